What follows belongs to an exercise in optimizing a design on an open flow for small area; a production flow would make more cautious choices.
The RTL was checked by simulation tests, not by an equivalence proof against the original design.
Order is by start time. A run may have started before the one above it ended, and the first run may already hold edits.
Some runs may be left out. An edit can pass the tests and still lose a function that they never use.
No driver is modelled on the clock port, so clock power and skew are understated where the tree is cut down; a real chip needs a root buffer or a tree.
Power is estimated from default activity; no workload was simulated.

[run.sh]
#!/bin/bash
# synth_recipe.tcl (not shown) runs the flow's synth.tcl, then flattens the netlist and writes it again
# the make line also repeats each setting of config.mk as NAME=value (left out here)
make -C /OpenROAD-flow-scripts/flow DESIGN_CONFIG=/design/flow/config.mk WORK_HOME=/design/flow/orfs CLKGATE_MAP_FILE= SYNTH_SCRIPT=/design/flow/synth_recipe.tcl finish
[config.mk]
export PLATFORM = sky130hd
export DESIGN_NAME = lcd_top
export DESIGN_NICKNAME = lcd_top
export VERILOG_FILES = /design/flow/design.v
export SDC_FILE = /design/flow/constraint.sdc
export NUM_CORES = 4
export LEC_CHECK = 0
export CAP_MARGIN = 20
export CORE_MARGIN = 2
export CORE_UTILIZATION = 40
export SLEW_MARGIN = 20
[constraint.sdc]
create_clock -name core_clock -period 10.0 [get_ports {clk}]
set_input_delay 2.0000 -clock core_clock [delete_from_list [all_inputs] [get_ports {clk}]]
set_output_delay 2.0000 -clock core_clock [all_outputs]
set_load 0.01 [all_outputs]
[design.v]
`timescale 1ns / 1ps
module lcd_init (
    input clk,
    input nrst,
    input sw0,
    input btn0,
    input btn1,
    input btn2,
    input btn3,
    output reg [3:0] data,
    output reg rs,
    output wire rw,
    output reg en
);
    localparam 
        FS_8bit1            = 5'd0,
        FS_8bit2            = 5'd1,
        FS_8bit3            = 5'd2,
        FS_4bit             = 5'd3,
        FS_NF               = 5'd4,
        DISPLAY_OFF         = 5'd5,
        CLEAR_DISPLAY       = 5'd6,
        ENTRY_MODE          = 5'd7,
        DISPLAY_ON          = 5'd8,
        FN_DELAY            = 5'd9,
        FIRST_NAME          = 5'd10,
        NEXT_LINE_DELAY     = 5'd11,
        NEXT_LINE           = 5'd12,
        LN_DELAY            = 5'd13,
        LAST_NAME           = 5'd14,
        CLEAR_NAME_DELAY    = 5'd15,
        CLEAR_NAME          = 5'd16,  
        ENABLE              = 5'd17,
        DONE                = 5'd18,
        TYPE_MODE           = 5'd19,
        BROWSE              = 5'd20;
    reg [5:0]   state;
    reg [5:0]   next_state;
    reg [31:0]  delay_counter;
    reg         flag;
    reg         next_flag;
    reg [31:0]  first_row;
    reg [39:0]  second_row;
    reg [2:0]   char_index;
    reg [6:0]   curr_addr;
    reg         btn0_pressed;
    reg         btn2_pressed;
    reg         btn3_pressed;
    reg         pressed;
    parameter S2    =   1994000;
    parameter M30   =     30000;
    parameter M6    =      6000;
    parameter M1    =      1000;
    parameter U400  =       400;
    assign rw = 1'b0;
    task handle_state;
        input [3:0] upper;
        input [3:0] lower;
        input [5:0] next;
        begin
            if (delay_counter == U400) begin
                data <= (flag) ? upper : lower;
                next_state <= (flag) ? state : next;
                state <= ENABLE;
                next_flag <= ~flag;
                flag <= 1;
                delay_counter <= 0;
            end else begin
                delay_counter <= delay_counter + 1;
            end
        end
    endtask
    always @(posedge clk or negedge nrst) begin
        if (!nrst) begin
            first_row  = {8'b01001101, 8'b01000001, 8'b01010010, 8'b01001011};
            second_row = {8'b01000011, 8'b01000001, 8'b01000111, 8'b01000001, 8'b01010011};
            state           <= FS_8bit1;
            next_state      <= FS_8bit2;
            delay_counter   <= 0;
            data            <= 4'b0000;
            rs              <= 0;
            en              <= 0;
            flag            <= 1;
            next_flag       <= 1;
            char_index      <= 0;
            curr_addr       <= 7'h0;
            btn0_pressed    <= 0;
            btn2_pressed    <= 0;
            btn3_pressed    <= 0;
            pressed         <= 0;
        end else begin
            case (state)
                ENABLE: begin
                    if (flag) begin  
                        if (delay_counter == U400) begin
                            en <= 1'b1;
                            delay_counter <= 0;
                            flag <= 0;  
                        end else begin
                            delay_counter <= delay_counter + 1;
                        end
                    end else begin  
                        if (delay_counter == M1) begin
                            en <= 1'b0;
                            state <= next_state;
                            delay_counter <= 0;
                            flag <= next_flag;  
                        end else begin
                            delay_counter <= delay_counter + 1;
                        end
                    end
                end
                FS_8bit1, FS_8bit2, FS_8bit3, FS_4bit: begin
                    if (delay_counter == (state == FS_8bit1 ? M30 : (state == FS_8bit2 ? M6 : U400))) begin
                        data <= (state == FS_4bit) ? 4'b0010 : 4'b0011;  
                        next_state <= state + 1;
                        state <= ENABLE;
                        flag <= 1;
                        next_flag <= 1;
                        delay_counter <= 0;
                    end else begin
                        delay_counter <= delay_counter + 1;
                    end
                end
                FS_NF: handle_state(4'b0010, 4'b1000, DISPLAY_OFF);
                DISPLAY_OFF: handle_state(4'b0000, 4'b1000, CLEAR_DISPLAY);
                CLEAR_DISPLAY: handle_state(4'b0000, 4'b0001, ENTRY_MODE);
                ENTRY_MODE: handle_state(4'b0000, 4'b0110, DISPLAY_ON);
                DISPLAY_ON: handle_state(4'b0000, 4'b1111, FN_DELAY);
                FN_DELAY, LN_DELAY: begin  
                    if (delay_counter == U400) begin
                        rs <= 1'b1;
                        state <= (state == FN_DELAY) ? FIRST_NAME : LAST_NAME;
                        next_state <= (state == FN_DELAY) ? FIRST_NAME : LAST_NAME;
                        flag <= 1;
                        delay_counter <= 0;
                    end else begin
                        delay_counter <= delay_counter + 1;
                    end
                end
                FIRST_NAME: begin
                    if (delay_counter == U400) begin
                        if (flag == 1) begin             
                            case (char_index)
                                0: data <= first_row[31:28];  
                                1: data <= first_row[23:20];  
                                2: data <= first_row[15:12];  
                                3: data <= first_row[7:4];    
                            endcase
                            flag <= 1;
                            next_flag <= 0; 
                        end else begin
                            case (char_index)
                                0: data <= first_row[27:24];  
                                1: data <= first_row[19:16];  
                                2: data <= first_row[11:8];   
                                3: data <= first_row[3:0];    
                            endcase
                            flag <= 1;
                            next_flag <= 1;
                            char_index <= char_index + 1; 
                        end
                        state <= ENABLE;
                        delay_counter <= 0;
                        if (char_index == 4 && flag == 1) begin
                            char_index <= 0;
                            state <= NEXT_LINE_DELAY;
                        end
                    end else begin
                        delay_counter <= delay_counter + 1;
                    end
                end
                NEXT_LINE_DELAY: begin
                    if (delay_counter == U400) begin
                        rs <= 1'b0;
                        state <= NEXT_LINE;
                        flag <= 1;
                        delay_counter <= 0;
                    end else begin
                        delay_counter <= delay_counter + 1;
                    end
                end
                NEXT_LINE: handle_state(4'b1100, 4'b0000, LN_DELAY);
                LAST_NAME: begin
                    if (delay_counter == U400) begin
                        if (flag == 1) begin             
                            case (char_index)
                                0: data <= second_row[39:36];  
                                1: data <= second_row[31:28];  
                                2: data <= second_row[23:20];  
                                3: data <= second_row[15:12];  
                                4: data <= second_row[7:4];    
                            endcase
                            flag <= 1;
                            next_flag <= 0; 
                        end else begin
                            case (char_index)
                                0: data <= second_row[35:32];  
                                1: data <= second_row[27:24];  
                                2: data <= second_row[19:16];  
                                3: data <= second_row[11:8];   
                                4: data <= second_row[3:0];    
                            endcase
                            flag <= 1;
                            next_flag <= 1;
                            char_index <= char_index + 1; 
                        end
                        state <= ENABLE;
                        delay_counter <= 0;
                        if (char_index == 5 && flag == 1) begin
                            char_index <= 0;
                            state <= CLEAR_NAME_DELAY;
                        end
                    end else begin
                        delay_counter <= delay_counter + 1;
                    end
                end
                CLEAR_NAME_DELAY: begin
                    if (delay_counter == S2) begin
                        rs <= 1'b0;
                        state <= CLEAR_NAME;
                        flag <= 1;
                        delay_counter <= 0;
                    end else begin
                        delay_counter <= delay_counter + 1;
                    end
                end
                CLEAR_NAME: handle_state(4'b0000, 4'b0001, DONE);
                DONE: begin
                    if (delay_counter == U400) begin
                        data <= 4'b0000;
                        state <= ENABLE;
                        next_state <= TYPE_MODE;
                        next_flag <= 1;
                        flag <= 1;
                        delay_counter <= 0;
                    end else begin
                        delay_counter <= delay_counter + 1;
                    end
                end
                TYPE_MODE: begin
                    if (sw0) begin  
                        if (btn0) begin
                            btn0_pressed <= 1;
                        end else if (btn2) begin
                            btn2_pressed <= 1;
                        end else if (btn3) begin
                            btn3_pressed <= 1;
                        end
                        if (!btn2 && btn2_pressed) begin  
                            if (curr_addr == 7'h27) begin
                                curr_addr <= 7'h40;
                            end else if (curr_addr == 7'h67) begin
                                curr_addr <= 7'h0;
                            end else begin
                                curr_addr <= curr_addr + 7'h1;
                            end 
                            state <= BROWSE;
                            flag <= 1;
                            next_flag <= 1;
                            delay_counter <= 0;
                            btn2_pressed <= 0;
                            rs <= 0;
                        end else if (!btn3 && btn3_pressed) begin  
                            if (curr_addr == 7'h0) begin
                                curr_addr <= 7'h67;
                            end else if (curr_addr == 7'h40) begin
                                curr_addr <= 7'h27;
                            end else begin
                                curr_addr = curr_addr - 7'h1;
                            end 
                            state <= BROWSE;
                            flag <= 1;
                            next_flag <= 1;
                            delay_counter <= 0;
                            btn3_pressed <= 0;
                            rs <= 0;
                        end else if (!btn0 && btn0_pressed) begin
                            if (curr_addr < 7'h28) begin
                                curr_addr <= curr_addr + 7'h40;
                            end else begin
                                curr_addr <= curr_addr - 7'h40;
                            end
                            state <= BROWSE;
                            flag <= 1;
                            next_flag <= 1;
                            delay_counter <= 0;
                            btn0_pressed <= 0;
                            rs <= 0;
                        end
                    end
                end
                BROWSE: handle_state(curr_addr[3:0], {1'b1, curr_addr[6:4]}, TYPE_MODE);
            endcase
        end
    end
endmodule
`timescale 1ns / 1ps
module lcd_top(
    input clk,
    input nrst,
    input sw0,
    input btn0,
    input btn1,
    input btn2,
    input btn3,
    output [3:0] data,   
    output rs,
    output rw,
    output en   
);
    wire [3:0] data_internal;
    wire rs_internal;
    wire rw_internal;
    wire en_internal;
    lcd_init init (
        .clk(clk),
        .nrst(nrst),
        .sw0(sw0),
        .btn0(btn0),
        .btn1(btn1),
        .btn2(btn2),
        .btn3(btn3),
        .data(data_internal),   
        .rs(rs_internal),      
        .rw(rw_internal),      
        .en(en_internal)       
    );
    assign data = data_internal;
    assign rs   = rs_internal;
    assign rw   = rw_internal;
    assign en   = en_internal;
endmodule
==> results of run 1 <==
[path summary, 6_finish.rpt]
| kind | from | end |
|---|---|---|
| max | btn2 | init.delay_counter[4] |
| min | init.btn0_pressed | init.btn0_pressed |
| max reg2reg | init.state[0] | init.delay_counter[9] |
| min reg2reg | init.btn0_pressed | init.btn0_pressed |
| max in group asynchronous | nrst | init.delay_counter[24] |
| min in group asynchronous | nrst | init.state[1] |
[synth_stat cells (4+ instances only)]
| cell | instances |
|---|---|
| sky130_fd_sc_hd__a211oi_1 | 8 |
| sky130_fd_sc_hd__dfrtp_1 | 62 |
| sky130_fd_sc_hd__nand3b_1 | 4 |
| sky130_fd_sc_hd__and3_1 | 15 |
| sky130_fd_sc_hd__a31oi_1 | 8 |
| sky130_fd_sc_hd__clkbuf_1 | 20 |
| sky130_fd_sc_hd__nand2b_1 | 6 |
| sky130_fd_sc_hd__nor3_1 | 29 |
| sky130_fd_sc_hd__o31ai_1 | 17 |
| sky130_fd_sc_hd__and4_1 | 4 |
| sky130_fd_sc_hd__xnor2_1 | 19 |
| sky130_fd_sc_hd__o22ai_1 | 4 |
| sky130_fd_sc_hd__inv_1 | 29 |
| sky130_fd_sc_hd__o21ai_0 | 32 |
| sky130_fd_sc_hd__nand3_1 | 32 |
| sky130_fd_sc_hd__nor4_1 | 9 |
| sky130_fd_sc_hd__o211ai_1 | 5 |
| sky130_fd_sc_hd__buf_2 | 11 |
| sky130_fd_sc_hd__a2111oi_0 | 5 |
| sky130_fd_sc_hd__nor2b_1 | 4 |
| sky130_fd_sc_hd__a2111oi_2 | 5 |
| sky130_fd_sc_hd__nand2_1 | 52 |
| sky130_fd_sc_hd__and3b_1 | 5 |
| sky130_fd_sc_hd__or4_1 | 12 |
| sky130_fd_sc_hd__nand4_1 | 14 |
| sky130_fd_sc_hd__buf_6 | 4 |
| sky130_fd_sc_hd__ha_1 | 14 |
| sky130_fd_sc_hd__nor2_1 | 43 |
| sky130_fd_sc_hd__mux2i_1 | 6 |
| sky130_fd_sc_hd__and2_1 | 5 |
| sky130_fd_sc_hd__mux2_2 | 12 |
| sky130_fd_sc_hd__a21oi_1 | 41 |
[logic make-up (layout without fill, tap and decap cells)]
logic type / after synthesis / in the layout / synth area share [%]
compound gates: 167 / 167 / 22.8
xor+xnor: 21 / 21 / 3.53
fa+ha+maj: 14 / 14 / 3.37
buf+inv: 69 / 63 / 6.03
flops: 65 / 65 / 31.3
mux: 20 / 20 / 4.33
other cells: 1 / 1 / 0.0721
simple gates: 261 / 261 / 28.5
[area by class of cell]
class,instances,area share [%]
Clock buffer,11,4.46
Tap cell,172,3.80
Inverter,29,1.92
Clock inverter,5,0.530
Sequential cell,65,28.8
Multi-Input combinational cell,484,57.7
Timing Repair Buffer,18,2.78
[per-stage QoR]
stage / hold WS, ns / setup slack, ns / cells / instance area, um2 / util, %
after floorplan: 0.449 / 6.35 / 618 / 5200 / -
after global placement: 0.472 / 5.01 / 768 / 5380 / 42.5
after detailed placement: 0.474 / 4.96 / 768 / 5380 / 42.5
after CTS: 0.489 / 5.30 / 784 / 5670 / 44.7
after global routing: 0.525 / 5.08 / 784 / 5670 / 44.7
final: 0.486 / 5.36 / 784 / 5670 / 44.7
[layer usage]
| metal | routed length, um | vias up | global-route usage, % | part of all wire [%] |
|---|---|---|---|---|
| li1 | - | 2294 | - | - |
| met1 | 6500 | 2346 | 28.6 | 47 |
| met2 | 6410 | 163 | 32.3 | 46 |
| met3 | 822 | 22 | 5.67 | 5.9 |
| met4 | 247 | 0 | 7.45 | 1.8 |
| met5 | 0 | - | 0 | 0 |
[sequential cells by signal, indices dropped and copies added (netlist names)]
signal,cells
init.next_state,6
init.flag,1
init.next_flag,1
init.rs,1
init.btn3_pressed,1
init.btn2_pressed,1
init.curr_addr,7
init.char_index,3
init.en,1
init.btn0_pressed,1
init.state,6
init.delay_counter,32
init.data,4
[worst max-delay path, cell delays in order]
cell and delay, ns:
sky130_fd_sc_hd__clkdlybuf4s50_1 0.53, sky130_fd_sc_hd__nor2b_1 0.13, sky130_fd_sc_hd__a211o_1 0.33, sky130_fd_sc_hd__a21oi_2 0.14, sky130_fd_sc_hd__buf_4 0.31, sky130_fd_sc_hd__a21o_1 0.79
sky130_fd_sc_hd__nor2_1 0.37, sky130_fd_sc_hd__a211oi_1 0.27
==> load_flow_metrics.sql, run 1 <==
INSERT INTO impl_metrics (metric_group, metric, value, unit) VALUES
('status', 'outcome', 'no timing/DRC/antenna violations', ''),
('route', 'detailedRoute.firstIterationViolations', '469', ''),
('floorplan', 'core', '12700', 'um2'),
('place', 'port-buffer-count', '11', ''),
('clock_tree', 'clock_sinks', '65', ''),
('timing', 'clock.fmax', '215', 'MHz'),
('timing', 'skew', '0.00537', 'ns'),
('timing', 'slew_violations', '0', ''),
('timing', 'post-route-period-util', '46.4', '%'),
('grt', 'maximum_number_of_pins_on_one_net_before_global_route_repair', '49', ''),
('floorplan', 'die_h', '118', 'um'),
('timing', 'grt_setup_unrepaired', 'no', ''),
('route', 'detail_route.drc_violations', '0', ''),
('floorplan', 'core.rowCount', '41', ''),
('logic_synthesis', 'netlist.top_cell.by_area', 'sky130_fd_sc_hd__dfrtp_1', ''),
('route', 'drt-vias-per-instance', '6.15', ''),
('logic_synthesis', 'avgSynthCellArea', '8.42', 'um2'),
('logic_synthesis', 'synth-edff-count', '0', ''),
('clock_tree', 'clk_latency', '0.35', 'ns'),
('min_path', 'worst_hold_path_type', 'reg2reg', ''),
('clock_tree', 'cts-htree-levels', '3', ''),
('clock_tree', 'cts_hold_buf', '0', ''),
('min_path', 'worstHoldPathCells', '2', ''),
('grt', 'grt_usage', '21.1', '%'),
('timing', 'finalHoldViolCount', '0', ''),
('critical_path', 'cp-end-kind', 'flip-flop', ''),
('timing', 'min_period', '4.64', 'ns'),
('timing', 'timing_worst_slew_pin_value', '0.999', 'ns'),
('logic_synthesis', 'synth-main-ff-cell', 'sky130_fd_sc_hd__dfrtp_1', ''),
('clock_tree', 'cts_tree', 'yes', ''),
('logic_synthesis', 'netlist_instances', '618', ''),
('route', 'finalWirelength', '14000', 'um'),
('floorplan', 'chipWidth', '118', 'um'),
('place', 'dp_hpwl', '9650', 'um'),
('logic_synthesis', 'top_cells_by_area_in_the_synthesized_netlist', 'sky130_fd_sc_hd__dfrtp_1 (30%), sky130_fd_sc_hd__a21oi_1 (3.9%), sky130_fd_sc_hd__nand2_1 (3.8%), sky130_fd_sc_hd__ha_1 (3.4%), sky130_fd_sc_hd__xnor2_1 (3.2%)', ''),
('clock_tree', 'tritoncts.num_buffers', '9', ''),
('logic_synthesis', 'yosys_warnings', '1', ''),
('logic_synthesis', 'netlist_area', '5200', 'um2'),
('logic_synthesis', 'asyncSetResetFlopFracSynth', '100', '%'),
('critical_path', 'worst_setup_sp_type', 'input pin', ''),
('grt', 'wire_length_of_the_first_global_routing_pass', '23800', 'um'),
('logic_synthesis', 'seq_cells_post_synth', '65', ''),
('critical_path', 'critical_path.max_fanout', '35', ''),
('route', 'ant_nets', '0', ''),
('critical_path', 'count_of_cells_along_the_worst_register_to_register_path', '10', ''),
('critical_path', 'worstSetupPathType', 'in2reg', ''),
('route', 'routed-via-count', '4825', ''),
('place', 'gpl.final_weighted_congestion', '0.894', ''),
('final_layout', 'sequential_cell_area', '1630', 'um2'),
('final_layout', 'drive_gt1_share', '11.4', '%'),
('final_layout', 'fillers', '1303', ''),
('timing', 'count_of_endpoints_failing_setup_in_the_final_report', '0', ''),
('floorplan', 'effective_utilization_at_floorplan', '41.1', '%'),
('clock_tree', 'clockRootBuffer', 'sky130_fd_sc_hd__clkbuf_16', ''),
('final_layout', 'multiInputGateArea', '3270', 'um2'),
('clock_tree', 'post_cts.resized_instances', '0', ''),
('floorplan', 'design.portCount', '14', ''),
('timing', 'fin_setup_tns', '0', 'ns'),
('grt', 'grt_antenna_before_repair', '0', ''),
('route', 'drt-pass1-iter-count', '5', ''),
('clock_tree', 'longest_clk_path_bufs', '2', ''),
('clock_tree', 'cts.repair_timing.setup_buffer_count', '0', ''),
('floorplan', 'floorplan.die_area', '13900', 'um2'),
('critical_path', 'worst_ep_required_time', '10.25', 'ns'),
('final_layout', 'number_of_antenna_cells_inserted', '0', ''),
('run', 'timing.max_cap.violations', '0', ''),
('logic_synthesis', 'ys_seq_area_share', '31.3', '%'),
('critical_path', 'crit_path_dat', '4.89', 'ns'),
('logic_synthesis', 'synth_largest_type_area_fraction', '29.8', '%'),
('final_layout', 'layout.cells.most_common_list', 'sky130_fd_sc_hd__dfrtp_1 (62), sky130_fd_sc_hd__nand2_1 (52), sky130_fd_sc_hd__nor2_1 (43)', ''),
('final_layout', 'num-nets-final', '628', ''),
('grt', 'global_route.overflow_total', '0', ''),
('logic_synthesis', 'syn-num-nets', '639', ''),
('logic_synthesis', 'synth_cell_type_count', '81', ''),
('final_layout', 'mostFrequentLayoutCell', 'sky130_fd_sc_hd__dfrtp_1', ''),
('timing', 'max-slew-margin-rel', '33.4', '%'),
('critical_path', 'r2r_slack', '5.92', 'ns'),
('clock_tree', 'path_clk_slew', '0.06', 'ns'),
('grt', 'grt_pass1_vias', '4623', ''),
('route', 'wl_per_cell', '17.8', 'um'),
('final_layout', 'area_growth_syn_to_layout', '8.90', '%');
Power of run 1 is not shown: the default activity estimate is doubtful for this run.
==> run 2: changes to the inputs <==
==> design.v (replaced) <==
`timescale 1ns / 1ps
module lcd_init (
    input clk,
    input nrst,
    input sw0,
    input btn0,
    input btn1,
    input btn2,
    input btn3,
    output reg [3:0] data,
    output reg rs,
    output wire rw,
    output wire en
);
    localparam W = 21;
    localparam [W-1:0] M_L = 21'h1404d, V_L = 21'h8;
    localparam [W-1:0] M_H = 21'h200bb, V_H = 21'ha8;
    localparam [W-1:0] M_P0 = 21'h12ed8e, V_P0 = 21'h2a90a;
    localparam [W-1:0] M_P1 = 21'h20d7f, V_P1 = 21'h2;
    localparam [W-1:0] M_XNL = 21'h12469, V_XNL = 21'h10420;
    localparam [W-1:0] M_XS2 = 21'h1fffff, V_XS2 = 21'h13ec51;
    localparam [1:0] PH_X = 2'd0, PH_L = 2'd1, PH_H = 2'd2, PH_P = 2'd3;
    localparam [5:0] K_DONE = 6'd37,
                     K_BR1  = 6'd38,    
                     K_BR2  = 6'd39,    
                     K_PR0  = 6'd40,    
                     K_PL0  = 6'd41,
                     K_PT0  = 6'd42,
                     K_PR1  = 6'd44,    
                     K_PL1  = 6'd45,
                     K_PT1  = 6'd46;
    reg [5:0]   k;
    reg [1:0]   ph;
    reg [W-1:0] cnt;
    reg [6:0]   addr;
    reg         b0p, b2p, b3p;
    assign rw = 1'b0;
    assign en = (ph == PH_H);
    function hit(input [W-1:0] m, input [W-1:0] v);
        hit = ((cnt & m) == v);
    endfunction
    wire idle = (ph == PH_X) && (k == K_DONE || k == K_BR2);
    wire mv_r = !btn2 && b2p;
    wire mv_l = !btn3 && b3p;
    wire mv_t = !btn0 && b0p;
    wire mv   = sw0 && (mv_r || mv_l || mv_t);
    reg adv;
    always @* begin
        case (ph)
            PH_L: adv = hit(M_L, V_L);
            PH_H: adv = hit(M_H, V_H);
            PH_P: adv = (k == 6'd0) ? hit(M_P0, V_P0) : (k == 6'd1) ? hit(M_P1, V_P1) : hit(M_L, V_L);
            default: case (k)
                6'd0:          adv = 1'b1;
                6'd22:         adv = hit(M_XNL, V_XNL);
                6'd34:         adv = hit(M_XS2, V_XS2);
                K_DONE, K_BR2: adv = mv;
                default:       adv = hit(M_L, V_L);
            endcase
        endcase
    end
    wire has_x = (k == 6'd14) || (k == 6'd22) || (k == 6'd24) || (k == 6'd34) ||
                 (k == K_DONE) || (k == K_BR2);
    wire [5:0] col = {addr[5:0]};
    wire       col_last = (addr[5:0] == 6'd39);
    wire       col_first = (addr[5:0] == 6'd0);
    always @(posedge clk or negedge nrst) begin
        if (!nrst) begin
            k   <= 6'd0;
            ph  <= PH_X;
            addr <= 7'd0;
            b0p <= 1'b0;
            b2p <= 1'b0;
            b3p <= 1'b0;
        end else begin
            if (idle && sw0) begin
                if (btn0)      b0p <= 1'b1;
                else if (btn2) b2p <= 1'b1;
                else if (btn3) b3p <= 1'b1;
                if (mv_r)      b2p <= 1'b0;
                else if (mv_l) b3p <= 1'b0;
                else if (mv_t) b0p <= 1'b0;
            end
            if (adv) begin
                case (ph)
                    PH_L: ph <= PH_H;
                    PH_H: ph <= has_x ? PH_X : PH_P;
                    PH_X: begin
                        ph <= PH_P;
                        if (idle)
                            k <= {3'b101, k == K_BR2, mv_r ? 2'd0 : mv_l ? 2'd1 : 2'd2};
                    end
                    default: begin
                        ph <= PH_L;
                        if (k[5:3] == 3'b101) begin
                            k <= K_BR1;
                            case (k[1:0])
                                2'd0: addr <= col_last ? {~addr[6], 6'd0} : addr + 7'd1;
                                2'd1: addr <= col_first ? {~addr[6], 6'd39} : addr - 7'd1;
                                default: addr <= {~addr[6], addr[5:0]};
                            endcase
                        end else begin
                            k <= k + 6'd1;
                        end
                    end
                endcase
            end
        end
    end
    always @(posedge clk) begin
        if (adv || idle) cnt <= {W{1'b0}};
        else             cnt <= {cnt[W-2:0], ~(cnt[20] ^ cnt[18])};
    end
    always @* begin
        if (k >= 6'd15 && k <= 6'd22)      rs = !(k == 6'd22 && ph == PH_P);
        else if (k >= 6'd25 && k <= 6'd34) rs = !(k == 6'd34 && ph == PH_P);
        else                               rs = (k == 6'd14 || k == 6'd24) && ph == PH_P;
    end
    always @* begin
        case (k)
            6'd1, 6'd2, 6'd3:  data = 4'h3;
            6'd4, 6'd5:        data = 4'h2;
            6'd6, 6'd8:        data = 4'h8;
            6'd12:             data = 4'h6;
            6'd10, 6'd36:      data = 4'h1;
            6'd14:             data = 4'hF;
            6'd15, 6'd17, 6'd21, 6'd25, 6'd27, 6'd29, 6'd31: data = 4'h4;
            6'd16:             data = 4'hD;
            6'd18, 6'd28, 6'd32: data = 4'h1;
            6'd19, 6'd33:      data = 4'h5;
            6'd20:             data = 4'h2;
            6'd22:             data = 4'hB;
            6'd23:             data = 4'hC;
            6'd26, 6'd34:      data = 4'h3;
            6'd30:             data = 4'h7;
            K_BR1:             data = addr[3:0];
            K_BR2, K_PR1, K_PL1, K_PT1: data = {1'b1, addr[6:4]};
            default:           data = 4'h0;
        endcase
    end
endmodule
`timescale 1ns / 1ps
module lcd_top(
    input clk,
    input nrst,
    input sw0,
    input btn0,
    input btn1,
    input btn2,
    input btn3,
    output [3:0] data,   
    output rs,
    output rw,
    output en   
);
    wire [3:0] data_internal;
    wire rs_internal;
    wire rw_internal;
    wire en_internal;
    lcd_init init (
        .clk(clk),
        .nrst(nrst),
        .sw0(sw0),
        .btn0(btn0),
        .btn1(btn1),
        .btn2(btn2),
        .btn3(btn3),
        .data(data_internal),   
        .rs(rs_internal),      
        .rw(rw_internal),      
        .en(en_internal)       
    );
    assign data = data_internal;
    assign rs   = rs_internal;
    assign rw   = rw_internal;
    assign en   = en_internal;
endmodule
==> run 2 against run 1 <==
  * Still clean
  * Flip-flop and latch count decreased by 26
  * Register-to-register slack improved by 0.05 ns
  * Clock skew increased by 0.0044 ns
  * Via count decreased by 50%
  * Utilization increased by 0.24 points
  * Worst hold slack got worse by 0.035 ns
  * Count of clock-buffer cells in the layout decreased by 4
  * Critical endpoint is now data[0]
==> load_flow_metrics.sql, run 2 <==
INSERT INTO impl_metrics (metric_group, metric, value, unit) VALUES
('logic_synthesis', 'ys_seq_area_share', '32.8', '%'),
('grt', 'wire_length_of_the_first_global_routing_pass', '11100', 'um'),
('min_path', 'hold_path_startpoint', 'init.cnt[9]', ''),
('timing', 'fin_setup_tns', '0', 'ns'),
('place', 'gpl.final_weighted_congestion', '0.863', ''),
('final_layout', 'largest_register_ff_count', '21', ''),
('final_layout', 'largest_registers', 'init.cnt: 21 flops, init.addr: 7 flops, init.k: 6 flops', ''),
('min_path', 'worst_hold_path_type', 'reg2reg', ''),
('critical_path', 'worst_setup_sp_type', 'flip-flop', ''),
('logic_synthesis', 'netlist_area', '2660', 'um2'),
('status', 'outcome', 'no timing/DRC/antenna violations', ''),
('route', 'finalWirelength', '6450', 'um'),
('place', 'placed_cells', '395', ''),
('logic_synthesis', 'yosys.cell_count.top_type', 'sky130_fd_sc_hd__nand2_1', ''),
('timing', 'skew', '0.00976', 'ns'),
('timing', 'post-route-period-util', '51.2', '%'),
('timing', 'max-slew-margin-rel', '29.8', '%'),
('route', 'drt-vias-per-instance', '5.94', ''),
('critical_path', 'worstReg2RegEnd', 'init.cnt[17]', ''),
('place', 'dp_hpwl', '4520', 'um'),
('route', 'detailedRoute.firstIterationViolations', '130', ''),
('logic_synthesis', 'yosys_warnings', '1', ''),
('logic_synthesis', 'netlist.top_cell.by_area', 'sky130_fd_sc_hd__dfrtp_1', ''),
('final_layout', 'stdcell_count', '403', ''),
('logic_synthesis', 'synth-edff-count', '0', ''),
('route', 'wl_per_cell', '16.0', 'um'),
('route', 'drt-pass1-iter-count', '5', ''),
('critical_path', 'worst_setup_path_startpoint', 'init.k[3]', ''),
('route', 'dr_wl_met3', '290', 'um'),
('logic_synthesis', 'netlist_instances', '329', ''),
('clock_tree', 'path_clk_slew', '0.08', 'ns'),
('floorplan', 'core.rowCount', '29', ''),
('logic_synthesis', 'top_cells_by_area_in_the_synthesized_netlist', 'sky130_fd_sc_hd__dfrtp_1 (17%), sky130_fd_sc_hd__dfxtp_1 (16%), sky130_fd_sc_hd__ha_1 (5.7%), sky130_fd_sc_hd__and2_1 (5.2%), sky130_fd_sc_hd__o21ai_0 (4.7%)', ''),
('grt', 'grt_pass1_vias', '2253', ''),
('clock_tree', 'longest_clk_path_bufs', '2', ''),
('clock_tree', 'clock_sinks', '39', ''),
('logic_synthesis', 'avgSynthCellArea', '8.07', 'um2'),
('floorplan', 'die_h', '85.5', 'um'),
('clock_tree', 'cts.repair_timing.setup_buffer_count', '0', ''),
('min_path', 'holdPathEnd', 'init.cnt[10]', ''),
('critical_path', 'cp-end-kind', 'output port', ''),
('min_path', 'worstHoldPathCells', '1', ''),
('timing', 'postLayoutSetupSlackWorst', '4.88', 'ns'),
('timing', 'slew_violations', '0', ''),
('final_layout', 'fillers', '641', ''),
('grt', 'grt_usage', '18.9', '%'),
('timing', 'grt_setup_unrepaired', 'no', ''),
('final_layout', 'drive_gt1_share', '5.52', '%'),
('grt', 'maximum_number_of_pins_on_one_net_before_global_route_repair', '29', ''),
('clock_tree', 'tritoncts.num_buffers', '5', ''),
('critical_path', 'count_of_cells_along_the_worst_register_to_register_path', '7', ''),
('final_layout', 'num-nets-final', '344', ''),
('grt', 'grt_antenna_before_repair', '0', ''),
('route', 'maxUsedRoutingLayer', 'met4', ''),
('critical_path', 'worstSetupPathType', 'reg2out', ''),
('run', 'timing.max_cap.violations', '0', ''),
('logic_synthesis', 'asyncSetResetFlopFracSynth', '46.2', '%'),
('route', 'ant_nets', '0', ''),
('logic_synthesis', 'syn-num-nets', '348', ''),
('final_layout', 'layout.cells.most_common_list', 'sky130_fd_sc_hd__nand2_1 (30), sky130_fd_sc_hd__o21ai_0 (25), sky130_fd_sc_hd__nor2_1 (22), sky130_fd_sc_hd__and2_1 (22), sky130_fd_sc_hd__dfxtp_1 (21)', ''),
('timing', 'timing_worst_slew_pin_value', '1.05', 'ns'),
('clock_tree', 'clk_latency', '0.29', 'ns'),
('floorplan', 'floorplan.die_area', '7310', 'um2'),
('floorplan', 'chipWidth', '85.5', 'um'),
('route', 'wl_met2', '2980', 'um'),
('logic_synthesis', 'commonest_cells_in_the_netlist', 'sky130_fd_sc_hd__nand2_1 (30), sky130_fd_sc_hd__o21ai_0 (25), sky130_fd_sc_hd__and2_1 (22), sky130_fd_sc_hd__nor2_1 (22), sky130_fd_sc_hd__dfxtp_1 (21)', ''),
('grt', 'global_route.overflow_total', '0', ''),
('timing', 'clock.fmax', '195', 'MHz'),
('final_layout', 'area_growth_syn_to_layout', '8.15', '%'),
('route', 'wirelength_met1', '3080', 'um'),
('clock_tree', 'cts-htree-levels', '2', ''),
('floorplan', 'effective_utilization_at_floorplan', '41.6', '%'),
('logic_synthesis', 'synth-main-ff-cell', 'sky130_fd_sc_hd__dfxtp_1', ''),
('final_layout', 'mostFrequentLayoutCell', 'sky130_fd_sc_hd__nand2_1', ''),
('logic_synthesis', 'synth_cell_type_count', '71', ''),
('route', 'routed-via-count', '2393', ''),
('timing', 'min_period', '5.12', 'ns'),
('clock_tree', 'cts_hold_buf', '0', ''),
('critical_path', 'r2r_slack', '5.97', 'ns'),
('clock_tree', 'clockRootBuffer', 'sky130_fd_sc_hd__clkbuf_8', ''),
('final_layout', 'largest_register', 'init.cnt', ''),
('clock_tree', 'cts_tree', 'yes', ''),
('route', 'detail_route.drc_violations', '0', ''),
('final_layout', 'number_of_antenna_cells_inserted', '0', ''),
('place', 'pre_cts_worst_setup_slack', '5.10', 'ns'),
('logic_synthesis', 'seq_cells_post_synth', '39', ''),
('timing', 'count_of_endpoints_failing_setup_in_the_final_report', '0', ''),
('critical_path', 'crit_path_dat', '3.12', 'ns'),
('critical_path', 'r2r_path_start', 'init.k[3]', ''),
('floorplan', 'core', '6390', 'um2'),
('critical_path', 'critical_path.max_fanout', '21', ''),
('clock_tree', 'post_cts.resized_instances', '0', ''),
('critical_path', 'worst_ep_required_time', '8.00', 'ns'),
('timing', 'finalHoldViolCount', '0', ''),
('floorplan', 'design.portCount', '14', ''),
('logic_synthesis', 'synth_largest_type_area_fraction', '17.0', '%'),
('place', 'port-buffer-count', '11', '');
==> run 2: cell types whose count changed in the layout (fill, tap and decap cells not counted), moves of 12 or more <==
cell / delta
sky130_fd_sc_hd__inv_1: -14
sky130_fd_sc_hd__dfrtp_1: -44
sky130_fd_sc_hd__o31ai_1: -12
sky130_fd_sc_hd__and2_1: +17
sky130_fd_sc_hd__nand2_1: -22
sky130_fd_sc_hd__nor3_1: -19
sky130_fd_sc_hd__nand3_1: -23
sky130_fd_sc_hd__a21oi_1: -22
sky130_fd_sc_hd__xnor2_1: -17
sky130_fd_sc_hd__nor2_1: -21
sky130_fd_sc_hd__and3_1: -14
sky130_fd_sc_hd__dfxtp_1: +21
==> run 2: worst max path at each step <==
stage / endpoint / slack (ns)
floorplan: data[2] / 6.31
global placement: init.cnt[3] / 5.03
detailed placement: init.cnt[17] / 5.10
CTS: data[0] / 4.95
global route: data[2] / 4.74
finish: data[0] / 4.88
==> run 2: logic make-up after synthesis <==
logic type	count (synthesis)	synth area share, %
muxes	7	2.97
buffers and inverters	38	6.13
xor gates and xnor gates	3	0.990
DFF	39	32.8
and+or+nand+nor	132	26.9
other	1	0.141
adders and majority gates	12	5.65
AOI/OAI and AO/OA	97	24.4
==> run 2: area by class of cell <==
| cell class | instances | area [um2] | share of cell area (%) |
|---|---|---|---|
| clock inverter | 1 | 5.00 | 0.174 |
| sequential | 39 | 871 | 30.3 |
| timing repair buffer | 11 | 110 | 3.83 |
| multi-input combinational | 252 | 1620 | 56.5 |
| tap | 77 | 96.3 | 3.36 |
| inverter | 16 | 60.1 | 2.09 |
| clock buffer | 7 | 108 | 3.75 |
==> run 2: metrics by stage <==
step	utilization [%]	area [um2]	hold WS, ns
floorplan	-	2660	0.421
global placement	43.2	2760	0.434
detailed placement	43.2	2760	0.439
CTS	45.0	2870	0.455
global route	45.0	2870	0.486
finish	45.0	2870	0.451
==> run 2: worst max-delay path, cell delays in order, from the launching register on <==
cell	delay, ns
sky130_fd_sc_hd__dfrtp_1	0.64
sky130_fd_sc_hd__or2_2	0.42
sky130_fd_sc_hd__nor4_1	0.74
sky130_fd_sc_hd__a211oi_1	0.11
sky130_fd_sc_hd__o21ai_0	0.20
sky130_fd_sc_hd__nor3_1	0.12
sky130_fd_sc_hd__nand2_1	0.07
sky130_fd_sc_hd__clkdlybuf4s50_1	0.53
==> run 2: per-layer routing <==
| layer | track usage, % | vias to the layer above |
|---|---|---|
| met5 | 0 | - |
| met4 | 6.35 | 0 |
| met3 | 2.82 | 9 |
| met2 | 29.6 | 61 |
| met1 | 26.6 | 1129 |
| li1 | - | 1194 |
Power of run 2 is not shown: the default activity estimate is doubtful for this run.
==> run 3: changes to the inputs <==
==> design.v (replaced) <==
`timescale 1ns / 1ps
module lcd_init (
    input clk,
    input nrst,
    input sw0,
    input btn0,
    input btn1,
    input btn2,
    input btn3,
    output reg [3:0] data,
    output reg rs,
    output wire rw,
    output wire en
);
    localparam [9:0]  M_U4  = 10'h38f, V_U4  = 10'h089;
    localparam [9:0]  M_M1  = 10'h3ff, V_M1  = 10'h247;
    localparam [9:0]  M_NL  = 10'h3dd, V_NL  = 10'h044;
    localparam [20:0] M_M6  = 21'h0043ff, V_M6  = 21'h0043cd;
    localparam [20:0] M_M30 = 21'h0307f7, V_M30 = 21'h010336;
    localparam [20:0] M_S2  = 21'h1ffffd, V_S2  = 21'h1dac59;
    localparam [5:0] K_START = 6'd11;
    localparam [1:0] PH_X = 2'd0, PH_L = 2'd1, PH_H = 2'd2, PH_P = 2'd3;
    reg [5:0]  k;
    reg [1:0]  ph;
    reg [9:0]  lo;
    reg [10:0] hi;
    assign rw = 1'b0;
    assign en = (ph == PH_H);
    wire tm   = k[5] & k[4];
    wire pend = tm & k[2];
    wire idle = tm & (ph == PH_X);
    wire [6:0] addr = hi[6:0];
    wire b0p = hi[7];
    wire b2p = hi[8];
    wire b3p = hi[9];
    wire mv_r = !btn2 && b2p;
    wire mv_l = !btn3 && b3p;
    wire mv_t = !btn0 && b0p;
    wire mv   = sw0 && (mv_r || mv_l || mv_t);
    wire hit_u4  = ((lo & M_U4) == V_U4);
    wire hit_m1  = ((lo & M_M1) == V_M1);
    wire hit_nl  = ((lo & M_NL) == V_NL);
    wire hit_m6  = (({hi, lo} & M_M6) == V_M6);
    wire hit_m30 = (({hi, lo} & M_M30) == V_M30);
    wire hit_s2  = (({hi, lo} & M_S2) == V_S2);
    reg adv;
    always @* begin
        case (ph)
            PH_L: adv = hit_u4;
            PH_H: adv = hit_m1;
            PH_P: adv = (k == 6'd11) ? hit_m30 : (k == 6'd12) ? hit_m6 : hit_u4;
            default: begin
                if (tm)                adv = mv;
                else if (k == 6'd11) adv = 1'b1;
                else if (k == 6'd33) adv = hit_nl;
                else if (k == 6'd45) adv = hit_s2;
                else                   adv = hit_u4;
            end
        endcase
    end
    wire has_x = (tm & ~k[2] & ~k[0]) | (k == 6'd25) | (k == 6'd33) | (k == 6'd35) | (k == 6'd45);
    wire [5:0] kinc;
    assign kinc[0] = ~k[0];
    assign kinc[1] = k[1] ^ k[0];
    assign kinc[2] = k[2] ^ (k[1] & k[0]);
    assign kinc[3] = k[3] ^ (k[2] & k[1] & k[0]);
    assign kinc[4] = k[4] ^ (k[3] & k[2] & k[1] & k[0]);
    assign kinc[5] = k[5] ^ (k[4] & k[3] & k[2] & k[1] & k[0]);
    always @(posedge clk or negedge nrst) begin
        if (!nrst) begin
            k  <= 6'd11;
            ph <= PH_X;
            rs <= 1'b0;
        end else if (adv) begin
            case (ph)
                PH_L: ph <= PH_H;
                PH_H: ph <= has_x ? PH_X : PH_P;
                PH_X: begin
                    ph <= PH_P;
                    if (tm)
                        k <= {2'b11, k[3], 1'b1, mv_r ? 2'd0 : mv_l ? 2'd1 : 2'd2};
                    else if (k != K_START)
                        rs <= ~rs;
                end
                default: begin
                    ph <= PH_L;
                    if (pend)
                        k <= 6'b111001;
                    else if (tm)
                        k <= 6'b111000;
                    else
                        k <= kinc;
                end
            endcase
        end
    end
    wire clr = adv | idle | hit_m1;
    always @(posedge clk) begin
        lo[0] <= ~(clr | (lo[9] ^ ~lo[6]));
        lo[9:1] <= ~(lo[8:0] | {9{clr}});
    end
    wire dec = k[0];
    wire tog = k[1];
    wire [5:0] col = addr[5:0];
    wire [5:0] y = col ^ {6{dec}};
    wire [5:0] t;
    assign t[0] = 1'b1;
    assign t[1] = y[0];
    assign t[2] = y[0] & y[1];
    assign t[3] = y[0] & y[1] & y[2];
    assign t[4] = y[0] & y[1] & y[2] & y[3];
    assign t[5] = y[0] & y[1] & y[2] & y[3] & y[4];
    wire wrap = dec ? (t[5] & y[5]) : (col == 6'd39);
    wire [5:0] col_n = tog ? col : wrap ? (dec ? 6'd39 : 6'd0) : (col ^ t);
    wire line_n = addr[6] ^ (tog | wrap);
    always @(posedge clk) begin
        if (tm) begin
            if (idle && sw0) begin
                if (btn0)      hi[7] <= 1'b1;
                else if (btn2) hi[8] <= 1'b1;
                else if (btn3) hi[9] <= 1'b1;
                if (mv_r)      hi[8] <= 1'b0;
                else if (mv_l) hi[9] <= 1'b0;
                else if (mv_t) hi[7] <= 1'b0;
            end
            if (adv && ph == PH_P && pend)
                hi[6:0] <= {line_n, col_n};
        end else if (adv) begin
            hi <= 11'd0;
        end else if (hit_m1) begin
            hi <= {hi[9:0], ~(hi[10] ^ hi[8])};
        end
    end
    always @* begin
        if (tm)
            data = ~k[3] ? 4'h0 : (k[2:0] == 3'b001) ? addr[3:0] : {1'b1, addr[6:4]};
        else
            case (k)
                6'd21, 6'd29, 6'd39, 6'd43, 6'd47: data = 4'h1;
                6'd15, 6'd16, 6'd31: data = 4'h2;
                6'd12, 6'd13, 6'd14, 6'd37, 6'd45: data = 4'h3;
                6'd26, 6'd28, 6'd32, 6'd36, 6'd38, 6'd40, 6'd42: data = 4'h4;
                6'd30, 6'd44: data = 4'h5;
                6'd23: data = 4'h6;
                6'd41: data = 4'h7;
                6'd17, 6'd19: data = 4'h8;
                6'd33: data = 4'hB;
                6'd34: data = 4'hC;
                6'd27: data = 4'hD;
                6'd25: data = 4'hF;
                default: data = 4'h0;
            endcase
    end
endmodule
`timescale 1ns / 1ps
module lcd_top(
    input clk,
    input nrst,
    input sw0,
    input btn0,
    input btn1,
    input btn2,
    input btn3,
    output [3:0] data,   
    output rs,
    output rw,
    output en   
);
    wire [3:0] data_internal;
    wire rs_internal;
    wire rw_internal;
    wire en_internal;
    lcd_init init (
        .clk(clk),
        .nrst(nrst),
        .sw0(sw0),
        .btn0(btn0),
        .btn1(btn1),
        .btn2(btn2),
        .btn3(btn3),
        .data(data_internal),   
        .rs(rs_internal),      
        .rw(rw_internal),      
        .en(en_internal)       
    );
    assign data = data_internal;
    assign rs   = rs_internal;
    assign rw   = rw_internal;
    assign en   = en_internal;
endmodule
==> run 3 against run 2 <==
  * Area after synthesis down 11%
  * Utilization up 0.91 points
  * Synthesized cell count down 15%
  * Setup slack better by 0.27 ns
==> load_flow_metrics.sql, run 3 <==
INSERT INTO impl_metrics (metric_group, metric, value, unit) VALUES
('status', 'outcome', 'no timing/DRC/antenna violations', ''),
('critical_path', 'worst_setup_sp_type', 'flip-flop', ''),
('critical_path', 'cp-end-kind', 'output port', ''),
('floorplan', 'design.portCount', '14', ''),
('critical_path', 'critical_path.slowest_cell', 'sky130_fd_sc_hd__dfrtp_1', ''),
('logic_synthesis', 'synth_largest_type_area_fraction', '14.0', '%'),
('final_layout', 'drive_gt1_share', '10.7', '%'),
('logic_synthesis', 'asyncSetResetFlopFracSynth', '30.0', '%'),
('clock_tree', 'cts.repair_timing.setup_buffer_count', '0', ''),
('final_layout', 'mostFrequentLayoutCell', 'sky130_fd_sc_hd__nor2_1', ''),
('grt', 'grt_antenna_before_repair', '0', ''),
('critical_path', 'critPathTopFamily', 'buffers and inverters', ''),
('critical_path', 'critPathBufInv', '2', ''),
('logic_synthesis', 'commonest_cells_in_the_netlist', 'sky130_fd_sc_hd__nor2_1 (32), sky130_fd_sc_hd__nand2_1 (24), sky130_fd_sc_hd__o21ai_0 (20)', ''),
('timing', 'skew', '0.00672', 'ns'),
('route', 'detail_route.drc_violations', '0', ''),
('place', 'dp_hpwl', '4240', 'um'),
('grt', 'global_route.overflow_total', '0', ''),
('logic_synthesis', 'netlist.top_cell.by_area', 'sky130_fd_sc_hd__edfxtp_1', ''),
('critical_path', 'cp_cell_sequence', 'clkinv_1 -> nand2_1 -> nor2_1 -> a21oi_1 -> o32ai_1 -> a221o_1 -> clkdlybuf4s50_1', ''),
('timing', 'worst_hold_slack', '0.465', 'ns'),
('clock_tree', 'post_cts.resized_instances', '0', ''),
('final_layout', 'stdcell_count', '353', ''),
('logic_synthesis', 'ys_seq_area_share', '32.1', '%'),
('clock_tree', 'tritoncts.num_buffers', '5', ''),
('floorplan', 'core.rowCount', '27', ''),
('clock_tree', 'clock_sinks', '30', ''),
('route', 'drt-vias-per-instance', '6.01', ''),
('timing', 'slew_violations', '0', ''),
('logic_synthesis', 'top_cells_by_area_in_the_synthesized_netlist', 'sky130_fd_sc_hd__edfxtp_1 (14%), sky130_fd_sc_hd__dfxtp_1 (8.5%), sky130_fd_sc_hd__dfrtp_1 (6.4%), sky130_fd_sc_hd__ha_1 (6.4%), sky130_fd_sc_hd__nor2_1 (5.1%)', ''),
('floorplan', 'core', '5610', 'um2'),
('timing', 'timing_worst_slew_pin_value', '0.928', 'ns'),
('critical_path', 'crit_path_dat', '2.85', 'ns'),
('clock_tree', 'longest_clk_path_bufs', '2', ''),
('floorplan', 'floorplan.die_area', '6540', 'um2'),
('logic_synthesis', 'syn-num-nets', '300', ''),
('timing', 'clock.fmax', '206', 'MHz'),
('place', 'gpl.final_weighted_congestion', '0.796', ''),
('floorplan', 'chipWidth', '80.9', 'um'),
('route', 'ant_nets', '0', ''),
('critical_path', 'crit_path_max_incr_delay', '0.75', 'ns'),
('timing', 'fin_setup_tns', '0', 'ns'),
('timing', 'finalHoldViolCount', '0', ''),
('grt', 'wire_length_of_the_first_global_routing_pass', '9910', 'um'),
('final_layout', 'number_of_antenna_cells_inserted', '0', ''),
('clock_tree', 'clk_latency', '0.28', 'ns'),
('clock_tree', 'cts_hold_buf', '0', ''),
('final_layout', 'area_growth_syn_to_layout', '8.84', '%'),
('logic_synthesis', 'synth-main-ff-cell', 'sky130_fd_sc_hd__edfxtp_1', ''),
('final_layout', 'fillers', '572', ''),
('floorplan', 'die_h', '80.9', 'um'),
('final_layout', 'num-nets-final', '299', ''),
('final_layout', 'largest_registers', 'init.hi: 11 flops, init.lo: 10 flops, init.k: 6 flops', ''),
('critical_path', 'worstSetupPathType', 'reg2out', ''),
('timing', 'post-route-period-util', '48.5', '%'),
('critical_path', 'worst_ep_required_time', '8.00', 'ns'),
('logic_synthesis', 'yosys_warnings', '1', ''),
('route', 'routed-via-count', '2120', ''),
('timing', 'min_period', '4.85', 'ns'),
('clock_tree', 'cts_tree', 'yes', ''),
('route', 'detailedRoute.firstIterationViolations', '178', ''),
('route', 'drt-pass1-iter-count', '4', ''),
('logic_synthesis', 'yosys.cell_count.top_type', 'sky130_fd_sc_hd__nor2_1', ''),
('floorplan', 'effective_utilization_at_floorplan', '42.1', '%'),
('run', 'timing.max_cap.violations', '0', ''),
('timing', 'count_of_endpoints_failing_setup_in_the_final_report', '0', ''),
('final_layout', 'largest_register_ff_count', '11', ''),
('timing', 'max-slew-margin-rel', '38.0', '%'),
('final_layout', 'largest_register', 'init.hi', ''),
('logic_synthesis', 'synth-edff-count', '11', ''),
('grt', 'grt_usage', '19.6', '%'),
('logic_synthesis', 'netlist_area', '2360', 'um2'),
('route', 'finalWirelength', '5870', 'um'),
('clock_tree', 'path_clk_slew', '0.07', 'ns'),
('grt', 'grt_pass1_vias', '1888', ''),
('logic_synthesis', 'avgSynthCellArea', '8.41', 'um2'),
('final_layout', 'layout.cells.most_common_list', 'sky130_fd_sc_hd__nor2_1 (32), sky130_fd_sc_hd__nand2_1 (24), sky130_fd_sc_hd__o21ai_0 (20)', ''),
('critical_path', 'count_of_cells_along_the_worst_register_to_register_path', '9', ''),
('clock_tree', 'cts-htree-levels', '2', ''),
('logic_synthesis', 'seq_cells_post_synth', '30', ''),
('critical_path', 'crit_cells', '7', ''),
('logic_synthesis', 'synth_cell_type_count', '68', ''),
('timing', 'grt_setup_unrepaired', 'no', ''),
('critical_path', 'critical_path.max_fanout', '22', ''),
('route', 'wl_per_cell', '16.6', 'um'),
('place', 'placed_cells', '345', ''),
('logic_synthesis', 'netlist_instances', '281', ''),
('min_path', 'worstHoldPathCells', '1', ''),
('clock_tree', 'clockRootBuffer', 'sky130_fd_sc_hd__clkbuf_8', ''),
('min_path', 'worst_hold_path_type', 'reg2reg', ''),
('grt', 'maximum_number_of_pins_on_one_net_before_global_route_repair', '27', ''),
('place', 'port-buffer-count', '11', '');
-- run 3: layout make-up --
cell class / count / area [um2] / area share [%]
Clock buffer: 6 / 82.6 / 3.21
Clock inverter: 2 / 11.3 / 0.438
Inverter: 16 / 60.1 / 2.33
Multi-Input combinational cell: 216 / 1460 / 56.7
Sequential cell: 30 / 759 / 29.5
Tap cell: 72 / 90.1 / 3.50
Timing Repair Buffer: 11 / 110 / 4.28
-- run 3: metrics by stage --
step / worst slack (ns) / area [um2] / util, %
after floorplan: 6.15 / 2360 / -
after global placement: 5.44 / 2480 / 44.2
after detailed placement: 5.45 / 2480 / 44.2
after CTS: 5.14 / 2570 / 45.9
after global routing: 4.91 / 2570 / 45.9
final: 5.15 / 2570 / 45.9
-- run 3: logic make-up (layout without fill, tap and decap cells) --
| family | count (synthesis) | after routing | share of synthesized area, % |
|---|---|---|---|
| adder cells (fa/ha/maj) | 12 | 12 | 6.35 |
| other | 1 | 1 | 0.159 |
| XOR/XNOR | 7 | 7 | 2.59 |
| AO/OA/AOI/OAI | 79 | 79 | 24.6 |
| buffers and inverters | 35 | 35 | 6.14 |
| AND/OR/NAND/NOR | 112 | 112 | 25.8 |
| flip-flops | 30 | 30 | 32.1 |
| multiplexers | 5 | 5 | 2.22 |
-- run 3: layer usage --
layer / part of all wire, % / GRT usage, % / vias to the layer above
li1: - / - / 1040
met1: 49 / 28.0 / 996
met2: 45 / 29.6 / 80
met3: 4.9 / 3.89 / 4
met4: 0.87 / 6.78 / 0
met5: 0 / 0 / -
-- run 3: final timing paths --
| kind | from | slack [ns] | to |
|---|---|---|---|
| worst max-delay path | init.k[2] | 5.15 | data[0] |
| worst min-delay path | init.lo[5] | 0.46 | init.lo[6] |
| worst max register to register | init.k[0] | 6.83 | init.hi[2] |
| worst min register to register | init.lo[5] | 0.46 | init.lo[6] |
| max in group asynchronous | nrst | 7.68 | init.k[1] |
| min in group asynchronous | nrst | 2.00 | init.ph[0] |
-- run 3: worst register-to-register path: stages (launching register included) --
cell and delay [ns]:
sky130_fd_sc_hd__dfstp_2 0.76, sky130_fd_sc_hd__inv_1 0.27, sky130_fd_sc_hd__ha_1 0.34, sky130_fd_sc_hd__nand3_1 0.12
sky130_fd_sc_hd__nor4_1 0.07, sky130_fd_sc_hd__o2111a_2 0.26, sky130_fd_sc_hd__o31ai_4 0.31, sky130_fd_sc_hd__and2_4 0.37
sky130_fd_sc_hd__o21ai_0 0.15, sky130_fd_sc_hd__and2_1 0.26
Power of run 3 is not shown: the default activity estimate is doubtful for this run.
==> run 4: changes to the inputs <==
==> flow/run.sh (new file) <==
#!/bin/bash
# The standard layout (standard.sh), with one change: Yosys's ABC
# mapping step uses an area-oriented script (flow/area.abc) instead of ORFS's
# speed script. Everything else, registers included, is the standard
# synthesis and flow.
set -euo pipefail
W=$PWD
{
  cat <<'TCL'
proc abc {args} {
  set i [lsearch -exact $args -script]
  if {$i >= 0} { lset args [expr {$i + 1}] $::env(AREA_ABC_SCRIPT) }
  yosys abc {*}$args
}
TCL
  cat "$W/synth_recipe.tcl"
} > "$W/area_synth.tcl"
sed -E "s#SYNTH_SCRIPT=[^ ]*synth_recipe\.tcl'?#SYNTH_SCRIPT=$W/area_synth.tcl#" "$W/standard.sh" > "$W/area_standard.sh"
grep -q "SYNTH_SCRIPT=$W/area_synth.tcl" "$W/area_standard.sh"
export AREA_ABC_SCRIPT="$W/flow/area.abc"
bash "$W/area_standard.sh" finish > "$W/flow.log" 2>&1
==> flow/area.abc (new file) <==
strash
balance -l; resub -K 6 -l; rewrite -l; resub -K 6 -N 2 -l; refactor -l; resub -K 8 -l; balance -l; resub -K 8 -N 2 -l; rewrite -l; resub -K 10 -l; rewrite -z -l; resub -K 10 -N 2 -l; balance -l; resub -K 12 -l; refactor -z -l; resub -K 12 -N 2 -l; rewrite -z -l; balance -l
dch -f
amap -m
topo
==> standard.sh (new file) <==
#!/bin/bash
# synth_recipe.tcl (not shown) runs the flow's synth.tcl, then flattens the netlist and writes it again
# the make line also repeats each setting of config.mk as NAME=value (left out here)
make -C /OpenROAD-flow-scripts/flow DESIGN_CONFIG=/design/flow/config.mk WORK_HOME=/design/flow/orfs CLKGATE_MAP_FILE= SYNTH_SCRIPT=/design/flow/synth_recipe.tcl "${@:-finish}"
removed: run.sh
==> run 4 against run 3 <==
  * Maximum frequency is 6.0% lower
  * Area after synthesis is 13% lower
  * Flip-flop and latch count stayed put
  * Cell count stayed put
  * First-iteration DRC count is 12% lower
  * Via count is 6.0% lower
  * Utilization is 0.81 points higher
  * Non-clock buffer count is 2 higher
  * Setup slack worse by 0.31 ns
  * Synthesized cell count is 6.4% lower
  * Routed wire length is 10% lower
  * Register-to-register slack worse by 1.1 ns
  * Critical path type unchanged
==> load_flow_metrics.sql, run 4 <==
INSERT INTO impl_metrics (metric_group, metric, value, unit) VALUES
('status', 'outcome', 'no timing/DRC/antenna violations', ''),
('critical_path', 'cp-end-kind', 'output port', ''),
('timing', 'post-route-period-util', '51.6', '%'),
('critical_path', 'worst_ep_required_time', '8.00', 'ns'),
('route', 'routed-via-count', '1993', ''),
('timing', 'max-slew-margin-rel', '53.3', '%'),
('critical_path', 'count_of_cells_along_the_worst_register_to_register_path', '15', ''),
('critical_path', 'critical_path.slowest_cell', 'sky130_fd_sc_hd__clkdlybuf4s50_1', ''),
('floorplan', 'effective_utilization_at_floorplan', '40.8', '%'),
('floorplan', 'die_h', '75.5', 'um'),
('power', 'clock_power_share', '42.5', '%'),
('timing', 'min_period', '5.16', 'ns'),
('critical_path', 'worst_setup_path_startpoint', 'init.k[4]', ''),
('logic_synthesis', 'netlist_area', '2050', 'um2'),
('place', 'placed_cells', '344', ''),
('critical_path', 'critPathTopFamily', 'buffers and inverters', ''),
('place', 'dp_hpwl', '3980', 'um'),
('floorplan', 'core', '5010', 'um2'),
('logic_synthesis', 'netlist.top_cell.by_area', 'sky130_fd_sc_hd__edfxtp_1', ''),
('logic_synthesis', 'yosys_warnings', '1', ''),
('critical_path', 'worst_setup_sp_type', 'flip-flop', ''),
('logic_synthesis', 'synth_cell_type_count', '41', ''),
('critical_path', 'crit_path_max_incr_delay', '0.56', 'ns'),
('min_path', 'worstHoldPathCells', '1', ''),
('critical_path', 'critical_path.max_fanout', '15', ''),
('critical_path', 'worstReg2RegEnd', 'init.hi[3]', ''),
('grt', 'global_route.overflow_total', '0', ''),
('clock_tree', 'cts_hold_buf', '0', ''),
('critical_path', 'r2r_slack', '5.77', 'ns'),
('final_layout', 'largest_register', 'init.hi', ''),
('logic_synthesis', 'synth_largest_type_area_fraction', '16.1', '%'),
('route', 'drt-vias-per-instance', '5.65', ''),
('power', 'max-vdd-ir-drop', '70.2', 'uV'),
('power', 'combinationalPowerShare', '3.7', '%'),
('power', 'cell_internal_pwr', '0.000187', 'W'),
('clock_tree', 'cts-htree-levels', '2', ''),
('critical_path', 'cp_cell_sequence', 'clkinv_1 -> nor2_1 -> buf_4 -> clkinv_1 -> nor2_1 -> o21ai_0 -> a21oi_1 -> nor2_1 -> o21ai_0 -> clkdlybuf4s50_1', ''),
('logic_synthesis', 'syn-num-nets', '282', ''),
('power', 'power.density_cell_area', '101', 'nW/um2'),
('final_layout', 'largest_register_ff_count', '11', ''),
('critical_path', 'critical_path.most_common_cell', 'sky130_fd_sc_hd__nor2_1', ''),
('power', 'p_sw_share', '20.9', '%'),
('timing', 'fin_setup_tns', '0', 'ns'),
('floorplan', 'chipWidth', '75.5', 'um'),
('timing', 'worst_hold_slack', '0.448', 'ns'),
('timing', 'count_of_endpoints_failing_setup_in_the_final_report', '0', ''),
('grt', 'grt_antenna_before_repair', '0', ''),
('final_layout', 'stdcell_count', '353', ''),
('run', 'timing.max_cap.violations', '0', ''),
('final_layout', 'largest_registers', 'init.hi: 11 flops, init.lo: 10 flops, init.k: 6 flops', ''),
('floorplan', 'floorplan.die_area', '5700', 'um2'),
('timing', 'slew_violations', '0', ''),
('place', 'gpl.final_weighted_congestion', '0.871', ''),
('clock_tree', 'cts_tree', 'yes', ''),
('floorplan', 'design.portCount', '14', ''),
('clock_tree', 'post_cts.resized_instances', '0', ''),
('route', 'ant_nets', '0', ''),
('power', 'power_leakage', '0.828', 'nW'),
('final_layout', 'number_of_antenna_cells_inserted', '0', ''),
('clock_tree', 'clock_sinks', '30', ''),
('logic_synthesis', 'seq_cells_post_synth', '30', ''),
('clock_tree', 'longest_clk_path_bufs', '2', ''),
('logic_synthesis', 'netlist_instances', '263', ''),
('final_layout', 'mostFrequentLayoutCell', 'sky130_fd_sc_hd__nor2_1', ''),
('logic_synthesis', 'ys_seq_area_share', '37.1', '%'),
('critical_path', 'critPathBufInv', '4', ''),
('grt', 'wire_length_of_the_first_global_routing_pass', '8670', 'um'),
('route', 'wl_per_cell', '15.0', 'um'),
('clock_tree', 'clk_latency', '0.29', 'ns'),
('timing', 'skew', '0.0116', 'ns'),
('min_path', 'worst_hold_path_type', 'reg2reg', ''),
('place', 'port-buffer-count', '11', ''),
('critical_path', 'worstSetupPathType', 'reg2out', ''),
('logic_synthesis', 'yosys.cell_count.top_type', 'sky130_fd_sc_hd__nor2_1', ''),
('logic_synthesis', 'asyncSetResetFlopFracSynth', '30.0', '%'),
('timing', 'finalHoldViolCount', '0', ''),
('timing', 'grt_setup_unrepaired', 'no', ''),
('power', 'p_total', '0.000236', 'W'),
('logic_synthesis', 'top_cells_by_area_in_the_synthesized_netlist', 'sky130_fd_sc_hd__edfxtp_1 (16%), sky130_fd_sc_hd__dfxtp_1 (9.8%), sky130_fd_sc_hd__nor2_1 (8.3%), sky130_fd_sc_hd__clkinv_1 (7.9%), sky130_fd_sc_hd__dfrtp_1 (7.3%)', ''),
('logic_synthesis', 'commonest_cells_in_the_netlist', 'sky130_fd_sc_hd__nor2_1 (45), sky130_fd_sc_hd__clkinv_1 (43), sky130_fd_sc_hd__nand2_1 (20)', ''),
('logic_synthesis', 'synth-edff-count', '11', ''),
('route', 'detail_route.drc_violations', '0', ''),
('power', 'sequentialPowerShare', '53.8', '%'),
('route', 'finalWirelength', '5280', 'um'),
('final_layout', 'area_growth_syn_to_layout', '14.3', '%'),
('grt', 'grt_usage', '20.4', '%'),
('floorplan', 'core.rowCount', '26', ''),
('power', 'power_switching', '0.0000493', 'W'),
('final_layout', 'drive_gt1_share', '3.89', '%'),
('final_layout', 'num-nets-final', '301', ''),
('logic_synthesis', 'synth-main-ff-cell', 'sky130_fd_sc_hd__edfxtp_1', ''),
('clock_tree', 'path_clk_slew', '0.06', 'ns'),
('timing', 'timing_worst_slew_pin_value', '0.694', 'ns'),
('clock_tree', 'clockRootBuffer', 'sky130_fd_sc_hd__clkbuf_8', ''),
('min_path', 'hold_path_startpoint', 'init.lo[8]', ''),
('timing', 'clock.fmax', '194', 'MHz'),
('critical_path', 'crit_path_dat', '3.16', 'ns'),
('clock_tree', 'tritoncts.num_buffers', '5', ''),
('grt', 'maximum_number_of_pins_on_one_net_before_global_route_repair', '16', ''),
('min_path', 'holdPathEnd', 'init.lo[9]', ''),
('route', 'drt-pass1-iter-count', '4', ''),
('clock_tree', 'cts.repair_timing.setup_buffer_count', '0', ''),
('critical_path', 'r2r_path_start', 'init.k[0]', ''),
('logic_synthesis', 'avgSynthCellArea', '7.78', 'um2'),
('grt', 'grt_pass1_vias', '1818', ''),
('route', 'detailedRoute.firstIterationViolations', '156', ''),
('final_layout', 'layout.cells.most_common_list', 'sky130_fd_sc_hd__nor2_1 (45), sky130_fd_sc_hd__clkinv_1 (43), sky130_fd_sc_hd__nand2_1 (20)', ''),
('final_layout', 'utilization', '46.7', '%');
run 4: cell types whose count changed in the layout (fill, tap and decap cells not counted), sizes merged, moves of 6 or more:
cell and delta:
clkinv +40, o22ai +13, nor2 +13, inv -15, nand3 -10, xnor2 -6
run 4: area by class of cell:
| cell class | instances | area [um2] |
|---|---|---|
| clock buffer | 8 | 90.1 |
| fill | 517 | 2670 |
| inverter | 43 | 161 |
| multi-input combinational | 189 | 1120 |
| sequential | 30 | 759 |
| tap | 70 | 87.6 |
| timing repair buffer | 13 | 123 |
run 4: metrics by stage:
stage               cell area (um2)  setup WS (ns)
finish                         2340           4.84
global route                   2340           4.62
CTS                            2330           4.91
detailed placement             2240           4.99
global placement               2240           5.05
floorplan                      2050           5.84
run 4: worst register-to-register path, stage by stage (launching register included):
cell and delay, ns:
sky130_fd_sc_hd__dfstp_2 0.69, sky130_fd_sc_hd__ha_1 0.27, sky130_fd_sc_hd__clkinv_1 0.10, sky130_fd_sc_hd__nor2_1 0.21, sky130_fd_sc_hd__nand3_1 0.13, sky130_fd_sc_hd__or4_1 0.42
sky130_fd_sc_hd__nor4_1 0.16, sky130_fd_sc_hd__o21ai_0 0.12, sky130_fd_sc_hd__nand3b_1 0.09, sky130_fd_sc_hd__nand2_1 0.05, sky130_fd_sc_hd__a31oi_1 0.43, sky130_fd_sc_hd__clkinv_1 0.36
sky130_fd_sc_hd__nor2_1 0.23, sky130_fd_sc_hd__clkinv_1 0.12, sky130_fd_sc_hd__o22ai_1 0.19, sky130_fd_sc_hd__o21a_1 0.35
run 4: power groups by stage:
| stage | Sequential, W | Combinational (W) | Clock, W |
|---|---|---|---|
| after floorplan | 0.000129 | 0.00000422 | 0 |
| after global placement | 0.000130 | 0.00000857 | 0 |
| after detailed placement | 0.000130 | 0.00000863 | 0 |
| after CTS | 0.000127 | 0.00000865 | 0.000103 |
| after global routing | 0.000127 | 0.00000976 | 0.000108 |
| final | 0.000127 | 0.00000868 | 0.000100 |
run 4: worst max-delay path by stage:
stage	end	slack [ns]	cells past startpoint
after global placement	init.hi[4]	5.05	9
final	data[1]	4.84	10
after detailed placement	init.hi[3]	4.99	9
after CTS	data[1]	4.91	10
after global routing	data[1]	4.62	10
after floorplan	data[1]	5.84	8
run 4: cells by family after synthesis:
group                      synth area share (%)
AOI/OAI and AO/OA                          25.7
xor gates and xnor gates                  0.428
and+or+nand+nor                            21.0
adders and majority gates                  7.34
other                                     0.183
DFF                                        37.1
buffers and inverters                      8.26
run 4: layer usage:
layer	GRT usage, %	wire length [um]	part of all wire (%)
met5	0	0	0
met4	8.77	107	2.0
met3	4.10	354	6.7
met2	31.3	2330	44
met1	28.1	2490	47
==> run 5: changes to the inputs <==
--- a/design.v
+++ b/design.v
@@ -21,3 +21,3 @@
     localparam [5:0] K_START = 6'd11;
-    localparam [1:0] PH_X = 2'd0, PH_L = 2'd1, PH_H = 2'd2, PH_P = 2'd3;
+    localparam [1:0] PH_L = 2'b00, PH_H = 2'b01, PH_X = 2'b11, PH_P = 2'b10;
     reg [5:0]  k;
@@ -74,7 +74,7 @@
         end else if (adv) begin
+            ph[1] <= ph[0];
+            ph[0] <= ~ph[1] & (~ph[0] | has_x);
             case (ph)
-                PH_L: ph <= PH_H;
-                PH_H: ph <= has_x ? PH_X : PH_P;
+                PH_L, PH_H: ;
                 PH_X: begin
-                    ph <= PH_P;
                     if (tm)
@@ -85,3 +85,2 @@
                 default: begin
-                    ph <= PH_L;
                     if (pend)
@@ -118,10 +117,7 @@
             if (idle && sw0) begin
-                if (btn0)      hi[7] <= 1'b1;
-                else if (btn2) hi[8] <= 1'b1;
-                else if (btn3) hi[9] <= 1'b1;
-                if (mv_r)      hi[8] <= 1'b0;
-                else if (mv_l) hi[9] <= 1'b0;
-                else if (mv_t) hi[7] <= 1'b0;
+                hi[7] <= btn0 | (b0p & (mv_r | mv_l));
+                hi[8] <= btn2 & (b2p | ~btn0);
+                hi[9] <= b3p ? (btn3 | mv_r) : (btn3 & ~btn0 & ~btn2);
             end
-            if (adv && ph == PH_P && pend)
+            if (adv && pend)
                 hi[6:0] <= {line_n, col_n};
--- a/flow/run.sh
+++ b/flow/run.sh
@@ -1,6 +1,9 @@
 #!/bin/bash
-# The standard layout (standard.sh), with one change: Yosys's ABC
-# mapping step uses an area-oriented script (flow/area.abc) instead of ORFS's
-# speed script. Everything else, registers included, is the standard
-# synthesis and flow.
+# The standard layout (standard.sh) with three changes:
+#  - Yosys's ABC mapping step uses an area-oriented script (flow/area.abc)
+#    instead of ORFS's speed script; the rest of the synthesis, registers
+#    included, is the standard synthesis (synth_recipe.tcl);
+#  - ports are buffered with buf_1;
+#  - clock tree synthesis uses clkbuf_4 and no dummy loads.
+# make's output goes to flow.log; each step's log is under orfs/logs/.
 set -euo pipefail
@@ -20,2 +23,5 @@
 export AREA_ABC_SCRIPT="$W/flow/area.abc"
-bash "$W/area_standard.sh" finish > "$W/flow.log" 2>&1
+bash "$W/area_standard.sh" \
+  "BUFFER_PORTS_ARGS=-buffer_cell sky130_fd_sc_hd__buf_1" \
+  "CTS_ARGS=-sink_clustering_enable -repair_clock_nets -dont_use_dummy_load -buf_list sky130_fd_sc_hd__clkbuf_4" \
+  finish > "$W/flow.log" 2>&1
==> run 5 against run 4 <==
  * Die area down 3.5%
  * Flip-flop and latch count unchanged
  * Via count down 3.4%
  * Clock skew up 0.0069 ns
  * Register-to-register slack better by 0.29 ns
  * Maximum frequency up 13%
  * Critical endpoint is now data[0]
  * Largest cell class unchanged
==> load_flow_metrics.sql, run 5 <==
INSERT INTO impl_metrics (metric_group, metric, value, unit) VALUES
('route', 'wl_per_cell', '14.6', 'um'),
('critical_path', 'worstSetupPathType', 'reg2out', ''),
('timing', 'fin_setup_tns', '0', 'ns'),
('floorplan', 'effective_utilization_at_floorplan', '41.7', '%'),
('timing', 'skew', '0.0185', 'ns'),
('logic_synthesis', 'avgSynthCellArea', '7.52', 'um2'),
('place', 'gpl.final_weighted_congestion', '0.883', ''),
('floorplan', 'die_h', '74.2', 'um'),
('route', 'detail_route.drc_violations', '0', ''),
('critical_path', 'cp-end-kind', 'output port', ''),
('floorplan', 'design.portCount', '14', ''),
('clock_tree', 'clk_latency', '0.32', 'ns'),
('final_layout', 'number_of_antenna_cells_inserted', '0', ''),
('clock_tree', 'tritoncts.num_buffers', '5', ''),
('logic_synthesis', 'yosys_warnings', '1', ''),
('final_layout', 'drive_gt1_share', '3.96', '%'),
('clock_tree', 'cts-htree-levels', '2', ''),
('min_path', 'holdPathEnd', 'init.lo[9]', ''),
('min_path', 'hold_path_startpoint', 'init.lo[8]', ''),
('logic_synthesis', 'synth.mux.area_fraction', '0', '%'),
('route', 'ant_nets', '0', ''),
('timing', 'finalHoldViolCount', '0', ''),
('critical_path', 'r2r_slack', '6.06', 'ns'),
('logic_synthesis', 'asyncSetResetFlopFracSynth', '30.0', '%'),
('clock_tree', 'post_cts.resized_instances', '0', ''),
('route', 'wirelength_met1', '2540', 'um'),
('logic_synthesis', 'netlist.top_cell.by_area', 'sky130_fd_sc_hd__edfxtp_1', ''),
('route', 'finalWirelength', '5040', 'um'),
('final_layout', 'area_growth_syn_to_layout', '8.25', '%'),
('route', 'detailedRoute.firstIterationViolations', '162', ''),
('clock_tree', 'clockRootBuffer', 'sky130_fd_sc_hd__clkbuf_4', ''),
('critical_path', 'worst_setup_sp_type', 'flip-flop', ''),
('route', 'drt-vias-per-instance', '5.58', ''),
('floorplan', 'chipWidth', '74.2', 'um'),
('final_layout', 'largest_register', 'init.hi', ''),
('timing', 'max-slew-margin-rel', '41.3', '%'),
('critical_path', 'count_of_cells_along_the_worst_register_to_register_path', '11', ''),
('logic_synthesis', 'yosys.area_share.xor_xnor', '0', '%'),
('clock_tree', 'path_clk_slew', '0.08', 'ns'),
('place', 'port-buffer-count', '11', ''),
('min_path', 'worstHoldPathCells', '1', ''),
('timing', 'timing_worst_slew_pin_value', '0.871', 'ns'),
('grt', 'grt_antenna_before_repair', '0', ''),
('logic_synthesis', 'netlist_instances', '262', ''),
('floorplan', 'core', '4720', 'um2'),
('route', 'routed-via-count', '1926', ''),
('timing', 'post-route-period-util', '45.8', '%'),
('final_layout', 'largest_register_ff_count', '11', ''),
('final_layout', 'mostFrequentLayoutCell', 'sky130_fd_sc_hd__nor2_1', ''),
('clock_tree', 'cts.repair_timing.setup_buffer_count', '0', ''),
('run', 'timing.max_cap.violations', '0', ''),
('route', 'wl_met2', '2280', 'um'),
('logic_synthesis', 'yosys.cell_count.top_type', 'sky130_fd_sc_hd__nor2_1', ''),
('logic_synthesis', 'syn-num-nets', '276', ''),
('critical_path', 'r2r_path_start', 'init.k[2]', ''),
('route', 'maxUsedRoutingLayer', 'met4', ''),
('logic_synthesis', 'yosys.area_share.simple', '23.4', '%'),
('floorplan', 'floorplan.die_area', '5500', 'um2'),
('grt', 'wire_length_of_the_first_global_routing_pass', '9050', 'um'),
('critical_path', 'worstReg2RegEnd', 'init.hi[5]', ''),
('logic_synthesis', 'post_synth_fa_ha_maj_area_fraction', '4.44', '%'),
('logic_synthesis', 'netlist_area', '1970', 'um2'),
('timing', 'clock.fmax', '219', 'MHz'),
('timing', 'slew_violations', '0', ''),
('grt', 'grt_pass1_vias', '1862', ''),
('place', 'dp_hpwl', '3840', 'um'),
('logic_synthesis', 'synth_cell_type_count', '40', ''),
('logic_synthesis', 'synth_top_family_by_area', 'compound AO/OA/AOI/OAI gates', ''),
('final_layout', 'num-nets-final', '294', ''),
('logic_synthesis', 'synth-edff-count', '11', ''),
('min_path', 'worst_hold_path_type', 'reg2reg', ''),
('floorplan', 'core.rowCount', '25', ''),
('critical_path', 'critical_path.max_fanout', '11', ''),
('status', 'outcome', 'no timing/DRC/antenna violations', ''),
('critical_path', 'crit_path_dat', '2.58', 'ns'),
('timing', 'postLayoutSetupSlackWorst', '5.42', 'ns'),
('timing', 'count_of_endpoints_failing_setup_in_the_final_report', '0', ''),
('timing', 'worst_hold_slack', '0.446', 'ns'),
('logic_synthesis', 'seq_cells_post_synth', '30', ''),
('logic_synthesis', 'synth_compound_area_share', '25.1', '%'),
('final_layout', 'layout.cells.most_common_list', 'sky130_fd_sc_hd__nor2_1 (47), sky130_fd_sc_hd__clkinv_1 (41), sky130_fd_sc_hd__nand2_1 (23)', ''),
('grt', 'grt_usage', '21.3', '%'),
('grt', 'global_route.overflow_total', '0', ''),
('clock_tree', 'cts_tree', 'yes', ''),
('clock_tree', 'clock_sinks', '30', ''),
('timing', 'min_period', '4.58', 'ns'),
('clock_tree', 'longest_clk_path_bufs', '2', ''),
('final_layout', 'utilization', '45.2', '%'),
('place', 'pre_cts_worst_setup_slack', '5.66', 'ns'),
('route', 'drt-pass1-iter-count', '4', ''),
('critical_path', 'worst_ep_required_time', '8.00', 'ns'),
('grt', 'maximum_number_of_pins_on_one_net_before_global_route_repair', '16', ''),
('logic_synthesis', 'synth_largest_type_area_fraction', '16.8', '%'),
('logic_synthesis', 'top_cells_by_area_in_the_synthesized_netlist', 'sky130_fd_sc_hd__edfxtp_1 (17%), sky130_fd_sc_hd__dfxtp_1 (10%), sky130_fd_sc_hd__nor2_1 (9.0%), sky130_fd_sc_hd__clkinv_1 (7.8%), sky130_fd_sc_hd__dfstp_2 (6.7%)', ''),
('route', 'dr_wl_met3', '205', 'um'),
('logic_synthesis', 'commonest_cells_in_the_netlist', 'sky130_fd_sc_hd__nor2_1 (47), sky130_fd_sc_hd__clkinv_1 (41), sky130_fd_sc_hd__nand2_1 (23)', ''),
('logic_synthesis', 'ys_seq_area_share', '38.7', '%'),
('clock_tree', 'cts_hold_buf', '0', ''),
('logic_synthesis', 'synth-main-ff-cell', 'sky130_fd_sc_hd__edfxtp_1', ''),
('timing', 'grt_setup_unrepaired', 'no', ''),
('final_layout', 'largest_registers', 'init.hi: 11 flops, init.lo: 10 flops, init.k: 6 flops', '');
## run 5: cell types whose count changed after synthesis, moves of 3 or more
cell	before	now
sky130_fd_sc_hd__or4_1	3	0
sky130_fd_sc_hd__nor3_1	8	11
sky130_fd_sc_hd__ha_1	12	7
sky130_fd_sc_hd__a21oi_1	10	16
sky130_fd_sc_hd__nand3_1	3	7
sky130_fd_sc_hd__nand2_1	20	23
sky130_fd_sc_hd__a211oi_1	5	2
## run 5: kinds of logic after synthesis
group,count (synthesis)
adder cells (fa/ha/maj),7
buffers and inverters,42
flip-flops,30
AND/OR/NAND/NOR,104
other,1
AO/OA/AOI/OAI,78
## run 5: per-layer routing
metal / track usage, % / up-vias
li1: - / 985
met1: 31.3 / 896
met2: 30.9 / 41
met3: 6.37 / 4
met4: 5.05 / 0
met5: 0 / -
## run 5: worst max path at each step
stage                       endpoint  slack (ns)      start
final                        data[0]        5.42  init.k[0]
after global routing         data[0]        5.11  init.k[4]
after CTS                    data[0]        5.41  init.k[0]
after detailed placement  init.hi[3]        5.66       btn2
after global placement    init.hi[2]        5.59       btn2
after floorplan              data[0]        5.87  init.k[4]
## run 5: layout make-up
class | instances | area, um2
inverters | 41 | 154
clock buffers | 5 | 37.5
fillers | 489 | 2590
multi-input cells | 190 | 1050
flip-flops and latches | 30 | 762
well taps | 67 | 83.8
repair buffers | 12 | 48.8
## run 5: metrics by stage
step | instance area, um2 | cells
2_1_floorplan | 1970 | 262
3_3_place_gp | 2100 | 340
3_5_place_dp | 2100 | 340
4_1_cts | 2130 | 345
5_1_grt | 2130 | 345
6_report | 2130 | 345
## run 5: critical path, stage by stage (launching register included)
cell and delay [ns]:
sky130_fd_sc_hd__dfstp_2 0.64, sky130_fd_sc_hd__clkinv_1 0.36, sky130_fd_sc_hd__ha_1 0.46, sky130_fd_sc_hd__o21ai_0 0.16, sky130_fd_sc_hd__a21oi_1 0.06, sky130_fd_sc_hd__a31oi_1 0.15
sky130_fd_sc_hd__nor2_1 0.05, sky130_fd_sc_hd__a31oi_1 0.15, sky130_fd_sc_hd__o21ai_0 0.10, sky130_fd_sc_hd__buf_1 0.13
Power of run 5 is not shown: the default activity estimate is doubtful for this run.
==> run 6: changes to the inputs <==
--- a/design.v
+++ b/design.v
@@ -20,3 +20,5 @@
     localparam [20:0] M_S2  = 21'h1ffffd, V_S2  = 21'h1dac59;
-    localparam [5:0] K_START = 6'd11;
+    localparam [5:0] K_START = 6'd6, K_S1 = 6'd7, K_NL = 6'd28, K_S2 = 6'd40;
+    localparam [5:0] K_X14 = 6'd20, K_X24 = 6'd30;
+    localparam [5:0] K_DONE = 6'd43, K_BR1 = 6'd54, K_PR = 6'd49, K_PL = 6'd52, K_PT = 6'd57;
     localparam [1:0] PH_L = 2'b00, PH_H = 2'b01, PH_X = 2'b11, PH_P = 2'b10;
@@ -28,4 +30,19 @@
     assign en = (ph == PH_H);
-    wire tm   = k[5] & k[4];
-    wire pend = tm & k[2];
+    wire [3:0] rom;
+    assign rom[0] = (k[4] & ~k[3] & k[2] & ~k[0]) | (k[4] & ~k[1] & ~k[0]) | (k[5] & ~k[0]) | (~k[5] & k[3] & ~k[2] & ~k[1]) | (~k[4] & ~k[3] & k[2] & k[1] & k[0]);
+    assign rom[1] = (~k[5] & ~k[4] & ~k[3] & k[0]) | (~k[5] & ~k[4] & ~k[2]) | (k[4] & k[2] & ~k[1] & ~k[0]) | (k[5] & ~k[1] & ~k[0]) | (k[4] & ~k[2] & k[1] & ~k[0]);
+    assign rom[2] = (k[4] & k[3] & k[0]) | (~k[3] & k[2] & ~k[1]) | (k[5] & ~k[3] & k[0]) | (k[4] & ~k[3] & k[2]) | (k[4] & ~k[3] & k[1] & ~k[0]);
+    assign rom[3] = (k[4] & k[3] & k[2] & ~k[1]) | (k[4] & ~k[3] & k[2] & ~k[0]) | (~k[4] & k[3] & k[2] & ~k[0]);
+    wire tm = (k[5] & k[4]) | (k[5] & k[3] & k[1] & k[0]);
+    wire pend_t = (~k[1]);
+    wire br1_t = (k[2] & k[1]);
+    wire dec_p = (k[2]);
+    wire tog_p = (k[3]);
+    wire has_x = (k[5] & k[3] & ~k[1] & ~k[0]) | (k[5] & k[3] & k[1] & k[0]) | (k[4] & k[3] & k[2] & ~k[0]) | (k[4] & k[2] & ~k[1] & ~k[0]);
+    wire start_p = (~k[5] & ~k[4] & ~k[3] & ~k[0]);
+    wire s1_p = (~k[5] & ~k[4] & ~k[3] & k[0]);
+    wire x_start = (~k[4] & ~k[3]);
+    wire x_nl = (k[4] & k[3] & ~k[1]);
+    wire x_s2 = (k[5]);
+    wire pend = tm & pend_t;
     wire idle = tm & (ph == PH_X);
@@ -35,2 +52,3 @@
     wire b3p = hi[9];
+    wire shown = hi[10];
     wire mv_r = !btn2 && b2p;
@@ -50,9 +68,9 @@
             PH_H: adv = hit_m1;
-            PH_P: adv = (k == 6'd11) ? hit_m30 : (k == 6'd12) ? hit_m6 : hit_u4;
+            PH_P: adv = start_p ? hit_m30 : s1_p ? hit_m6 : hit_u4;
             default: begin
-                if (tm)                adv = mv;
-                else if (k == 6'd11) adv = 1'b1;
-                else if (k == 6'd33) adv = hit_nl;
-                else if (k == 6'd45) adv = hit_s2;
-                else                   adv = hit_u4;
+                if (tm)           adv = mv;
+                else if (x_start) adv = 1'b1;
+                else if (x_nl)    adv = hit_nl;
+                else if (x_s2)    adv = hit_s2;
+                else              adv = hit_u4;
             end
@@ -60,13 +78,12 @@
     end
-    wire has_x = (tm & ~k[2] & ~k[0]) | (k == 6'd25) | (k == 6'd33) | (k == 6'd35) | (k == 6'd45);
-    wire [5:0] kinc;
-    assign kinc[0] = ~k[0];
-    assign kinc[1] = k[1] ^ k[0];
-    assign kinc[2] = k[2] ^ (k[1] & k[0]);
-    assign kinc[3] = k[3] ^ (k[2] & k[1] & k[0]);
-    assign kinc[4] = k[4] ^ (k[3] & k[2] & k[1] & k[0]);
-    assign kinc[5] = k[5] ^ (k[4] & k[3] & k[2] & k[1] & k[0]);
+    wire [5:0] kstep;
+    assign kstep[0] = ~k[0];
+    assign kstep[1] = k[1] ^ k[0];
+    assign kstep[2] = k[2] ^ (k[1] & k[0]);
+    assign kstep[3] = k[3] ^ (k[2] & k[1] & k[0]);
+    assign kstep[4] = k[4] ^ (k[3] & k[2] & k[1] & k[0]);
+    assign kstep[5] = k[5] ^ (k[4] & k[3] & k[2] & k[1] & k[0]);
     always @(posedge clk or negedge nrst) begin
         if (!nrst) begin
-            k  <= 6'd11;
+            k  <= K_START;
             ph <= PH_X;
@@ -80,4 +97,4 @@
                     if (tm)
-                        k <= {2'b11, k[3], 1'b1, mv_r ? 2'd0 : mv_l ? 2'd1 : 2'd2};
-                    else if (k != K_START)
+                        k <= mv_r ? K_PR : mv_l ? K_PL : K_PT;
+                    else if (!x_start)
                         rs <= ~rs;
@@ -85,8 +102,6 @@
                 default: begin
-                    if (pend)
-                        k <= 6'b111001;
-                    else if (tm)
-                        k <= 6'b111000;
+                    if (tm)
+                        k <= pend_t ? K_BR1 : K_DONE;
                     else
-                        k <= kinc;
+                        k <= kstep;
                 end
@@ -100,4 +115,4 @@
     end
-    wire dec = k[0];
-    wire tog = k[1];
+    wire dec = dec_p;
+    wire tog = tog_p;
     wire [5:0] col = addr[5:0];
@@ -121,4 +136,6 @@
             end
-            if (adv && pend)
+            if (adv && pend) begin
                 hi[6:0] <= {line_n, col_n};
+                hi[10] <= 1'b1;
+            end
         end else if (adv) begin
@@ -131,19 +148,5 @@
         if (tm)
-            data = ~k[3] ? 4'h0 : (k[2:0] == 3'b001) ? addr[3:0] : {1'b1, addr[6:4]};
+            data = br1_t ? addr[3:0] : shown ? {1'b1, addr[6:4]} : 4'h0;
         else
-            case (k)
-                6'd21, 6'd29, 6'd39, 6'd43, 6'd47: data = 4'h1;
-                6'd15, 6'd16, 6'd31: data = 4'h2;
-                6'd12, 6'd13, 6'd14, 6'd37, 6'd45: data = 4'h3;
-                6'd26, 6'd28, 6'd32, 6'd36, 6'd38, 6'd40, 6'd42: data = 4'h4;
-                6'd30, 6'd44: data = 4'h5;
-                6'd23: data = 4'h6;
-                6'd41: data = 4'h7;
-                6'd17, 6'd19: data = 4'h8;
-                6'd33: data = 4'hB;
-                6'd34: data = 4'hC;
-                6'd27: data = 4'hD;
-                6'd25: data = 4'hF;
-                default: data = 4'h0;
-            endcase
+            data = rom;
     end
==> run 6 against run 5 <==
  * Global-route usage shrank 0.98 points
  * Utilization fell by 0.51 points
  * Die area down 8.2%
  * Worst hold slack better by 0.010 ns
  * Critical path type unchanged
  * Clock skew rose by 0.012 ns
  * Sequential share of layout area is 3.4 points higher
  * Register-to-register slack improved by 0.27 ns
  * Critical path depth shrank 1
  * Area after synthesis fell by 8.6%
  * Highest routed layer unchanged
  * Largest cell class unchanged
  * Non-clock buffer count did not move
==> load_flow_metrics.sql, run 6 <==
INSERT INTO impl_metrics (metric_group, metric, value, unit) VALUES
('status', 'outcome', 'no timing/DRC/antenna violations', ''),
('place', 'dp_hpwl', '3550', 'um'),
('critical_path', 'cp-end-kind', 'output port', ''),
('logic_synthesis', 'top_cells_by_area_in_the_synthesized_netlist', 'sky130_fd_sc_hd__edfxtp_1 (18%), sky130_fd_sc_hd__dfxtp_1 (11%), sky130_fd_sc_hd__clkinv_1 (7.9%), sky130_fd_sc_hd__nor2_1 (7.3%), sky130_fd_sc_hd__dfrtp_1 (6.9%)', ''),
('min_path', 'holdPathEnd', 'init.lo[2]', ''),
('grt', 'grt_antenna_before_repair', '0', ''),
('logic_synthesis', 'ys_seq_area_share', '42.3', '%'),
('logic_synthesis', 'synth-main-ff-cell', 'sky130_fd_sc_hd__edfxtp_1', ''),
('timing', 'slew_violations', '0', ''),
('timing', 'post-route-period-util', '44.6', '%'),
('timing', 'skew', '0.0305', 'ns'),
('timing', 'fin_setup_tns', '0', 'ns'),
('logic_synthesis', 'netlist_instances', '233', ''),
('clock_tree', 'cts-htree-levels', '2', ''),
('final_layout', 'number_of_antenna_cells_inserted', '0', ''),
('timing', 'min_period', '4.46', 'ns'),
('clock_tree', 'cts_hold_buf', '0', ''),
('floorplan', 'effective_utilization_at_floorplan', '41.4', '%'),
('logic_synthesis', 'yosys.cell_count.top_type', 'sky130_fd_sc_hd__clkinv_1', ''),
('logic_synthesis', 'synth_cell_type_count', '34', ''),
('grt', 'grt_usage', '20.3', '%'),
('route', 'detail_route.drc_violations', '0', ''),
('route', 'drt-pass1-iter-count', '4', ''),
('logic_synthesis', 'seq_cells_post_synth', '30', ''),
('critical_path', 'critical_path.most_common_cell', 'sky130_fd_sc_hd__clkinv_1', ''),
('floorplan', 'core.rowCount', '24', ''),
('final_layout', 'num-nets-final', '259', ''),
('critical_path', 'r2r_slack', '6.33', 'ns'),
('logic_synthesis', 'yosys_warnings', '1', ''),
('critical_path', 'worstSetupPathType', 'reg2out', ''),
('logic_synthesis', 'syn-num-nets', '241', ''),
('critical_path', 'critPathTopFamily', 'buffers and inverters', ''),
('place', 'port-buffer-count', '11', ''),
('final_layout', 'largest_register_ff_count', '11', ''),
('critical_path', 'worst_ep_required_time', '8.00', 'ns'),
('timing', 'max-slew-margin-rel', '40.2', '%'),
('grt', 'met2_use_gr', '31.9', '%'),
('min_path', 'hold_path_startpoint', 'init.lo[1]', ''),
('critical_path', 'count_of_cells_along_the_worst_register_to_register_path', '10', ''),
('final_layout', 'layout.cells.most_common_list', 'sky130_fd_sc_hd__clkinv_1 (38), sky130_fd_sc_hd__nor2_1 (35), sky130_fd_sc_hd__nand2_1 (21)', ''),
('final_layout', 'largest_registers', 'init.hi: 11 flops, init.lo: 10 flops, init.k: 6 flops', ''),
('clock_tree', 'clock_sinks', '30', ''),
('timing', 'timing_worst_slew_pin_value', '0.888', 'ns'),
('route', 'detailedRoute.firstIterationViolations', '153', ''),
('final_layout', 'fillers', '440', ''),
('logic_synthesis', 'netlist.top_cell.by_area', 'sky130_fd_sc_hd__edfxtp_1', ''),
('final_layout', 'largest_register', 'init.hi', ''),
('floorplan', 'die_h', '71.1', 'um'),
('clock_tree', 'tritoncts.num_buffers', '5', ''),
('final_layout', 'area_growth_syn_to_layout', '7.99', '%'),
('critical_path', 'worst_setup_sp_type', 'flip-flop', ''),
('critical_path', 'r2r_path_start', 'init.k[3]', ''),
('floorplan', 'design.portCount', '14', ''),
('min_path', 'worst_hold_path_type', 'reg2reg', ''),
('timing', 'clock.fmax', '224', 'MHz'),
('logic_synthesis', 'avgSynthCellArea', '7.73', 'um2'),
('critical_path', 'critical_path.slowest_cell', 'sky130_fd_sc_hd__dfrtp_1', ''),
('logic_synthesis', 'netlist_area', '1800', 'um2'),
('timing', 'finalHoldViolCount', '0', ''),
('clock_tree', 'cts_tree', 'yes', ''),
('grt', 'grt_pass1_vias', '1729', ''),
('floorplan', 'chipWidth', '71.1', 'um'),
('logic_synthesis', 'asyncSetResetFlopFracSynth', '30.0', '%'),
('grt', 'grt_met3_use', '3.42', '%'),
('critical_path', 'crit_path_max_incr_delay', '0.47', 'ns'),
('final_layout', 'drive_gt1_share', '4.02', '%'),
('critical_path', 'critPathBufInv', '4', ''),
('clock_tree', 'post_cts.resized_instances', '0', ''),
('route', 'drt-vias-per-instance', '5.95', ''),
('critical_path', 'cp_cell_sequence', 'clkinv_1 -> nor4_1 -> a21oi_1 -> buf_4 -> clkinv_1 -> a2111oi_0 -> a31oi_1 -> buf_1', ''),
('critical_path', 'worstReg2RegEnd', 'init.hi[1]', ''),
('critical_path', 'critical_path.max_fanout', '19', ''),
('timing', 'count_of_endpoints_failing_setup_in_the_final_report', '0', ''),
('grt', 'global_route.usage.met1', '27.6', '%'),
('logic_synthesis', 'synth_largest_type_area_fraction', '18.3', '%'),
('grt', 'global_route.overflow_total', '0', ''),
('min_path', 'worstHoldPathCells', '1', ''),
('run', 'timing.max_cap.violations', '0', ''),
('critical_path', 'crit_path_dat', '2.46', 'ns'),
('final_layout', 'mostFrequentLayoutCell', 'sky130_fd_sc_hd__clkinv_1', ''),
('timing', 'grt_setup_unrepaired', 'no', ''),
('grt', 'gr-max-usage-layer', 'met2', ''),
('clock_tree', 'clk_latency', '0.34', 'ns'),
('route', 'routed-via-count', '1792', ''),
('logic_synthesis', 'commonest_cells_in_the_netlist', 'sky130_fd_sc_hd__clkinv_1 (38), sky130_fd_sc_hd__nor2_1 (35), sky130_fd_sc_hd__nand2_1 (21)', ''),
('route', 'finalWirelength', '4690', 'um'),
('grt', 'maximum_number_of_pins_on_one_net_before_global_route_repair', '20', ''),
('grt', 'wire_length_of_the_first_global_routing_pass', '8050', 'um'),
('clock_tree', 'cts.repair_timing.setup_buffer_count', '0', ''),
('route', 'ant_nets', '0', ''),
('clock_tree', 'path_clk_slew', '0.08', 'ns'),
('floorplan', 'core', '4350', 'um2'),
('place', 'gpl.final_weighted_congestion', '0.896', ''),
('clock_tree', 'clockRootBuffer', 'sky130_fd_sc_hd__clkbuf_4', ''),
('logic_synthesis', 'synth-edff-count', '11', ''),
('floorplan', 'floorplan.die_area', '5050', 'um2'),
('route', 'wl_per_cell', '15.6', 'um'),
('clock_tree', 'longest_clk_path_bufs', '2', '');
## run 6: cell count changes after synthesis, sizes merged, moves of 3 or more
cell / change
o21a: -3
clkinv: -3
nor2: -12
o221ai: +3
nor3: -4
ha: -6
nor4: +3
## run 6: cell families (layout without fill, tap and decap cells)
| group | Yosys count | in the layout | synth area share (%) |
|---|---|---|---|
| flip-flops | 30 | 30 | 42.3 |
| adder cells (fa/ha/maj) | 1 | 1 | 0.695 |
| other | 1 | 1 | 0.208 |
| AO/OA/AOI/OAI | 76 | 76 | 27.2 |
| buffers and inverters | 39 | 55 | 8.34 |
| AND/OR/NAND/NOR | 86 | 86 | 21.3 |
## run 6: metrics by stage
step           hold WS [ns]  instance area (um2)  std cells  util (%)  setup WS (ns)
2_1_floorplan         0.417                 1800        233         -           5.74
3_3_place_gp          0.427                 1910        296      43.8           5.51
3_5_place_dp          0.446                 1910        296      43.8           5.51
4_1_cts               0.462                 1940        301      44.7           5.57
5_1_grt               0.476                 1940        301      44.7           5.30
6_report              0.456                 1940        301      44.7           5.54
## run 6: per-layer routing
layer  wire, um  up-vias
li1           -      906
met1       2160      817
met5          0        -
met2       2140       58
met4        119        0
met3        266       11
## run 6: worst max-delay path by stage
| stage | from | end | slack [ns] | cells past startpoint |
|---|---|---|---|---|
| 2_1_floorplan | init.k[3] | data[0] | 5.74 | 6 |
| 3_3_place_gp | btn2 | init.hi[2] | 5.51 | 8 |
| 3_5_place_dp | btn2 | init.hi[2] | 5.51 | 8 |
| 4_1_cts | init.k[3] | data[0] | 5.57 | 8 |
| 5_1_grt | init.k[0] | data[0] | 5.30 | 8 |
| 6_report | init.k[3] | data[0] | 5.54 | 8 |
## run 6: final cells by class
class / instances / area, um2 / share of cell area (%)
multi-input cells: 164 / 890 / 45.8
well taps: 52 / 65.1 / 3.35
flip-flops and latches: 30 / 761 / 39.1
repair buffers: 12 / 48.8 / 2.51
clock buffers: 5 / 37.5 / 1.93
inverters: 38 / 143 / 7.34
## run 6: worst reg2reg max path: stages (launching register included)
cell and delay [ns]:
sky130_fd_sc_hd__dfrtp_1 0.47, sky130_fd_sc_hd__clkinv_1 0.29, sky130_fd_sc_hd__nor4_1 0.44, sky130_fd_sc_hd__a21oi_1 0.07
sky130_fd_sc_hd__buf_4 0.22, sky130_fd_sc_hd__nor2_1 0.17, sky130_fd_sc_hd__clkinv_1 0.14, sky130_fd_sc_hd__o221ai_1 0.53
sky130_fd_sc_hd__nand3_1 0.44, sky130_fd_sc_hd__nand2_1 0.23, sky130_fd_sc_hd__o21ai_0 0.34
Power of run 6 is not shown: the default activity estimate is doubtful for this run.
==> run 7: changes to the inputs <==
--- a/design.v
+++ b/design.v
@@ -126,3 +126,3 @@
     assign t[5] = y[0] & y[1] & y[2] & y[3] & y[4];
-    wire wrap = dec ? (t[5] & y[5]) : (col == 6'd39);
+    wire wrap = dec ? (t[5] & y[5]) : (col[5] & col[2] & col[1] & col[0]);
     wire [5:0] col_n = tog ? col : wrap ? (dec ? 6'd39 : 6'd0) : (col ^ t);
@@ -148,3 +148,3 @@
         if (tm)
-            data = br1_t ? addr[3:0] : shown ? {1'b1, addr[6:4]} : 4'h0;
+            data = br1_t ? addr[3:0] : {shown, addr[6:4]};
         else
==> run 7 against run 6 <==
  * Still clean
  * Largest cell class unchanged
  * Critical endpoint is now data[3]
  * Die area down 1.1%
  * Routed wire length down 1.5%
  * Sequential share of layout area is 0.43 points higher
  * Clock skew down 0.018 ns
  * Design area is 1.1% lower
  * Global-route usage barely moved
==> load_flow_metrics.sql, run 7 <==
INSERT INTO impl_metrics (metric_group, metric, value, unit) VALUES
('route', 'detailedRoute.firstIterationViolations', '215', ''),
('timing', 'max-slew-margin-rel', '33.0', '%'),
('floorplan', 'chipWidth', '70.7', 'um'),
('clock_tree', 'cts.repair_timing.setup_buffer_count', '0', ''),
('route', 'routed-via-count', '1772', ''),
('min_path', 'holdPathEnd', 'init.lo[5]', ''),
('place', 'placed_area', '1890', 'um2'),
('floorplan', 'core', '4320', 'um2'),
('critical_path', 'r2r_slack', '6.00', 'ns'),
('logic_synthesis', 'yosys.area_share.xor_xnor', '0', '%'),
('logic_synthesis', 'synth_top_family_by_area', 'compound AO/OA/AOI/OAI gates', ''),
('floorplan', 'design.portCount', '14', ''),
('logic_synthesis', 'synth-edff-count', '11', ''),
('logic_synthesis', 'netlist_area', '1780', 'um2'),
('logic_synthesis', 'synth_largest_type_area_fraction', '18.6', '%'),
('floorplan', 'effective_utilization_at_floorplan', '41.1', '%'),
('final_layout', 'fillers', '436', ''),
('final_layout', 'largest_register_ff_count', '11', ''),
('timing', 'count_of_endpoints_failing_setup_in_the_final_report', '0', ''),
('logic_synthesis', 'netlist.top_cell.by_area', 'sky130_fd_sc_hd__edfxtp_1', ''),
('logic_synthesis', 'synth_compound_area_share', '27.6', '%'),
('logic_synthesis', 'seq_cells_post_synth', '30', ''),
('route', 'drt-vias-per-instance', '6.09', ''),
('final_layout', 'drive_gt1_share', '4.18', '%'),
('place', 'gpl.final_weighted_congestion', '0.905', ''),
('final_layout', 'num-nets-final', '249', ''),
('final_layout', 'largest_registers', 'init.hi: 11 flops, init.lo: 10 flops, init.k: 6 flops', ''),
('logic_synthesis', 'commonest_cells_in_the_netlist', 'sky130_fd_sc_hd__clkinv_1 (36), sky130_fd_sc_hd__nor2_1 (32), sky130_fd_sc_hd__o22ai_1 (21)', ''),
('route', 'drt-pass1-iter-count', '5', ''),
('logic_synthesis', 'top_cells_by_area_in_the_synthesized_netlist', 'sky130_fd_sc_hd__edfxtp_1 (19%), sky130_fd_sc_hd__dfxtp_1 (11%), sky130_fd_sc_hd__clkinv_1 (7.6%), sky130_fd_sc_hd__o22ai_1 (7.4%), sky130_fd_sc_hd__dfrtp_1 (7.0%)', ''),
('clock_tree', 'cts-htree-levels', '2', ''),
('logic_synthesis', 'netlist_instances', '223', ''),
('critical_path', 'r2r_path_start', 'init.k[0]', ''),
('route', 'finalWirelength', '4620', 'um'),
('critical_path', 'worst_ep_required_time', '8.00', 'ns'),
('logic_synthesis', 'post_synth_fa_ha_maj_area_fraction', '0.703', '%'),
('min_path', 'hold_path_startpoint', 'init.lo[4]', ''),
('critical_path', 'count_of_cells_along_the_worst_register_to_register_path', '10', ''),
('final_layout', 'mostFrequentLayoutCell', 'sky130_fd_sc_hd__clkinv_1', ''),
('critical_path', 'worst_setup_sp_type', 'flip-flop', ''),
('floorplan', 'floorplan.die_area', '5000', 'um2'),
('logic_synthesis', 'avgSynthCellArea', '7.98', 'um2'),
('grt', 'grt_antenna_before_repair', '0', ''),
('timing', 'post-route-period-util', '46.3', '%'),
('timing', 'min_period', '4.63', 'ns'),
('final_layout', 'number_of_antenna_cells_inserted', '0', ''),
('clock_tree', 'clk_latency', '0.32', 'ns'),
('clock_tree', 'path_clk_slew', '0.09', 'ns'),
('status', 'outcome', 'no timing/DRC/antenna violations', ''),
('final_layout', 'largest_register', 'init.hi', ''),
('place', 'port-buffer-count', '11', ''),
('clock_tree', 'cts_tree', 'yes', ''),
('clock_tree', 'longest_clk_path_bufs', '2', ''),
('critical_path', 'cp-end-kind', 'output port', ''),
('logic_synthesis', 'asyncSetResetFlopFracSynth', '30.0', '%'),
('place', 'dp_hpwl', '3490', 'um'),
('logic_synthesis', 'ys_seq_area_share', '42.8', '%'),
('clock_tree', 'post_cts.resized_instances', '0', ''),
('clock_tree', 'tritoncts.num_buffers', '5', ''),
('final_layout', 'sequential_cell_area', '761', 'um2'),
('timing', 'fin_setup_tns', '0', 'ns'),
('logic_synthesis', 'yosys_warnings', '1', ''),
('critical_path', 'worstSetupPathType', 'reg2out', ''),
('timing', 'timing_worst_slew_pin_value', '0.995', 'ns'),
('logic_synthesis', 'syn-num-nets', '231', ''),
('grt', 'wire_length_of_the_first_global_routing_pass', '8060', 'um'),
('route', 'wl_per_cell', '15.9', 'um'),
('logic_synthesis', 'synth_cell_type_count', '33', ''),
('logic_synthesis', 'yosys.area_share.simple', '20.7', '%'),
('final_layout', 'post_route_standard_cell_area_excluding_fillers', '1920', 'um2'),
('timing', 'finalHoldViolCount', '0', ''),
('timing', 'clock.fmax', '216', 'MHz'),
('grt', 'grt_pass1_vias', '1658', ''),
('critical_path', 'worstReg2RegEnd', 'init.hi[5]', ''),
('grt', 'grt_usage', '20.3', '%'),
('clock_tree', 'cts_hold_buf', '0', ''),
('floorplan', 'core.rowCount', '24', ''),
('critical_path', 'critical_path.max_fanout', '12', ''),
('grt', 'maximum_number_of_pins_on_one_net_before_global_route_repair', '14', ''),
('timing', 'slew_violations', '0', ''),
('timing', 'skew', '0.0127', 'ns'),
('min_path', 'worst_hold_path_type', 'reg2reg', ''),
('min_path', 'worstHoldPathCells', '1', ''),
('logic_synthesis', 'yosys.cell_count.top_type', 'sky130_fd_sc_hd__clkinv_1', ''),
('critical_path', 'crit_path_dat', '2.63', 'ns'),
('route', 'detail_route.drc_violations', '0', ''),
('final_layout', 'area_growth_syn_to_layout', '8.09', '%'),
('timing', 'grt_setup_unrepaired', 'no', ''),
('logic_synthesis', 'synth.mux.area_fraction', '0', '%'),
('run', 'timing.max_cap.violations', '0', ''),
('final_layout', 'multiInputGateArea', '876', 'um2'),
('route', 'ant_nets', '0', ''),
('timing', 'worst_hold_slack', '0.458', 'ns'),
('clock_tree', 'clockRootBuffer', 'sky130_fd_sc_hd__clkbuf_4', ''),
('logic_synthesis', 'synth-main-ff-cell', 'sky130_fd_sc_hd__edfxtp_1', ''),
('grt', 'global_route.overflow_total', '0', ''),
('final_layout', 'layout.cells.most_common_list', 'sky130_fd_sc_hd__clkinv_1 (36), sky130_fd_sc_hd__nor2_1 (32), sky130_fd_sc_hd__o22ai_1 (21)', ''),
('clock_tree', 'clock_sinks', '30', ''),
('floorplan', 'die_h', '70.7', 'um');
[run 7: area by class of cell]
| class | instances | share of cell area (%) |
|---|---|---|
| Clock buffer | 5 | 1.95 |
| Inverter | 36 | 7.03 |
| Multi-Input combinational cell | 156 | 45.5 |
| Sequential cell | 30 | 39.6 |
| Tap cell | 52 | 3.38 |
| Timing Repair Buffer | 12 | 2.54 |
[run 7: critical path, cell delays in order, from the launching register on]
cell and delay (ns):
sky130_fd_sc_hd__dfrtp_1 0.53, sky130_fd_sc_hd__clkinv_1 0.19, sky130_fd_sc_hd__nor4_1 0.08, sky130_fd_sc_hd__a21oi_1 0.57
sky130_fd_sc_hd__clkinv_1 0.42, sky130_fd_sc_hd__o32ai_1 0.34, sky130_fd_sc_hd__buf_1 0.19
[run 7: logic make-up (layout without fill, tap and decap cells)]
kind of cell,after synthesis,after routing
other,1,1
AO/OA/AOI/OAI,73,73
adder cells (fa/ha/maj),1,1
AND/OR/NAND/NOR,81,81
flip-flops,30,30
buffers and inverters,37,53
[run 7: worst max-delay path by stage]
stage               startpoint         end  slack [ns]  cells after the start
floorplan            init.k[0]     data[3]        5.72                      5
global placement          btn2  init.hi[3]        5.53                      8
detailed placement        btn2  init.hi[3]        5.50                      8
CTS                  init.k[0]     data[3]        5.39                      6
global route         init.k[0]     data[3]        5.17                      6
finish               init.k[0]     data[3]        5.37                      6
[run 7: through the flow]
step / std cells / util [%] / setup WS, ns
3_3_place_gp: 286 / 43.6 / 5.53
4_1_cts: 291 / 44.5 / 5.39
5_1_grt: 291 / 44.5 / 5.17
2_1_floorplan: 223 / - / 5.72
3_5_place_dp: 286 / 43.6 / 5.50
6_report: 291 / 44.5 / 5.37
[run 7: per-layer routing]
layer  GRT usage (%)  share of wire (%)
met1            29.1                 47
met2            29.5                 45
met3            5.56                6.7
met4            7.13                1.5
met5               0                  0
Power of run 7 is not shown: the default activity estimate is doubtful for this run.
==> run 8: changes to the inputs <==
--- a/flow/run.sh
+++ b/flow/run.sh
@@ -1,9 +1,2 @@
 #!/bin/bash
-# The standard layout (standard.sh) with three changes:
-#  - Yosys's ABC mapping step uses an area-oriented script (flow/area.abc)
-#    instead of ORFS's speed script; the rest of the synthesis, registers
-#    included, is the standard synthesis (synth_recipe.tcl);
-#  - ports are buffered with buf_1;
-#  - clock tree synthesis uses clkbuf_4 and no dummy loads.
-# make's output goes to flow.log; each step's log is under orfs/logs/.
 set -euo pipefail
@@ -26,2 +19,3 @@
   "CTS_ARGS=-sink_clustering_enable -repair_clock_nets -dont_use_dummy_load -buf_list sky130_fd_sc_hd__clkbuf_4" \
+  "POST_CTS_TCL=$W/flow/clock_leaves.tcl" \
   finish > "$W/flow.log" 2>&1
==> flow/clock_leaves.tcl (new file) <==
set block [ord::get_db_block]
set clk_net [$block findNet clk]
set root ""
foreach it [$clk_net getITerms] {
  if {[$it isInputSignal]} { set root [$it getInst] }
}
if {$root eq ""} { error "no root buffer on clk" }
set root_out [[$root findITerm X] getNet]
set leaves {}
foreach it [$root_out getITerms] {
  if {[$it getInst] ne $root} { lappend leaves $it }
}
if {[llength $leaves] > 4} { error "root buffer drives [llength $leaves] pins" }
foreach it $leaves {
  $it disconnect
  $it connect $clk_net
}
odb::dbInst_destroy $root
odb::dbNet_destroy $root_out
puts "clock port now drives [llength $leaves] leaf buffers directly"
==> run 8 against run 7 <==
  * Still clean on timing, DRC and antenna
  * Count of clock-buffer cells in the layout fell by 1
  * Design area decreased by 0.39%
  * Worst hold slack barely moved
  * Utilization fell by 0.17 points
  * Register-to-register slack improved by 0.04 ns
  * Maximum frequency increased by 4.2%
  * Critical endpoint unchanged
==> load_flow_metrics.sql, run 8 <==
INSERT INTO impl_metrics (metric_group, metric, value, unit) VALUES
('grt', 'grt_usage', '19.9', '%'),
('logic_synthesis', 'syn-num-nets', '231', ''),
('logic_synthesis', 'seq_cells_post_synth', '30', ''),
('logic_synthesis', 'netlist_instances', '223', ''),
('clock_tree', 'clk_latency', '0.15', 'ns'),
('timing', 'timing_worst_slew_pin_value', '0.982', 'ns'),
('place', 'dp_hpwl', '3490', 'um'),
('final_layout', 'layout.cells.most_common_list', 'sky130_fd_sc_hd__clkinv_1 (36), sky130_fd_sc_hd__nor2_1 (32), sky130_fd_sc_hd__o22ai_1 (21)', ''),
('logic_synthesis', 'synth_cell_type_count', '33', ''),
('grt', 'global_route.overflow_total', '0', ''),
('critical_path', 'worst_setup_path_startpoint', 'init.k[0]', ''),
('timing', 'min_period', '4.44', 'ns'),
('final_layout', 'num-nets-final', '248', ''),
('critical_path', 'count_of_cells_along_the_worst_register_to_register_path', '10', ''),
('route', 'drt-pass1-iter-count', '4', ''),
('logic_synthesis', 'synth-edff-count', '11', ''),
('critical_path', 'critical_path.max_fanout', '12', ''),
('logic_synthesis', 'synth-main-ff-cell', 'sky130_fd_sc_hd__edfxtp_1', ''),
('place', 'pre_cts_worst_setup_slack', '5.50', 'ns'),
('route', 'detailedRoute.firstIterationViolations', '182', ''),
('timing', 'grt_setup_unrepaired', 'no', ''),
('logic_synthesis', 'avgSynthCellArea', '7.98', 'um2'),
('grt', 'grt_pass1_vias', '1660', ''),
('logic_synthesis', 'asyncSetResetFlopFracSynth', '30.0', '%'),
('floorplan', 'chipWidth', '70.7', 'um'),
('grt', 'grt_antenna_before_repair', '0', ''),
('timing', 'fin_setup_tns', '0', 'ns'),
('timing', 'clock.fmax', '225', 'MHz'),
('timing', 'skew', '0.0127', 'ns'),
('run', 'timing.max_cap.violations', '0', ''),
('timing', 'finalHoldViolCount', '0', ''),
('logic_synthesis', 'commonest_cells_in_the_netlist', 'sky130_fd_sc_hd__clkinv_1 (36), sky130_fd_sc_hd__nor2_1 (32), sky130_fd_sc_hd__o22ai_1 (21)', ''),
('place', 'port-buffer-count', '11', ''),
('final_layout', 'number_of_antenna_cells_inserted', '0', ''),
('critical_path', 'worst_ep_required_time', '8.00', 'ns'),
('critical_path', 'r2r_slack', '6.04', 'ns'),
('logic_synthesis', 'netlist_area', '1780', 'um2'),
('logic_synthesis', 'ys_seq_area_share', '42.8', '%'),
('final_layout', 'drive_gt1_share', '3.78', '%'),
('critical_path', 'worstReg2RegEnd', 'init.hi[5]', ''),
('logic_synthesis', 'yosys.cell_count.top_type', 'sky130_fd_sc_hd__clkinv_1', ''),
('floorplan', 'effective_utilization_at_floorplan', '41.1', '%'),
('route', 'finalWirelength', '4540', 'um'),
('logic_synthesis', 'yosys_warnings', '1', ''),
('logic_synthesis', 'netlist.top_cell.by_area', 'sky130_fd_sc_hd__edfxtp_1', ''),
('min_path', 'worst_hold_path_type', 'reg2reg', ''),
('floorplan', 'design.portCount', '14', ''),
('final_layout', 'largest_register', 'init.hi', ''),
('clock_tree', 'path_clk_slew', '0.09', 'ns'),
('floorplan', 'core', '4320', 'um2'),
('route', 'drt-vias-per-instance', '6.05', ''),
('critical_path', 'worstSetupPathType', 'reg2out', ''),
('route', 'routed-via-count', '1755', ''),
('timing', 'count_of_endpoints_failing_setup_in_the_final_report', '0', ''),
('grt', 'maximum_number_of_pins_on_one_net_before_global_route_repair', '14', ''),
('floorplan', 'floorplan.die_area', '5000', 'um2'),
('route', 'wl_per_cell', '15.7', 'um'),
('critical_path', 'cp-end-kind', 'output port', ''),
('grt', 'wire_length_of_the_first_global_routing_pass', '8020', 'um'),
('route', 'ant_nets', '0', ''),
('final_layout', 'utilization', '44.3', '%'),
('critical_path', 'worst_setup_sp_type', 'flip-flop', ''),
('floorplan', 'die_h', '70.7', 'um'),
('clock_tree', 'clock_sinks', '30', ''),
('logic_synthesis', 'top_cells_by_area_in_the_synthesized_netlist', 'sky130_fd_sc_hd__edfxtp_1 (19%), sky130_fd_sc_hd__dfxtp_1 (11%), sky130_fd_sc_hd__clkinv_1 (7.6%), sky130_fd_sc_hd__o22ai_1 (7.4%), sky130_fd_sc_hd__dfrtp_1 (7.0%)', ''),
('final_layout', 'largest_register_ff_count', '11', ''),
('timing', 'postLayoutSetupSlackWorst', '5.56', 'ns'),
('final_layout', 'mostFrequentLayoutCell', 'sky130_fd_sc_hd__clkinv_1', ''),
('timing', 'slew_violations', '0', ''),
('timing', 'post-route-period-util', '44.4', '%'),
('timing', 'max-slew-margin-rel', '33.9', '%'),
('final_layout', 'area_growth_syn_to_layout', '7.67', '%'),
('critical_path', 'timing.critical_path.to', 'data[3]', ''),
('floorplan', 'core.rowCount', '24', ''),
('logic_synthesis', 'synth_largest_type_area_fraction', '18.6', '%'),
('critical_path', 'crit_path_dat', '2.44', 'ns'),
('route', 'detail_route.drc_violations', '0', ''),
('final_layout', 'largest_registers', 'init.hi: 11 flops, init.lo: 10 flops, init.k: 6 flops', ''),
('critical_path', 'r2r_path_start', 'init.k[0]', ''),
('place', 'gpl.final_weighted_congestion', '0.905', ''),
('status', 'outcome', 'no timing/DRC/antenna violations', '');
-- run 8: cell count changes in the layout (fill, tap and decap cells not counted) --
cell,before,now
sky130_fd_sc_hd__clkbuf_4,5,4
-- run 8: kinds of logic after synthesis --
family | after synthesis | share of synthesized area [%]
buffers and inverters | 37 | 8.02
other | 1 | 0.211
AND/OR/NAND/NOR | 81 | 20.7
adder cells (fa/ha/maj) | 1 | 0.703
flip-flops | 30 | 42.8
AO/OA/AOI/OAI | 73 | 27.6
-- run 8: final cells by class --
class	count	area, um2
tap	52	65.1
sequential	30	761
inverter	36	135
clock buffer	4	30.0
timing repair buffer	12	48.8
multi-input combinational	156	876
fill	436	2410
-- run 8: through the flow --
stage | instance area (um2) | std cells | hold WS, ns
after global routing | 1920 | 290 | 0.468
final | 1920 | 290 | 0.458
after global placement | 1890 | 286 | 0.435
after detailed placement | 1890 | 286 | 0.440
after floorplan | 1780 | 223 | 0.417
-- run 8: critical path: stages, from the launching register on --
cell                       delay (ns)
sky130_fd_sc_hd__dfrtp_1         0.53
sky130_fd_sc_hd__clkinv_1        0.18
sky130_fd_sc_hd__nor4_1          0.08
sky130_fd_sc_hd__a21oi_1         0.56
sky130_fd_sc_hd__clkinv_1        0.42
sky130_fd_sc_hd__o32ai_1         0.34
sky130_fd_sc_hd__buf_1           0.19
-- run 8: worst min path at each step --
stage,endpoint,cells past startpoint,slack (ns),startpoint
6_report,init.lo[5],1,0.46,init.lo[4]
5_1_grt,init.lo[3],1,0.47,init.lo[2]
3_5_place_dp,init.lo[5],1,0.44,init.lo[4]
3_3_place_gp,init.lo[5],1,0.43,init.lo[4]
2_1_floorplan,init.lo[4],1,0.42,init.lo[3]
-- run 8: routing by layer --
layer / part of all wire (%) / vias to the layer above / wire, um / global-route usage (%)
li1: - / 883 / - / -
met1: 48 / 811 / 2180 / 29.0
met2: 44 / 51 / 2010 / 28.9
met3: 5.5 / 10 / 252 / 4.84
met4: 2.2 / 0 / 101 / 6.50
met5: 0 / - / 0 / 0
Power of run 8 is not shown: the default activity estimate is doubtful for this run.

[port drivers added, routing unchanged]
The results above use ideal ports. As a check the final layouts listed here were re-extracted and re-timed, cells and wires unchanged.
Step 1: set_driving_cell puts a clkbuf_16 on clk and a buf_2 on each other input, an assumption about the parent block.
Step 2 moves the port delays by t, midway between the first and last clock arrival at a register: inputs arrive t later, outputs are due t later. That takes back most of the time a late clock gives input paths.
a / b / c = ideal / step 1 / step 2; a / b = the first two.
run	shift t [ns]	slack for setup (ns)	cell pins on the clock port's net
run 1	0.388	5.357 / 5.367 / 4.979	1
run 2	0.314	4.878 / 4.853 / 5.054	1
run 3	0.309	5.146 / 5.115 / 5.425	1
run 4	0.305	4.835 / 4.811 / 5.015	1
run 5	0.337	5.425 / 5.401 / 5.647	1
run 6	0.353	5.536 / 5.513 / 5.588	1
run 7	0.343	5.371 / 5.345 / 5.555	1
run 8	0.188	5.557 / 5.514 / 5.586	4
After both steps setup and hold are still met in every run listed. For run 1, which loses most, drivers alone change the setup slack by +0.010 ns; drivers and shift together by -0.378 ns.
